Source: an optimization exercise on an open RTL-to-GDS flow (aim: small area). Production flows keep margins and buffers that such runs may drop.
RTL that was checked went through simulation tests only; none was proved equivalent to the original.
Order is by start time. A run may have started before the one above it ended, and the first run may already hold edits.
The series may have gaps, and a smaller design here may also do less where the tests do not look.
The RTL of run 1 was laid out without a check of its function.

==> design/flow/design.v <==
module pe (
    input logic clk,
    input logic [31:0] a,
    input logic [31:0] b,
    input logic [3:0] opcode,
    output logic [31:0] out
);
typedef enum logic [3:0] {NOP, LOAD_A, LOAD_B, ADD, SUB, MUL, DOT, BUFFER_RES_1, BUFFER_RES_2,STORE, STOP} OPCODE; 
always_comb begin
    unique0 case(opcode)
        NOP: out = 0;
        LOAD_A: out = 0;
        LOAD_B: out = 0;
        ADD: out = a + b;
        SUB: out = a - b;
        MUL: out = a * b;
        DOT: out = a * b;
        BUFFER_RES_1: out = 0;
        BUFFER_RES_2: out = 0;
        STORE: out = 0;
        STOP: out = 0;
        default: out = 0;
    endcase
end
endmodule
module addsub (
    input logic clk,rst,
    input logic [31:0] a,
    input logic [31:0] b,
    output logic [31:0] out
);
reg [31:0] result_reg;
always_ff @(posedge clk) begin
    if(rst) begin
        result_reg <= 0;
    end else begin
        result_reg <= a + b;
    end
end
assign out = result_reg;
endmodule
module summation_tree #(
    parameter PE_ELEMENTS = 4,  
    parameter DATA_LEN = 32    
)(
    input  logic [PE_ELEMENTS-1:0][DATA_LEN-1:0] pe_out,
    input  logic                clk,
    input  logic                rstn,
    output logic [DATA_LEN-1:0] sum_out
);
    localparam NUM_STAGES = $clog2(PE_ELEMENTS);  
    logic [NUM_STAGES-1:0][PE_ELEMENTS-1:0][DATA_LEN-1:0] sumstage;
    genvar i, j;
    generate
        for (i = 0; i < PE_ELEMENTS; i++) begin : init_stage
            assign sumstage[0][i] = pe_out[i];
        end
    endgenerate
    generate
        for (i = 1; i < NUM_STAGES; i++) begin : summation_stages
            localparam VAR = PE_ELEMENTS >> i;  
            for (j = 0; j < VAR; j++) begin : adders
                addsub adder (
                    .clk(clk),
                    .rst(!rstn),
                    .a(sumstage[i-1][2*j]),
                    .b(sumstage[i-1][2*j+1]),
                    .out(sumstage[i][j])
                );
            end
        end
    endgenerate
    addsub lastadder (
                    .clk(clk),
                    .rst(!rstn),
                    .a(sumstage[NUM_STAGES-1][0]),
                    .b(sumstage[NUM_STAGES-1][1]),
                    .out(sum_out)
    );
endmodule
module execute_stage#(
    parameter PE_ELEMENTS = 4,
    parameter  DATA_LEN = 32,
    localparam OPCODE_LEN = 4
)(
    input logic rstn, clk,
    input logic [OPCODE_LEN-1:0] opcode,
    input logic [PE_ELEMENTS-1:0][DATA_LEN-1:0]data_a,
    input logic [PE_ELEMENTS-1:0][DATA_LEN-1:0]data_b,
    output logic [PE_ELEMENTS-1:0][DATA_LEN-1:0] result_stage_1,
    output logic result_stage_1_valid,
    output logic [DATA_LEN-1:0] result_stage_2,
    output logic result_stage_2_valid,
    output logic store_result,
    output logic stop
);
localparam NUM_STAGES = $clog2(PE_ELEMENTS);  
typedef enum logic [OPCODE_LEN-1:0] {NOP, LOAD_A, LOAD_B, ADD, SUB, MUL, DOT, BUFFER_RES_1, BUFFER_RES_2,STORE, STOP} OPCODE; 
logic [(PE_ELEMENTS-1):0][DATA_LEN-1:0] pe_stage_1_output_buffer[NUM_STAGES]; 
logic [OPCODE_LEN-1:0] opcode_buffer[NUM_STAGES];
logic [PE_ELEMENTS-1:0][DATA_LEN-1:0] pe_out;
logic [DATA_LEN-1:0] sum_out;
logic [DATA_LEN-1:0] acc_output;
logic [DATA_LEN-1:0] acc_output_hold;
genvar i;
generate
    for (i = 0; i < PE_ELEMENTS; i++) begin : pe_inst
        pe pe_instance (
            .clk(clk),
            .a(data_a[i]),
            .b(data_b[i]),
            .opcode(opcode),
            .out(pe_out[i])
        );
    end
endgenerate
summation_tree #(
    .PE_ELEMENTS(PE_ELEMENTS),  
    .DATA_LEN(DATA_LEN)    
) sum_tree (
    .pe_out(pe_out),
    .clk(clk),
    .rstn(rstn),
    .sum_out(sum_out)
);
addsub adder4(
    .clk(clk),
    .rst(!rstn),
    .a(sum_out),
    .b(acc_output),
    .out(acc_output_hold)
);
always @(posedge clk) begin
    if (!rstn) begin
        for (int i = 0; i < NUM_STAGES; i++) begin
            for (int j = 0; j < PE_ELEMENTS; j++) begin
                pe_stage_1_output_buffer[i][j] <= '0;
            end
        end
    end else begin
        for (int j = 0; j < PE_ELEMENTS; j++) begin
            pe_stage_1_output_buffer[0][j] <= pe_out[j];
        end
        for (int i = 1; i < NUM_STAGES; i++) begin
            for (int j = 0; j < PE_ELEMENTS; j++) begin
                pe_stage_1_output_buffer[i][j] <= pe_stage_1_output_buffer[i-1][j];
            end
        end
    end
end
always@(posedge clk) begin
    if (!rstn) begin
        for (int i = 0; i < NUM_STAGES; i++) begin
            opcode_buffer[i] <= '0;
        end
    end else begin
        opcode_buffer[0] <= opcode;  
        for (int i = 1; i < NUM_STAGES; i++) begin
            opcode_buffer[i] <= opcode_buffer[i-1];
        end
    end
end
assign result_stage_1 = pe_stage_1_output_buffer[NUM_STAGES-1];
assign result_stage_2 = acc_output_hold;
assign result_stage_1_valid = opcode_buffer[NUM_STAGES-2] == BUFFER_RES_1;
assign result_stage_2_valid = opcode_buffer[NUM_STAGES-1] == BUFFER_RES_2;
assign store_result = opcode_buffer[NUM_STAGES-1] == STORE;
assign stop = opcode_buffer[NUM_STAGES-1] == STOP;
always_comb begin
    acc_output = (opcode_buffer[NUM_STAGES-1] == BUFFER_RES_2) ? 0 : acc_output_hold;
end
endmodule
module mem_stage#(
    parameter PE_ELEMENTS = 4,
    parameter DMEM_DEPTH = 1024,
    parameter DATA_LEN = 32,
    localparam DRAM_ADDR_WIDTH  = $clog2(DMEM_DEPTH/PE_ELEMENTS)
)(
    input logic rstn, clk,
    input logic [PE_ELEMENTS-1:0][DATA_LEN-1:0] result_stage_1,
    input logic result_stage_1_valid,
    input logic [DATA_LEN-1:0] result_stage_2,
    input logic result_stage_2_valid,
    input store_result,
    input logic [DRAM_ADDR_WIDTH-1:0]write_addr,
    output logic [DRAM_ADDR_WIDTH-1:0] mat_res_addr,
    output logic [PE_ELEMENTS-1:0][DATA_LEN-1:0] mat_res_din,
    output logic mat_res_en
);
logic [PE_ELEMENTS-1:0][DATA_LEN-1:0] result;
always_ff@(posedge clk) begin
    if (!rstn) begin
        result <= 0;
    end
    else if (result_stage_1_valid && !store_result)
        result <= result_stage_1;
    else if (result_stage_2_valid && !store_result) begin
        result[PE_ELEMENTS-1] <= result_stage_2;
        for (int i=1; i<PE_ELEMENTS; i++) begin
            result[i-1] <= result[i];
        end
    end
end
assign mat_res_addr = write_addr;
assign mat_res_din = result;
assign mat_res_en = store_result;
endmodule
module decode_stage#(
    parameter PE_ELEMENTS = 4,
    parameter DMEM_DEPTH = 1024,
    parameter DATA_LEN = 32,
    localparam DMEM_ADDR_WIDTH  = $clog2(DMEM_DEPTH/PE_ELEMENTS)
)(
    input logic rstn, clk,
    input logic [11:0] imem_read_data,
    output logic [3:0] opcode,
    output logic [PE_ELEMENTS-1:0][DATA_LEN-1:0]data_a,
    output logic [PE_ELEMENTS-1:0][DATA_LEN-1:0]data_b,
    output logic [DMEM_ADDR_WIDTH-1:0]write_addr,
    output logic [(DMEM_ADDR_WIDTH-1):0] mat_a_addr,
    input logic [PE_ELEMENTS-1:0][DATA_LEN-1:0] mat_a_dout,
    output logic mat_a_en,
    output logic [(DMEM_ADDR_WIDTH-1):0] mat_b_addr,
    input logic [PE_ELEMENTS-1:0][DATA_LEN-1:0] mat_b_dout,
    output logic mat_b_en
);
localparam OPCODE_LEN = 4;
typedef enum logic [OPCODE_LEN-1:0] {NOP, LOAD_A, LOAD_B, ADD, SUB, MUL, DOT, BUFFER_RES_1, BUFFER_RES_2,STORE, STOP} OPCODE; 
logic rena, renb,write_addr_buf_en ;
logic [OPCODE_LEN-1:0] opcode_buffer;
logic [DMEM_ADDR_WIDTH-1:0] write_addr_buffer;
always_comb begin
    unique0 case (imem_read_data[OPCODE_LEN-1:0])
        STOP: begin
            rena = 0;
            renb = 0;
            write_addr_buf_en = 0; 
        end
        LOAD_A: begin
            rena = 1;
            renb = 0;
            write_addr_buf_en = 0; 
        end
        LOAD_B: begin
            rena = 0;
            renb = 1;
            write_addr_buf_en = 0; 
        end
        ADD: begin
            rena = 0;
            renb = 0;
            write_addr_buf_en = 0; 
        end
        SUB: begin
            rena = 0;
            renb = 0;
            write_addr_buf_en = 0;  
        end
        MUL: begin
            rena = 0;
            renb = 0;
            write_addr_buf_en = 0; 
        end
        DOT: begin
            rena = 0;
            renb = 0;
            write_addr_buf_en = 0;  
        end
        BUFFER_RES_1: begin
            rena = 0;
            renb = 0;
            write_addr_buf_en = 0;  
        end
        BUFFER_RES_2: begin
            rena = 0;
            renb = 0;
            write_addr_buf_en = 0; 
        end
        STORE: begin
            rena = 0;
            renb = 0;
            write_addr_buf_en = 1;  
        end
        default: begin
            rena = 0;
            renb = 0;
            write_addr_buf_en = 0;  
        end
    endcase
end
always_ff@(posedge clk) begin
    if (!rstn) begin
        write_addr_buffer <= 0;
    end else if (write_addr_buf_en == 1) begin
        write_addr_buffer <= imem_read_data[11:OPCODE_LEN];
    end
end
always_ff@(posedge clk) begin
    if (!rstn) begin
        opcode_buffer <= 0;
    end else begin 
        opcode_buffer <= imem_read_data[OPCODE_LEN-1:0];
    end
end
assign mat_a_en = rena;
assign mat_a_addr = imem_read_data[11:4];
assign data_a = mat_a_dout;
assign mat_b_en = renb;
assign mat_b_addr = imem_read_data[11:4];
assign data_b = mat_b_dout;
assign opcode = opcode_buffer;
assign write_addr = write_addr_buffer;
endmodule
module fetch_stage#(
    parameter  IMEM_DEPTH = 2048,
    localparam PC_LEN  = $clog2(2*IMEM_DEPTH)
)(
    input logic rstn, clk, start,
    output logic [11:0] imem_read_data,
    output logic [(PC_LEN-1):0] instr_addr,
    input logic [15:0] instr_dout,
    output logic instr_en
);
localparam ILEN = 12;  
localparam OPCODE_LEN = 4;
logic [PC_LEN-1:0] pc;
logic start_buffer;
assign imem_read_data = instr_dout[11:0];
assign instr_en = 1'b1;
always_ff@(posedge clk) begin
    if (!rstn) begin
        pc <= 0;
        start_buffer <= 0;
    end
    else begin
        if (start_buffer == 1) begin
            if (imem_read_data[OPCODE_LEN-1:0] != 4'b1010)
                pc <= pc + 1;
            else begin
                start_buffer <= 0;
                pc <= 0;
            end
        end
        else begin
            if (start == 1) begin
                pc <= 0;
                start_buffer <= 1;
            end
        end 
    end 
end
assign instr_addr = pc;
endmodule
module proc #(
    parameter PE_ELEMENTS = 4,
    parameter DMEM_DEPTH = 1024,
    parameter IMEM_DEPTH = 2048,
    parameter DATA_LEN = 32   
)(
    input logic rstn, clk, start,
    output logic stop,
    output logic [($clog2(2*IMEM_DEPTH)-1):0] instr_addr,
    input logic [15:0] instr_dout,
    output logic instr_en,
    output logic [($clog2(DMEM_DEPTH/PE_ELEMENTS)-1):0] mat_a_addr,
    input logic [PE_ELEMENTS-1:0][DATA_LEN-1:0] mat_a_dout,
    output logic mat_a_en,
    output logic [($clog2(DMEM_DEPTH/PE_ELEMENTS)-1):0] mat_b_addr,
    input logic [PE_ELEMENTS-1:0][DATA_LEN-1:0] mat_b_dout,
    output logic mat_b_en,
    output logic [($clog2(DMEM_DEPTH/PE_ELEMENTS)-1):0] mat_res_addr,
    output logic [PE_ELEMENTS-1:0][DATA_LEN-1:0] mat_res_din,
    output logic mat_res_en 
);
localparam OPCODE_LEN = 4;
localparam PC_LEN  = $clog2(2*IMEM_DEPTH);
logic [11:0] imem_read_data;
logic [OPCODE_LEN-1:0] opcode;
logic [PE_ELEMENTS-1:0][DATA_LEN-1:0]data_a;
logic [PE_ELEMENTS-1:0][DATA_LEN-1:0]data_b;
logic [($clog2(DMEM_DEPTH/PE_ELEMENTS)-1):0]write_addr;
logic [PE_ELEMENTS-1:0][DATA_LEN-1:0] result_stage_1;
logic result_stage_1_valid;
logic [DATA_LEN-1:0] result_stage_2;
logic result_stage_2_valid;
logic store_result;
fetch_stage #(
    .IMEM_DEPTH(IMEM_DEPTH)
) fetch (
    .rstn(rstn),
    .clk(clk),
    .start(start),
    .imem_read_data(imem_read_data),
    .instr_addr(instr_addr),
    .instr_dout(instr_dout),
    .instr_en(instr_en)
);
decode_stage #(
    .PE_ELEMENTS(PE_ELEMENTS),
    .DMEM_DEPTH(DMEM_DEPTH),
    .DATA_LEN(DATA_LEN)
)decode(
    .rstn(rstn & !start),
    .clk(clk),
    .imem_read_data(imem_read_data),
    .opcode(opcode),
    .data_a(data_a),
    .data_b(data_b),
    .write_addr(write_addr),
    .mat_a_addr(mat_a_addr),
    .mat_a_dout(mat_a_dout),
    .mat_a_en(mat_a_en),
    .mat_b_addr(mat_b_addr),
    .mat_b_dout(mat_b_dout),
    .mat_b_en(mat_b_en)
);
execute_stage#(
    .PE_ELEMENTS(PE_ELEMENTS),
    .DATA_LEN(DATA_LEN)
) execute(
    .rstn(rstn & !start),
    .clk(clk),
    .opcode(opcode),
    .data_a(data_a),
    .data_b(data_b),
    .result_stage_1(result_stage_1),
    .result_stage_1_valid(result_stage_1_valid),
    .result_stage_2(result_stage_2),
    .result_stage_2_valid(result_stage_2_valid),
    .store_result(store_result),
    .stop(stop)  
);
mem_stage #(
    .PE_ELEMENTS(PE_ELEMENTS),
    .DMEM_DEPTH(DMEM_DEPTH),
    .DATA_LEN(DATA_LEN)
)mem(
    .rstn(rstn & !start),
    .clk(clk),
    .result_stage_1(result_stage_1),
    .result_stage_1_valid(result_stage_1_valid),
    .result_stage_2(result_stage_2),
    .result_stage_2_valid(result_stage_2_valid),
    .store_result(store_result),
    .write_addr(write_addr),
    .mat_res_addr(mat_res_addr),
    .mat_res_din(mat_res_din),
    .mat_res_en(mat_res_en)
);
endmodule
module simd_proc (
    input  logic         clk,
    input  logic         rstn,
    input  logic         start,
    output logic         stop,
    output logic [10:0]  instr_addr,
    input  logic [15:0]  instr_dout,
    output logic         instr_en,
    output logic [3:0]   mat_a_addr,
    input  logic [511:0] mat_a_dout,
    output logic         mat_a_en,
    output logic [3:0]   mat_b_addr,
    input  logic [511:0] mat_b_dout,
    output logic         mat_b_en,
    output logic [3:0]   mat_res_addr,
    output logic [511:0] mat_res_din,
    output logic         mat_res_en
);
proc #(
    .PE_ELEMENTS(16),
    .DMEM_DEPTH(256),
    .IMEM_DEPTH(1024),
    .DATA_LEN(32)
) processor (
    .rstn(rstn),
    .clk(clk),
    .start(start),
    .stop(stop),
    .instr_addr(instr_addr),
    .instr_dout(instr_dout),
    .instr_en(instr_en),
    .mat_a_addr(mat_a_addr),
    .mat_a_dout(mat_a_dout),
    .mat_a_en(mat_a_en),
    .mat_b_addr(mat_b_addr),
    .mat_b_dout(mat_b_dout),
    .mat_b_en(mat_b_en),
    .mat_res_addr(mat_res_addr),
    .mat_res_din(mat_res_din),
    .mat_res_en(mat_res_en)
);
endmodule
==> design/flow/run.sh <==
#!/bin/bash
# synth_recipe.tcl (not shown) runs the flow's synth.tcl, then flattens the netlist and writes it again
# the make line also repeats each setting of config.mk as NAME=value (left out here)
make -C /OpenROAD-flow-scripts/flow DESIGN_CONFIG=/design/flow/config.mk WORK_HOME=/design/flow/orfs CLKGATE_MAP_FILE= SYNTH_SCRIPT=/design/flow/synth_recipe.tcl finish
==> design/flow/config.mk <==
export PLATFORM = sky130hd
export DESIGN_NAME = simd_proc
export DESIGN_NICKNAME = simd_proc
export VERILOG_FILES = /design/flow/design.v
export SDC_FILE = /design/flow/constraint.sdc
export NUM_CORES = 4
export LEC_CHECK = 0
export CAP_MARGIN = 20
export CORE_MARGIN = 2
export CORE_UTILIZATION = 40
export PLACE_DENSITY = 0.6
export SLEW_MARGIN = 20
==> design/flow/constraint.sdc <==
create_clock -name core_clock -period 12.0 [get_ports {clk}]
set_input_delay 2.4000 -clock core_clock [delete_from_list [all_inputs] [get_ports {clk}]]
set_output_delay 2.4000 -clock core_clock [all_outputs]
set_load 0.01 [all_outputs]
==> results of run 1 <==
==> synth_stat cells (all sizes together) (61+ instances only) <==
library cell	instances
and2	6753
inv	6708
fa	6560
nand2	5476
dfxtp	3108
ha	2993
clkbuf	2321
xnor2	1760
nor2	1733
a21oi	1188
o21ai	930
xor2	837
a21o	530
a311oi	498
nor3	306
nand2b	284
o21a	266
nor2b	206
nand3	161
o22ai	160
a22o	148
o21bai	148
o31ai	137
or3	126
a211oi	121
a31oi	121
and3	101
or2	65
nor4	63
nand4	61
==> area by class of cell <==
cell class	count	share of cell area [%]
inverters	6708	5.54
clock inverters	156	0.492
diodes	151	0.0832
repair buffers	3680	7.62
multi-input cells	32600	66.9
clock buffers	431	2.02
well taps	13300	3.66
flip-flops and latches	3108	13.7
==> path summary, 6_finish.rpt <==
path | start | endpoint
worst max-delay path | mat_b_dout[386] | register
worst min-delay path | processor.execute.pe_stage_1_output_buffer[1][16] | processor.execute.pe_stage_1_output_buffer[2][16]
worst max register to register | processor.decode.opcode_buffer[3] | register
worst min register to register | processor.execute.pe_stage_1_output_buffer[1][16] | processor.execute.pe_stage_1_output_buffer[2][16]
==> per-layer routing <==
layer / vias up / GRT usage [%] / wire (um)
li1: 141000 / - / -
met1: 162000 / 36.9 / 597000
met2: 12200 / 48.0 / 690000
met3: 3089 / 6.47 / 123000
met4: 62 / 21.7 / 138000
met5: - / 0 / 391
==> metrics by stage <==
stage | setup slack (ns) | std cells | instance area [um^2]
after floorplan | 0.767 | 44800 | 400000
after global placement | -0.380 | 59400 | 442000
after detailed placement | -0.116 | 59400 | 442000
after CTS | 0.803 | 60000 | 454000
after global routing | 0.401 | 60100 | 454000
final | 0.774 | 60100 | 454000
==> logic make-up (layout without fill, tap and decap cells) <==
| logic type | after synthesis | count (layout) | share of synthesized area [%] |
|---|---|---|---|
| buffers and inverters | 9085 | 11000 | 8.54 |
| other | 1 | 152 | 0.000938 |
| multiplexers | 27 | 27 | 0.0676 |
| adder cells (fa/ha/maj) | 9553 | 9553 | 42.2 |
| flip-flops | 3108 | 3108 | 15.6 |
| AND/OR/NAND/NOR | 15500 | 15500 | 19.7 |
| AO/OA/AOI/OAI | 4894 | 4894 | 8.21 |
| XOR/XNOR | 2600 | 2600 | 5.71 |
==> results.txt, run 1 <==
status no timing/DRC/antenna violations; Max-Cap Viols 0; WHS 0.366 ns; Synth area leaders fa_1, dfxtp_1, and2_1, ha_1, inv_1; Final Max Slew Viols 0; multi-input logic area 304000 um^2; ys flop type dfxtp_1; unrepaired setup endpoints after global routing false; # Post-CTS Setup Buffers 0; Post-CTS Resized 0; Critical Path AT 12.07 ns; Die Footprint 1010000 um^2; Synth area leader fa_1; WL/cell 25.8 um; Via density 5.30; final hold vios 0; cell family with most CP delay adder cells; worst-path fanout max 33; chip width 1000 um; GPL Wtd Cong 1.01; commonest non-fill, non-tap cells in the layout and2_1, inv_1, fa_1, nand2_1, dfxtp_1; H-Tree Depth 5; worst reg2reg setup slack 3.24 ns; Max-slew headroom 10.3%; startpoint type of the worst setup path input pin; global-route wire length before repair 2260000 um; port bufs 1573; clk slew on worst S/H paths 0.06 ns; Clock Root Buffer clkbuf_16; Yosys Warn Count 8; Final Net Count 57000; Synth Net Count 55400; post-route setup TNS 0 ns; fraction of layout cells with a size suffix above 1 6.04%; Num CTS Buffers 328; Ports 1583; die height 1000 um; Starting Density 40.1%; final WL 1550000 um; fin util 45.5%; initial DRC count 24100; crit share post-route 93.6%; GRT Total Usage 30.4%; drt pass-1 iters 6; crit end category register; row cnt 367; FF+latch count, synth 3108; Final min period 11.23 ns; final setup fails 0; post-synthesis cell area 400000 um^2; Seq/Total Area, Yosys 15.6%; CTS Sinks 3108; slowest stage delay, CP 0.88 ns; Synth cell types 108; initial antenna violation count 253; crit path kind input pin to register; Clk Latency, worst-skew pair 1.00 ns; Hold Path Depth 1; top cell type's share of synthesized area 32.8%; ys async rst share 0%; CTS tree done; Cells after Synth 44800; Filler cells 96500; Core ar. 997000 um^2; Area Growth Syn to Fin 13.6%; Routed Antenna Nets 0; vias in the first global route 335000; via count 319000; WP buf/inv 6; Worst-Margin Slew 1.34 ns; Crit-path slowest cell o22ai_1; Mean Syn Cell Area 8.93 um^2; worst r2r path cells 29; final clock skew 0.0905 ns; most common cell after layout, fill and taps aside and2_1; post-cts hold buffer count 0; Worst path depth 36; CTS Buffer Depth 4; most used cell, CP fa_1; DR DRC count 0; global route overflow 0; total area of sequential cells 62200 um^2; Hold Path Class register to register; Post-synth EDFFs 0; largest net degree at the start of global routing 300; Max Fclk 89.1 MHz; Final HPWL DP 1290000 um; Req. time, crit path 12.85 ns
Power of run 1 is left out: the tool's default activity adds up to more than one toggle a clock period on the data nets, which glitch-free logic cannot reach.
## Run 2: large edit since run 1, in outline
design/flow/design.v: 492 -> 2573 lines; modules unchanged: 0
  pe: edited, 25 -> 1204 lines, not shown
  addsub: edited, 16 -> 147 lines
  summation_tree: edited, 39 -> 1075 lines, shown in part
  simd_proc: edited, 42 -> 147 lines
  removed: execute_stage, mem_stage, decode_stage, fetch_stage, proc
==> module addsub as of run 2 <==
module addsub (
    input  logic [31:0] a,
    input  logic [31:0] b,
    input  logic sub,
    output logic [31:0] p
);
  wire [31:0] bx = b ^ {32{sub}};
  wire [31:0] hp = a ^ bx;
  wire [31:0] hg = a & bx;
  wire g0c = hg[0] | (hp[0] & sub);
  wire cg1 = hg[1] | (hp[1] & g0c);
  wire cp1 = hp[1] & hp[0];
  wire cg2 = hg[3] | (hp[3] & hg[2]);
  wire cp2 = hp[3] & hp[2];
  wire cg3 = hg[5] | (hp[5] & hg[4]);
  wire cp3 = hp[5] & hp[4];
  wire cg4 = hg[7] | (hp[7] & hg[6]);
  wire cp4 = hp[7] & hp[6];
  wire cg5 = hg[9] | (hp[9] & hg[8]);
  wire cp5 = hp[9] & hp[8];
  wire cg6 = hg[11] | (hp[11] & hg[10]);
  wire cp6 = hp[11] & hp[10];
  wire cg7 = hg[13] | (hp[13] & hg[12]);
  wire cp7 = hp[13] & hp[12];
  wire cg8 = hg[15] | (hp[15] & hg[14]);
  wire cp8 = hp[15] & hp[14];
  wire cg9 = hg[17] | (hp[17] & hg[16]);
  wire cp9 = hp[17] & hp[16];
  wire cg10 = hg[19] | (hp[19] & hg[18]);
  wire cp10 = hp[19] & hp[18];
  wire cg11 = hg[21] | (hp[21] & hg[20]);
  wire cp11 = hp[21] & hp[20];
  wire cg12 = hg[23] | (hp[23] & hg[22]);
  wire cp12 = hp[23] & hp[22];
  wire cg13 = hg[25] | (hp[25] & hg[24]);
  wire cp13 = hp[25] & hp[24];
  wire cg14 = hg[27] | (hp[27] & hg[26]);
  wire cp14 = hp[27] & hp[26];
  wire cg15 = hg[29] | (hp[29] & hg[28]);
  wire cp15 = hp[29] & hp[28];
  wire cg16 = cg2 | (cp2 & cg1);
  wire cp16 = cp2 & cp1;
  wire cg17 = cg4 | (cp4 & cg3);
  wire cp17 = cp4 & cp3;
  wire cg18 = cg6 | (cp6 & cg5);
  wire cp18 = cp6 & cp5;
  wire cg19 = cg8 | (cp8 & cg7);
  wire cp19 = cp8 & cp7;
  wire cg20 = cg10 | (cp10 & cg9);
  wire cp20 = cp10 & cp9;
  wire cg21 = cg12 | (cp12 & cg11);
  wire cp21 = cp12 & cp11;
  wire cg22 = cg14 | (cp14 & cg13);
  wire cp22 = cp14 & cp13;
  wire cg23 = cg17 | (cp17 & cg16);
  wire cp23 = cp17 & cp16;
  wire cg24 = cg19 | (cp19 & cg18);
  wire cp24 = cp19 & cp18;
  wire cg25 = cg21 | (cp21 & cg20);
  wire cp25 = cp21 & cp20;
  wire cg26 = cg24 | (cp24 & cg23);
  wire cp26 = cp24 & cp23;
  wire cg27 = cg25 | (cp25 & cg26);
  wire cp27 = cp25 & cp26;
  wire cg28 = cg18 | (cp18 & cg23);
  wire cp28 = cp18 & cp23;
  wire cg29 = cg20 | (cp20 & cg26);
  wire cp29 = cp20 & cp26;
  wire cg30 = cg22 | (cp22 & cg27);
  wire cp30 = cp22 & cp27;
  wire cg31 = cg3 | (cp3 & cg16);
  wire cp31 = cp3 & cp16;
  wire cg32 = cg5 | (cp5 & cg23);
  wire cp32 = cp5 & cp23;
  wire cg33 = cg7 | (cp7 & cg28);
  wire cp33 = cp7 & cp28;
  wire cg34 = cg9 | (cp9 & cg26);
  wire cp34 = cp9 & cp26;
  wire cg35 = cg11 | (cp11 & cg29);
  wire cp35 = cp11 & cp29;
  wire cg36 = cg13 | (cp13 & cg27);
  wire cp36 = cp13 & cp27;
  wire cg37 = cg15 | (cp15 & cg30);
  wire cp37 = cp15 & cp30;
  wire cg38 = hg[2] | (hp[2] & cg1);
  wire cp38 = hp[2] & cp1;
  wire cg39 = hg[4] | (hp[4] & cg16);
  wire cp39 = hp[4] & cp16;
  wire cg40 = hg[6] | (hp[6] & cg31);
  wire cp40 = hp[6] & cp31;
  wire cg41 = hg[8] | (hp[8] & cg23);
  wire cp41 = hp[8] & cp23;
  wire cg42 = hg[10] | (hp[10] & cg32);
  wire cp42 = hp[10] & cp32;
  wire cg43 = hg[12] | (hp[12] & cg28);
  wire cp43 = hp[12] & cp28;
  wire cg44 = hg[14] | (hp[14] & cg33);
  wire cp44 = hp[14] & cp33;
  wire cg45 = hg[16] | (hp[16] & cg26);
  wire cp45 = hp[16] & cp26;
  wire cg46 = hg[18] | (hp[18] & cg34);
  wire cp46 = hp[18] & cp34;
  wire cg47 = hg[20] | (hp[20] & cg29);
  wire cp47 = hp[20] & cp29;
  wire cg48 = hg[22] | (hp[22] & cg35);
  wire cp48 = hp[22] & cp35;
  wire cg49 = hg[24] | (hp[24] & cg27);
  wire cp49 = hp[24] & cp27;
  wire cg50 = hg[26] | (hp[26] & cg36);
  wire cp50 = hp[26] & cp36;
  wire cg51 = hg[28] | (hp[28] & cg30);
  wire cp51 = hp[28] & cp30;
  wire cg52 = hg[30] | (hp[30] & cg37);
  wire cp52 = hp[30] & cp37;
  assign p[0] = hp[0] ^ sub;
  assign p[1] = hp[1] ^ g0c;
  assign p[2] = hp[2] ^ cg1;
  assign p[3] = hp[3] ^ cg38;
  assign p[4] = hp[4] ^ cg16;
  assign p[5] = hp[5] ^ cg39;
  assign p[6] = hp[6] ^ cg31;
  assign p[7] = hp[7] ^ cg40;
  assign p[8] = hp[8] ^ cg23;
  assign p[9] = hp[9] ^ cg41;
  assign p[10] = hp[10] ^ cg32;
  assign p[11] = hp[11] ^ cg42;
  assign p[12] = hp[12] ^ cg28;
  assign p[13] = hp[13] ^ cg43;
  assign p[14] = hp[14] ^ cg33;
  assign p[15] = hp[15] ^ cg44;
  assign p[16] = hp[16] ^ cg26;
  assign p[17] = hp[17] ^ cg45;
  assign p[18] = hp[18] ^ cg34;
  assign p[19] = hp[19] ^ cg46;
  assign p[20] = hp[20] ^ cg29;
  assign p[21] = hp[21] ^ cg47;
  assign p[22] = hp[22] ^ cg35;
  assign p[23] = hp[23] ^ cg48;
  assign p[24] = hp[24] ^ cg27;
  assign p[25] = hp[25] ^ cg49;
  assign p[26] = hp[26] ^ cg36;
  assign p[27] = hp[27] ^ cg50;
  assign p[28] = hp[28] ^ cg30;
  assign p[29] = hp[29] ^ cg51;
  assign p[30] = hp[30] ^ cg37;
  assign p[31] = hp[31] ^ cg52;
endmodule
==> module summation_tree, changes in run 2, first 50 of 1113 lines <==
@@ -1,39 +1,1075 @@
-module summation_tree #(
-    parameter PE_ELEMENTS = 4,  
-    parameter DATA_LEN = 32    
-)(
-    input  logic [PE_ELEMENTS-1:0][DATA_LEN-1:0] pe_out,
-    input  logic                clk,
-    input  logic                rstn,
-    output logic [DATA_LEN-1:0] sum_out
+module summation_tree (
+    input  logic [511:0] q,
+    input  logic [31:0] acc,
+    output logic [31:0] p
 );
-    localparam NUM_STAGES = $clog2(PE_ELEMENTS);  
-    logic [NUM_STAGES-1:0][PE_ELEMENTS-1:0][DATA_LEN-1:0] sumstage;
-    genvar i, j;
-    generate
-        for (i = 0; i < PE_ELEMENTS; i++) begin : init_stage
-            assign sumstage[0][i] = pe_out[i];
-        end
-    endgenerate
-    generate
-        for (i = 1; i < NUM_STAGES; i++) begin : summation_stages
-            localparam VAR = PE_ELEMENTS >> i;  
-            for (j = 0; j < VAR; j++) begin : adders
-                addsub adder (
-                    .clk(clk),
-                    .rst(!rstn),
-                    .a(sumstage[i-1][2*j]),
-                    .b(sumstage[i-1][2*j+1]),
-                    .out(sumstage[i][j])
-                );
-            end
-        end
-    endgenerate
-    addsub lastadder (
-                    .clk(clk),
-                    .rst(!rstn),
-                    .a(sumstage[NUM_STAGES-1][0]),
-                    .b(sumstage[NUM_STAGES-1][1]),
-                    .out(sum_out)
-    );
+  wire n1 = acc[0] ^ q[0] ^ q[128];
+  wire n2 = (acc[0] & q[0]) | (acc[0] & q[128]) | (q[0] & q[128]);
+  wire n3 = q[160] ^ q[192] ^ q[224];
+  wire n4 = (q[160] & q[192]) | (q[160] & q[224]) | (q[192] & q[224]);
+  wire n5 = acc[1] ^ q[129] ^ q[161];
+  wire n6 = (acc[1] & q[129]) | (acc[1] & q[161]) | (q[129] & q[161]);
+  wire n7 = q[193] ^ q[1] ^ q[225];
==> module simd_proc as of run 2 <==
module simd_proc (
    input  logic         clk,
    input  logic         rstn,
    input  logic         start,
    output logic         stop,
    output logic [10:0]  instr_addr,
    input  logic [15:0]  instr_dout,
    output logic         instr_en,
    output logic [3:0]   mat_a_addr,
    input  logic [511:0] mat_a_dout,
    output logic         mat_a_en,
    output logic [3:0]   mat_b_addr,
    input  logic [511:0] mat_b_dout,
    output logic         mat_b_en,
    output logic [3:0]   mat_res_addr,
    output logic [511:0] mat_res_din,
    output logic         mat_res_en
);
localparam logic [3:0] LOAD_A = 4'd1, LOAD_B = 4'd2, ADD = 4'd3, SUB = 4'd4,
                       MUL = 4'd5, DOT = 4'd6, BRES1 = 4'd7, BRES2 = 4'd8,
                       STORE = 4'd9, STOP = 4'd10;
wire [3:0] iop = instr_dout[3:0];
wire       clear = !rstn || start;
logic [10:0] pc;
logic        running;
always_ff @(posedge clk) begin
    if (!rstn) begin
        pc <= '0;
        running <= 1'b0;
    end else if (running) begin
        if (iop == STOP) begin
            pc <= '0;
            running <= 1'b0;
        end else begin
            pc <= pc + 11'd1;
        end
    end else if (start) begin
        pc <= '0;
        running <= 1'b1;
    end
end
assign instr_addr = pc;
assign instr_en   = 1'b1;
assign mat_a_en   = (iop == LOAD_A);
assign mat_a_addr = instr_dout[7:4];
assign mat_b_en   = (iop == LOAD_B);
assign mat_b_addr = instr_dout[7:4];
logic op_mul, op_add, op_sub, op_br1, op_br2, op_st, op_sp;
always_ff @(posedge clk) begin
    if (clear) begin
        {op_mul, op_add, op_sub, op_br1, op_br2, op_st, op_sp} <= '0;
    end else begin
        op_mul <= (iop == MUL) || (iop == DOT);
        op_add <= (iop == ADD);
        op_sub <= (iop == SUB);
        op_br1 <= (iop == BRES1);
        op_br2 <= (iop == BRES2);
        op_st  <= (iop == STORE);
        op_sp  <= (iop == STOP);
    end
end
logic [3:0] waddr;
always_ff @(posedge clk) begin
    if (iop == STORE) waddr <= instr_dout[7:4];
end
logic d0_br1, d0_br2, d0_st, d0_sp;
logic d1_br1, d1_br2, d1_st, d1_sp;
logic d2_br1, d2_br2, d2_st, d2_sp;
logic d3_br2, d3_st, d3_sp;
always_ff @(posedge clk) begin
    if (clear) begin
        {d0_br1, d0_br2, d0_st, d0_sp} <= '0;
        {d1_br1, d1_br2, d1_st, d1_sp} <= '0;
        {d2_br1, d2_br2, d2_st, d2_sp} <= '0;
        {d3_br2, d3_st, d3_sp} <= '0;
    end else begin
        {d0_br1, d0_br2, d0_st, d0_sp} <= {op_br1, op_br2, op_st, op_sp};
        {d1_br1, d1_br2, d1_st, d1_sp} <= {d0_br1, d0_br2, d0_st, d0_sp};
        {d2_br1, d2_br2, d2_st, d2_sp} <= {d1_br1, d1_br2, d1_st, d1_sp};
        {d3_br2, d3_st, d3_sp} <= {d2_br2, d2_st, d2_sp};
    end
end
logic cd1, cd2, cd3;
always_ff @(posedge clk) begin
    cd1 <= clear;
    cd2 <= cd1;
    cd3 <= cd2;
end
assign stop       = d3_sp;
assign mat_res_en = d3_st;
assign mat_res_addr = waddr;
logic [511:0] pe_out;
logic [255:0] mlo;
logic [255:0] mres;
genvar i;
generate
    for (i = 0; i < 8; i++) begin : g_mul
        pe u_mul (
            .a(op_mul ? mat_a_dout[32*(i+8) +: 32] : mat_a_dout[32*i +: 32]),
            .b(op_mul ? mat_b_dout[32*(i+8) +: 32] : mat_b_dout[32*i +: 32]),
            .p(mres[32*i +: 32])
        );
    end
    for (i = 0; i < 16; i++) begin : g_lane
        logic [31:0] as_out, m_out;
        addsub u_as (
            .a  (mat_a_dout[32*i +: 32]),
            .b  (mat_b_dout[32*i +: 32]),
            .sub(op_sub),
            .p  (as_out)
        );
        if (i < 8) begin : g_lo
            assign m_out = mlo[32*i +: 32];
        end else begin : g_hi
            assign m_out = mres[32*(i-8) +: 32];
        end
        assign pe_out[32*i +: 32] = ({32{op_mul}} & m_out) | ({32{op_add || op_sub}} & as_out);
    end
endgenerate
always_ff @(posedge clk) begin
    if (!op_mul) mlo <= mres;
end
logic [511:0] q;
always_ff @(posedge clk) q <= pe_out;
logic [31:0] acc, acc_sum, acc_d1, acc_d2, acc_d3;
summation_tree u_sum (
    .q  (q),
    .acc(d0_br2 ? 32'd0 : acc),
    .p  (acc_sum)
);
always_ff @(posedge clk) begin
    acc <= (clear || cd1) ? 32'd0 : acc_sum;
    acc_d1 <= acc;
    acc_d2 <= acc_d1;
    acc_d3 <= acc_d2;
end
logic [511:0] prow;
always_ff @(posedge clk) begin
    if ((op_br1 && !d0_st) || cd2) prow <= q;
end
logic [511:0] res;
always_ff @(posedge clk) begin
    if ((d2_br1 && !d3_st) || cd3) res <= prow;
    else if (d3_br2) res <= {acc_d3, res[511:32]};
end
assign mat_res_din = res;
endmodule
--- a/design/flow/config.mk
+++ b/design/flow/config.mk
@@ -9,4 +9,4 @@
 export CORE_MARGIN = 2
-export CORE_UTILIZATION = 40
-export PLACE_DENSITY = 0.6
+export CORE_UTILIZATION = 55
+export PLACE_DENSITY = 0.68
 export SLEW_MARGIN = 20
==> run 2 against run 1 <==
  * Still clean on timing, DRC and antenna
  * Critical path depth decreased by 4
  * Area after synthesis decreased by 48%
  * Core utilization is 18 points higher
  * Synthesized cell count shrank 57%
  * Die area fell by 62%
  * Sequential share of layout area is 8.3 points higher
  * Largest cell class unchanged
==> results.txt, run 2 <==
status no timing/DRC/antenna violations; Synth area leaders fa_1, edfxtp_1, xnor2_1, dfxtp_1, ha_1; Clk Latency, worst-skew pair 0.93 ns; Synth cell types 79; Hold Path Class register to register; Max-Cap Viols 0; FF+latch count, synth 1961; ys async rst share 0%; Worst-Margin Slew 1.30 ns; post-synthesis cell area 206000 um^2; unrepaired setup endpoints after global routing false; drt pass-1 iters 8; Die Footprint 380000 um^2; fraction of layout cells with a size suffix above 1 9.56%; CTS Buffer Depth 4; H-Tree Depth 4; crit path kind input pin to register; top cell type's share of synthesized area 23.4%; Cells after Synth 19100; Crit-path slowest cell fa_1; final hold vios 0; top cells by count, synth inv_1, xnor2_1, fa_1; Max-slew headroom 12.7%; Final Net Count 25100; WL/cell 34.0 um; Synth area leader fa_1; via count 159000; Seq/Total Area, Yosys 25.3%; final clock skew 0.0662 ns; Synth Net Count 23600; Mean Syn Cell Area 10.8 um^2; worst-path fanout max 13; final setup fails 0; Yosys Warn Count 1; Final HPWL DP 749000 um; Core ar. 372000 um^2; largest net degree at the start of global routing 159; Final Max Slew Viols 0; startpoint type of the worst setup path input pin; Post-synth EDFFs 1284; GPL Wtd Cong 1.06; Area Growth Syn to Fin 15.0%; Max Fclk 93.2 MHz; most used cell, CP xnor2_1; slowest stage delay, CP 0.56 ns; crit share post-route 89.4%; port bufs 1573; GRT Total Usage 45.8%; Critical Path AT 11.50 ns; CTS Sinks 1961; CTS tree done; DR DRC count 0; final WL 879000 um; Clock Root Buffer clkbuf_16; initial antenna violation count 150; Post-CTS Resized 0; commonest non-fill, non-tap cells in the layout inv_1, xnor2_1, fa_1, clkdlybuf4s50_1, edfxtp_1; clk slew on worst S/H paths 0.06 ns; post-route setup TNS 0 ns; row cnt 224; Starting Density 55.3%; # Post-CTS Setup Buffers 0; chip width 616 um; die height 616 um; biggest regs prow (512), q (512), res (512); Routed Antenna Nets 0; most common cell after layout, fill and taps aside inv_1; post-cts hold buffer count 0; ys flop type edfxtp_1; vias in the first global route 157000; crit end category register; initial DRC count 18000; most common cell in the netlist inv_1; global-route wire length before repair 1210000 um; Final min period 10.73 ns; Via density 6.14; Ports 1583; Num CTS Buffers 204; global route overflow 0; Req. time, crit path 12.77 ns
==> run 2: changes by cell type after synthesis, moves of 1284 or more <==
cell      change
clkbuf_1   -1582
nor2_1     -1500
edfxtp_1   +1284
nand2_1    -4741
ha_1       -1924
inv_1      -3753
dfxtp_1    -2431
fa_1       -4150
and2_1     -6711
==> run 2: layout make-up <==
class / count / area [um^2]
fill: 30700 / 136000
multi-input combinational: 13200 / 139000
clock inverter: 94 / 936
antenna: 123 / 308
timing repair buffer: 2254 / 21300
inverter: 2959 / 11100
clock buffer: 289 / 5890
sequential: 1961 / 52100
tap: 4972 / 6220
==> run 2: worst paths after layout <==
check	from	endpoint	slack, ns	cells past startpoint
hold reg to reg	acc_d1[25]	acc_d2[25]	0.28	0
hold / removal	acc_d1[25]	acc_d2[25]	0.28	0
setup / recovery	mat_b_dout[327]	q[351]	1.27	32
setup reg to reg	op_mul	q[351]	1.57	32
==> run 2: stage by stage <==
stage | worst slack [ns] | utilization [%] | hold WS (ns) | instances | cell area [um^2]
3_3_place_gp | 0.529 | 61.7 | 0.311 | 25300 | 230000
5_1_grt | 0.820 | 63.6 | 0.271 | 25800 | 237000
2_1_floorplan | 0.523 | - | 0.310 | 19100 | 206000
6_report | 1.27 | 63.6 | 0.279 | 25900 | 237000
3_5_place_dp | 0.465 | 61.7 | 0.312 | 25300 | 230000
4_1_cts | 1.36 | 63.5 | 0.274 | 25700 | 237000
==> run 2: cells by family (layout without fill, tap and decap cells) <==
logic type / Yosys count / count (layout) / share of synthesized area [%]
flip-flops: 1961 / 1961 / 25.3
buffers and inverters: 3967 / 5596 / 7.49
multiplexers: 1178 / 1178 / 6.83
AND/OR/NAND/NOR: 1633 / 1633 / 3.81
other: 1 / 124 / 0.00182
AO/OA/AOI/OAI: 3806 / 3806 / 13.5
XOR/XNOR: 3102 / 3102 / 13.2
adder cells (fa/ha/maj): 3479 / 3479 / 29.9
==> run 2: layer usage <==
metal  wire [um]  vias up  track usage [%]
met5         453        -                0
met4       92000       66             39.2
met3       97100     1955             13.1
met2      373000     8629             67.0
met1      316000    80800             55.7
li1            -    67400                -
==> run 2: worst max-delay path, delay by kind of cell <==
kind                       cells  cell delay [ns]
buffers and inverters          5             1.27
xor gates and xnor gates       8             1.41
adders and majority gates      6             2.71
and+or+nand+nor                2             0.75
AOI/OAI and AO/OA             10             2.45
muxes                          1             0.48
Power of run 2 is not shown: the default activity estimate is doubtful for this run.
--- run 3: outline of the changes from run 2 ---
design/flow/design.v: 2573 -> 2602 lines; modules unchanged: 2
  summation_tree: edited, 1075 -> 707 lines, shown in part
  sum_lo: new, 382 lines
  simd_proc: edited, 147 -> 162 lines
==> module summation_tree as of run 3, first 35 of 707 lines <==
module summation_tree (
    input  logic [255:0] q,
    input  logic [95:0] acc,
    output logic [31:0] p
);
  wire n1 = acc[0] ^ acc[32] ^ acc[64];
  wire n2 = (acc[0] & acc[32]) | (acc[0] & acc[64]) | (acc[32] & acc[64]);
  wire n3 = acc[1] ^ acc[33] ^ acc[65];
  wire n4 = (acc[1] & acc[33]) | (acc[1] & acc[65]) | (acc[33] & acc[65]);
  wire n5 = q[129] ^ q[161];
  wire n6 = q[129] & q[161];
  wire n7 = acc[2] ^ acc[34] ^ acc[66];
  wire n8 = (acc[2] & acc[34]) | (acc[2] & acc[66]) | (acc[34] & acc[66]);
  wire n9 = q[130] ^ q[162] ^ q[194];
  wire n10 = (q[130] & q[162]) | (q[130] & q[194]) | (q[162] & q[194]);
  wire n11 = acc[35] ^ acc[3] ^ acc[67];
  wire n12 = (acc[35] & acc[3]) | (acc[35] & acc[67]) | (acc[3] & acc[67]);
  wire n13 = q[131] ^ q[163] ^ q[195];
  wire n14 = (q[131] & q[163]) | (q[131] & q[195]) | (q[163] & q[195]);
  wire n15 = acc[36] ^ acc[4] ^ acc[68];
  wire n16 = (acc[36] & acc[4]) | (acc[36] & acc[68]) | (acc[4] & acc[68]);
  wire n17 = q[100] ^ q[132] ^ q[164];
  wire n18 = (q[100] & q[132]) | (q[100] & q[164]) | (q[132] & q[164]);
  wire n19 = acc[37] ^ acc[5] ^ acc[69];
  wire n20 = (acc[37] & acc[5]) | (acc[37] & acc[69]) | (acc[5] & acc[69]);
  wire n21 = q[101] ^ q[133] ^ q[165];
  wire n22 = (q[101] & q[133]) | (q[101] & q[165]) | (q[133] & q[165]);
  wire n23 = acc[38] ^ acc[6] ^ acc[70];
  wire n24 = (acc[38] & acc[6]) | (acc[38] & acc[70]) | (acc[6] & acc[70]);
  wire n25 = q[102] ^ q[134] ^ q[166];
  wire n26 = (q[102] & q[134]) | (q[102] & q[166]) | (q[134] & q[166]);
  wire n27 = acc[39] ^ acc[71] ^ acc[7];
  wire n28 = (acc[39] & acc[71]) | (acc[39] & acc[7]) | (acc[71] & acc[7]);
  wire n29 = q[103] ^ q[135] ^ q[167];
  wire n30 = (q[103] & q[135]) | (q[103] & q[167]) | (q[135] & q[167]);
==> module sum_lo as of run 3 <==
module sum_lo (
    input  logic [255:0] q,
    output logic [31:0] s,
    output logic [31:0] c
);
  wire n1 = q[0] ^ q[128] ^ q[160];
  wire n2 = (q[0] & q[128]) | (q[0] & q[160]) | (q[128] & q[160]);
  wire n3 = q[129] ^ q[161] ^ q[193];
  wire n4 = (q[129] & q[161]) | (q[129] & q[193]) | (q[161] & q[193]);
  wire n5 = q[1] ^ q[225];
  wire n6 = q[1] & q[225];
  wire n7 = q[130] ^ q[162] ^ q[194];
  wire n8 = (q[130] & q[162]) | (q[130] & q[194]) | (q[162] & q[194]);
  wire n9 = q[226] ^ q[2] ^ q[34];
  wire n10 = (q[226] & q[2]) | (q[226] & q[34]) | (q[2] & q[34]);
  wire n11 = q[131] ^ q[163] ^ q[195];
  wire n12 = (q[131] & q[163]) | (q[131] & q[195]) | (q[163] & q[195]);
  wire n13 = q[227] ^ q[35] ^ q[3];
  wire n14 = (q[227] & q[35]) | (q[227] & q[3]) | (q[35] & q[3]);
  wire n15 = q[100] ^ q[132] ^ q[164];
  wire n16 = (q[100] & q[132]) | (q[100] & q[164]) | (q[132] & q[164]);
  wire n17 = q[196] ^ q[228] ^ q[36];
  wire n18 = (q[196] & q[228]) | (q[196] & q[36]) | (q[228] & q[36]);
  wire n19 = q[101] ^ q[133] ^ q[165];
  wire n20 = (q[101] & q[133]) | (q[101] & q[165]) | (q[133] & q[165]);
  wire n21 = q[197] ^ q[229] ^ q[37];
  wire n22 = (q[197] & q[229]) | (q[197] & q[37]) | (q[229] & q[37]);
  wire n23 = q[102] ^ q[134] ^ q[166];
  wire n24 = (q[102] & q[134]) | (q[102] & q[166]) | (q[134] & q[166]);
  wire n25 = q[198] ^ q[230] ^ q[38];
  wire n26 = (q[198] & q[230]) | (q[198] & q[38]) | (q[230] & q[38]);
  wire n27 = q[103] ^ q[135] ^ q[167];
  wire n28 = (q[103] & q[135]) | (q[103] & q[167]) | (q[135] & q[167]);
  wire n29 = q[199] ^ q[231] ^ q[39];
  wire n30 = (q[199] & q[231]) | (q[199] & q[39]) | (q[231] & q[39]);
  wire n31 = q[104] ^ q[136] ^ q[168];
  wire n32 = (q[104] & q[136]) | (q[104] & q[168]) | (q[136] & q[168]);
  wire n33 = q[200] ^ q[232] ^ q[40];
  wire n34 = (q[200] & q[232]) | (q[200] & q[40]) | (q[232] & q[40]);
  wire n35 = q[105] ^ q[137] ^ q[169];
  wire n36 = (q[105] & q[137]) | (q[105] & q[169]) | (q[137] & q[169]);
  wire n37 = q[201] ^ q[233] ^ q[41];
  wire n38 = (q[201] & q[233]) | (q[201] & q[41]) | (q[233] & q[41]);
  wire n39 = q[106] ^ q[10] ^ q[138];
  wire n40 = (q[106] & q[10]) | (q[106] & q[138]) | (q[10] & q[138]);
  wire n41 = q[170] ^ q[202] ^ q[234];
  wire n42 = (q[170] & q[202]) | (q[170] & q[234]) | (q[202] & q[234]);
  wire n43 = q[107] ^ q[11] ^ q[139];
  wire n44 = (q[107] & q[11]) | (q[107] & q[139]) | (q[11] & q[139]);
  wire n45 = q[171] ^ q[203] ^ q[235];
  wire n46 = (q[171] & q[203]) | (q[171] & q[235]) | (q[203] & q[235]);
  wire n47 = q[108] ^ q[12] ^ q[140];
  wire n48 = (q[108] & q[12]) | (q[108] & q[140]) | (q[12] & q[140]);
  wire n49 = q[172] ^ q[204] ^ q[236];
  wire n50 = (q[172] & q[204]) | (q[172] & q[236]) | (q[204] & q[236]);
  wire n51 = q[109] ^ q[13] ^ q[141];
  wire n52 = (q[109] & q[13]) | (q[109] & q[141]) | (q[13] & q[141]);
  wire n53 = q[173] ^ q[205] ^ q[237];
  wire n54 = (q[173] & q[205]) | (q[173] & q[237]) | (q[205] & q[237]);
  wire n55 = q[110] ^ q[142] ^ q[14];
  wire n56 = (q[110] & q[142]) | (q[110] & q[14]) | (q[142] & q[14]);
  wire n57 = q[174] ^ q[206] ^ q[238];
  wire n58 = (q[174] & q[206]) | (q[174] & q[238]) | (q[206] & q[238]);
  wire n59 = q[111] ^ q[143] ^ q[15];
  wire n60 = (q[111] & q[143]) | (q[111] & q[15]) | (q[143] & q[15]);
  wire n61 = q[175] ^ q[207] ^ q[239];
  wire n62 = (q[175] & q[207]) | (q[175] & q[239]) | (q[207] & q[239]);
  wire n63 = q[112] ^ q[144] ^ q[16];
  wire n64 = (q[112] & q[144]) | (q[112] & q[16]) | (q[144] & q[16]);
  wire n65 = q[176] ^ q[208] ^ q[240];
  wire n66 = (q[176] & q[208]) | (q[176] & q[240]) | (q[208] & q[240]);
  wire n67 = q[113] ^ q[145] ^ q[177];
  wire n68 = (q[113] & q[145]) | (q[113] & q[177]) | (q[145] & q[177]);
  wire n69 = q[17] ^ q[209] ^ q[241];
  wire n70 = (q[17] & q[209]) | (q[17] & q[241]) | (q[209] & q[241]);
  wire n71 = q[114] ^ q[146] ^ q[178];
  wire n72 = (q[114] & q[146]) | (q[114] & q[178]) | (q[146] & q[178]);
  wire n73 = q[18] ^ q[210] ^ q[242];
  wire n74 = (q[18] & q[210]) | (q[18] & q[242]) | (q[210] & q[242]);
  wire n75 = q[115] ^ q[147] ^ q[179];
  wire n76 = (q[115] & q[147]) | (q[115] & q[179]) | (q[147] & q[179]);
  wire n77 = q[19] ^ q[211] ^ q[243];
  wire n78 = (q[19] & q[211]) | (q[19] & q[243]) | (q[211] & q[243]);
  wire n79 = q[116] ^ q[148] ^ q[180];
  wire n80 = (q[116] & q[148]) | (q[116] & q[180]) | (q[148] & q[180]);
  wire n81 = q[20] ^ q[212] ^ q[244];
  wire n82 = (q[20] & q[212]) | (q[20] & q[244]) | (q[212] & q[244]);
  wire n83 = q[117] ^ q[149] ^ q[181];
  wire n84 = (q[117] & q[149]) | (q[117] & q[181]) | (q[149] & q[181]);
  wire n85 = q[213] ^ q[21] ^ q[245];
  wire n86 = (q[213] & q[21]) | (q[213] & q[245]) | (q[21] & q[245]);
  wire n87 = q[118] ^ q[150] ^ q[182];
  wire n88 = (q[118] & q[150]) | (q[118] & q[182]) | (q[150] & q[182]);
  wire n89 = q[214] ^ q[22] ^ q[246];
  wire n90 = (q[214] & q[22]) | (q[214] & q[246]) | (q[22] & q[246]);
  wire n91 = q[119] ^ q[151] ^ q[183];
  wire n92 = (q[119] & q[151]) | (q[119] & q[183]) | (q[151] & q[183]);
  wire n93 = q[215] ^ q[23] ^ q[247];
  wire n94 = (q[215] & q[23]) | (q[215] & q[247]) | (q[23] & q[247]);
  wire n95 = q[120] ^ q[152] ^ q[184];
  wire n96 = (q[120] & q[152]) | (q[120] & q[184]) | (q[152] & q[184]);
  wire n97 = q[216] ^ q[248] ^ q[24];
  wire n98 = (q[216] & q[248]) | (q[216] & q[24]) | (q[248] & q[24]);
  wire n99 = q[121] ^ q[153] ^ q[185];
  wire n100 = (q[121] & q[153]) | (q[121] & q[185]) | (q[153] & q[185]);
  wire n101 = q[217] ^ q[249] ^ q[25];
  wire n102 = (q[217] & q[249]) | (q[217] & q[25]) | (q[249] & q[25]);
  wire n103 = q[122] ^ q[154] ^ q[186];
  wire n104 = (q[122] & q[154]) | (q[122] & q[186]) | (q[154] & q[186]);
  wire n105 = q[218] ^ q[250] ^ q[26];
  wire n106 = (q[218] & q[250]) | (q[218] & q[26]) | (q[250] & q[26]);
  wire n107 = q[123] ^ q[155] ^ q[187];
  wire n108 = (q[123] & q[155]) | (q[123] & q[187]) | (q[155] & q[187]);
  wire n109 = q[219] ^ q[251] ^ q[27];
  wire n110 = (q[219] & q[251]) | (q[219] & q[27]) | (q[251] & q[27]);
  wire n111 = q[124] ^ q[156] ^ q[188];
  wire n112 = (q[124] & q[156]) | (q[124] & q[188]) | (q[156] & q[188]);
  wire n113 = q[220] ^ q[252] ^ q[28];
  wire n114 = (q[220] & q[252]) | (q[220] & q[28]) | (q[252] & q[28]);
  wire n115 = q[125] ^ q[157] ^ q[189];
  wire n116 = (q[125] & q[157]) | (q[125] & q[189]) | (q[157] & q[189]);
  wire n117 = q[221] ^ q[253] ^ q[29];
  wire n118 = (q[221] & q[253]) | (q[221] & q[29]) | (q[253] & q[29]);
  wire n119 = q[126] ^ q[158] ^ q[190];
  wire n120 = (q[126] & q[158]) | (q[126] & q[190]) | (q[158] & q[190]);
  wire n121 = q[222] ^ q[254] ^ q[30];
  wire n122 = (q[222] & q[254]) | (q[222] & q[30]) | (q[254] & q[30]);
  wire n123 = q[127] ^ q[159] ^ q[191];
  wire n124 = q[223] ^ q[255] ^ q[31];
  wire n125 = q[192] ^ q[224] ^ q[32];
  wire n126 = (q[192] & q[224]) | (q[192] & q[32]) | (q[224] & q[32]);
  wire n127 = q[33] ^ q[65] ^ q[97];
  wire n128 = (q[33] & q[65]) | (q[33] & q[97]) | (q[65] & q[97]);
  wire n129 = n5 ^ n2;
  wire n130 = n5 & n2;
  wire n131 = q[66] ^ q[98] ^ n6;
  wire n132 = (q[66] & q[98]) | (q[66] & n6) | (q[98] & n6);
  wire n133 = n4 ^ n7 ^ n9;
  wire n134 = (n4 & n7) | (n4 & n9) | (n7 & n9);
  wire n135 = q[67] ^ q[99] ^ n10;
  wire n136 = (q[67] & q[99]) | (q[67] & n10) | (q[99] & n10);
  wire n137 = n8 ^ n11 ^ n13;
  wire n138 = (n8 & n11) | (n8 & n13) | (n11 & n13);
  wire n139 = q[4] ^ q[68] ^ n12;
  wire n140 = (q[4] & q[68]) | (q[4] & n12) | (q[68] & n12);
  wire n141 = n14 ^ n15 ^ n17;
  wire n142 = (n14 & n15) | (n14 & n17) | (n15 & n17);
  wire n143 = q[5] ^ q[69] ^ n16;
  wire n144 = (q[5] & q[69]) | (q[5] & n16) | (q[69] & n16);
  wire n145 = n18 ^ n19 ^ n21;
  wire n146 = (n18 & n19) | (n18 & n21) | (n19 & n21);
  wire n147 = q[6] ^ q[70] ^ n20;
  wire n148 = (q[6] & q[70]) | (q[6] & n20) | (q[70] & n20);
  wire n149 = n22 ^ n23 ^ n25;
  wire n150 = (n22 & n23) | (n22 & n25) | (n23 & n25);
  wire n151 = q[71] ^ q[7] ^ n24;
  wire n152 = (q[71] & q[7]) | (q[71] & n24) | (q[7] & n24);
  wire n153 = n26 ^ n27 ^ n29;
  wire n154 = (n26 & n27) | (n26 & n29) | (n27 & n29);
  wire n155 = q[72] ^ q[8] ^ n28;
  wire n156 = (q[72] & q[8]) | (q[72] & n28) | (q[8] & n28);
  wire n157 = n30 ^ n31 ^ n33;
  wire n158 = (n30 & n31) | (n30 & n33) | (n31 & n33);
  wire n159 = q[73] ^ q[9] ^ n32;
  wire n160 = (q[73] & q[9]) | (q[73] & n32) | (q[9] & n32);
  wire n161 = n34 ^ n35 ^ n37;
  wire n162 = (n34 & n35) | (n34 & n37) | (n35 & n37);
  wire n163 = q[42] ^ q[74] ^ n36;
  wire n164 = (q[42] & q[74]) | (q[42] & n36) | (q[74] & n36);
  wire n165 = n38 ^ n39 ^ n41;
  wire n166 = (n38 & n39) | (n38 & n41) | (n39 & n41);
  wire n167 = q[43] ^ q[75] ^ n40;
  wire n168 = (q[43] & q[75]) | (q[43] & n40) | (q[75] & n40);
  wire n169 = n42 ^ n43 ^ n45;
  wire n170 = (n42 & n43) | (n42 & n45) | (n43 & n45);
  wire n171 = q[44] ^ q[76] ^ n44;
  wire n172 = (q[44] & q[76]) | (q[44] & n44) | (q[76] & n44);
  wire n173 = n46 ^ n47 ^ n49;
  wire n174 = (n46 & n47) | (n46 & n49) | (n47 & n49);
  wire n175 = q[45] ^ q[77] ^ n48;
  wire n176 = (q[45] & q[77]) | (q[45] & n48) | (q[77] & n48);
  wire n177 = n50 ^ n51 ^ n53;
  wire n178 = (n50 & n51) | (n50 & n53) | (n51 & n53);
  wire n179 = q[46] ^ q[78] ^ n52;
  wire n180 = (q[46] & q[78]) | (q[46] & n52) | (q[78] & n52);
  wire n181 = n54 ^ n55 ^ n57;
  wire n182 = (n54 & n55) | (n54 & n57) | (n55 & n57);
  wire n183 = q[47] ^ q[79] ^ n56;
  wire n184 = (q[47] & q[79]) | (q[47] & n56) | (q[79] & n56);
  wire n185 = n58 ^ n59 ^ n61;
  wire n186 = (n58 & n59) | (n58 & n61) | (n59 & n61);
  wire n187 = q[48] ^ q[80] ^ n60;
  wire n188 = (q[48] & q[80]) | (q[48] & n60) | (q[80] & n60);
  wire n189 = n62 ^ n63 ^ n65;
  wire n190 = (n62 & n63) | (n62 & n65) | (n63 & n65);
  wire n191 = q[49] ^ q[81] ^ n64;
  wire n192 = (q[49] & q[81]) | (q[49] & n64) | (q[81] & n64);
  wire n193 = n66 ^ n67 ^ n69;
  wire n194 = (n66 & n67) | (n66 & n69) | (n67 & n69);
  wire n195 = q[50] ^ q[82] ^ n68;
  wire n196 = (q[50] & q[82]) | (q[50] & n68) | (q[82] & n68);
  wire n197 = n70 ^ n71 ^ n73;
  wire n198 = (n70 & n71) | (n70 & n73) | (n71 & n73);
  wire n199 = q[51] ^ q[83] ^ n72;
  wire n200 = (q[51] & q[83]) | (q[51] & n72) | (q[83] & n72);
  wire n201 = n74 ^ n75 ^ n77;
  wire n202 = (n74 & n75) | (n74 & n77) | (n75 & n77);
  wire n203 = q[52] ^ q[84] ^ n76;
  wire n204 = (q[52] & q[84]) | (q[52] & n76) | (q[84] & n76);
  wire n205 = n78 ^ n79 ^ n81;
  wire n206 = (n78 & n79) | (n78 & n81) | (n79 & n81);
  wire n207 = q[53] ^ q[85] ^ n80;
  wire n208 = (q[53] & q[85]) | (q[53] & n80) | (q[85] & n80);
  wire n209 = n82 ^ n83 ^ n85;
  wire n210 = (n82 & n83) | (n82 & n85) | (n83 & n85);
  wire n211 = q[54] ^ q[86] ^ n84;
  wire n212 = (q[54] & q[86]) | (q[54] & n84) | (q[86] & n84);
  wire n213 = n86 ^ n87 ^ n89;
  wire n214 = (n86 & n87) | (n86 & n89) | (n87 & n89);
  wire n215 = q[55] ^ q[87] ^ n88;
  wire n216 = (q[55] & q[87]) | (q[55] & n88) | (q[87] & n88);
  wire n217 = n90 ^ n91 ^ n93;
  wire n218 = (n90 & n91) | (n90 & n93) | (n91 & n93);
  wire n219 = q[56] ^ q[88] ^ n92;
  wire n220 = (q[56] & q[88]) | (q[56] & n92) | (q[88] & n92);
  wire n221 = n94 ^ n95 ^ n97;
  wire n222 = (n94 & n95) | (n94 & n97) | (n95 & n97);
  wire n223 = q[57] ^ q[89] ^ n96;
  wire n224 = (q[57] & q[89]) | (q[57] & n96) | (q[89] & n96);
  wire n225 = n98 ^ n101 ^ n99;
  wire n226 = (n98 & n101) | (n98 & n99) | (n101 & n99);
  wire n227 = q[58] ^ q[90] ^ n100;
  wire n228 = (q[58] & q[90]) | (q[58] & n100) | (q[90] & n100);
  wire n229 = n102 ^ n103 ^ n105;
  wire n230 = (n102 & n103) | (n102 & n105) | (n103 & n105);
  wire n231 = q[59] ^ q[91] ^ n104;
  wire n232 = (q[59] & q[91]) | (q[59] & n104) | (q[91] & n104);
  wire n233 = n106 ^ n107 ^ n109;
  wire n234 = (n106 & n107) | (n106 & n109) | (n107 & n109);
  wire n235 = q[60] ^ q[92] ^ n108;
  wire n236 = (q[60] & q[92]) | (q[60] & n108) | (q[92] & n108);
  wire n237 = n110 ^ n111 ^ n113;
  wire n238 = (n110 & n111) | (n110 & n113) | (n111 & n113);
  wire n239 = q[61] ^ q[93] ^ n112;
  wire n240 = (q[61] & q[93]) | (q[61] & n112) | (q[93] & n112);
  wire n241 = n114 ^ n115 ^ n117;
  wire n242 = (n114 & n115) | (n114 & n117) | (n115 & n117);
  wire n243 = q[62] ^ q[94] ^ n116;
  wire n244 = (q[62] & q[94]) | (q[62] & n116) | (q[94] & n116);
  wire n245 = n118 ^ n119 ^ n121;
  wire n246 = (n118 & n119) | (n118 & n121) | (n119 & n121);
  wire n247 = q[63] ^ q[95] ^ n120;
  wire n248 = n122 ^ n123 ^ n124;
  wire n249 = q[64] ^ q[96];
  wire n250 = q[64] & q[96];
  wire n251 = n126 ^ n127 ^ n3;
  wire n252 = (n126 & n127) | (n126 & n3) | (n127 & n3);
  wire n253 = n128 ^ n130 ^ n131;
  wire n254 = (n128 & n130) | (n128 & n131) | (n130 & n131);
  wire n255 = n132 ^ n134 ^ n135;
  wire n256 = (n132 & n134) | (n132 & n135) | (n134 & n135);
  wire n257 = n136 ^ n138 ^ n139;
  wire n258 = (n136 & n138) | (n136 & n139) | (n138 & n139);
  wire n259 = n140 ^ n142 ^ n143;
  wire n260 = (n140 & n142) | (n140 & n143) | (n142 & n143);
  wire n261 = n144 ^ n146 ^ n147;
  wire n262 = (n144 & n146) | (n144 & n147) | (n146 & n147);
  wire n263 = n148 ^ n150 ^ n151;
  wire n264 = (n148 & n150) | (n148 & n151) | (n150 & n151);
  wire n265 = n152 ^ n154 ^ n155;
  wire n266 = (n152 & n154) | (n152 & n155) | (n154 & n155);
  wire n267 = n156 ^ n158 ^ n159;
  wire n268 = (n156 & n158) | (n156 & n159) | (n158 & n159);
  wire n269 = n160 ^ n162 ^ n163;
  wire n270 = (n160 & n162) | (n160 & n163) | (n162 & n163);
  wire n271 = n164 ^ n166 ^ n167;
  wire n272 = (n164 & n166) | (n164 & n167) | (n166 & n167);
  wire n273 = n168 ^ n170 ^ n171;
  wire n274 = (n168 & n170) | (n168 & n171) | (n170 & n171);
  wire n275 = n172 ^ n174 ^ n175;
  wire n276 = (n172 & n174) | (n172 & n175) | (n174 & n175);
  wire n277 = n176 ^ n178 ^ n179;
  wire n278 = (n176 & n178) | (n176 & n179) | (n178 & n179);
  wire n279 = n180 ^ n182 ^ n183;
  wire n280 = (n180 & n182) | (n180 & n183) | (n182 & n183);
  wire n281 = n184 ^ n186 ^ n187;
  wire n282 = (n184 & n186) | (n184 & n187) | (n186 & n187);
  wire n283 = n188 ^ n190 ^ n191;
  wire n284 = (n188 & n190) | (n188 & n191) | (n190 & n191);
  wire n285 = n192 ^ n194 ^ n195;
  wire n286 = (n192 & n194) | (n192 & n195) | (n194 & n195);
  wire n287 = n196 ^ n198 ^ n199;
  wire n288 = (n196 & n198) | (n196 & n199) | (n198 & n199);
  wire n289 = n200 ^ n202 ^ n203;
  wire n290 = (n200 & n202) | (n200 & n203) | (n202 & n203);
  wire n291 = n204 ^ n206 ^ n207;
  wire n292 = (n204 & n206) | (n204 & n207) | (n206 & n207);
  wire n293 = n208 ^ n210 ^ n211;
  wire n294 = (n208 & n210) | (n208 & n211) | (n210 & n211);
  wire n295 = n212 ^ n214 ^ n215;
  wire n296 = (n212 & n214) | (n212 & n215) | (n214 & n215);
  wire n297 = n216 ^ n218 ^ n219;
  wire n298 = (n216 & n218) | (n216 & n219) | (n218 & n219);
  wire n299 = n220 ^ n222 ^ n223;
  wire n300 = (n220 & n222) | (n220 & n223) | (n222 & n223);
  wire n301 = n224 ^ n226 ^ n227;
  wire n302 = (n224 & n226) | (n224 & n227) | (n226 & n227);
  wire n303 = n228 ^ n230 ^ n231;
  wire n304 = (n228 & n230) | (n228 & n231) | (n230 & n231);
  wire n305 = n232 ^ n234 ^ n235;
  wire n306 = (n232 & n234) | (n232 & n235) | (n234 & n235);
  wire n307 = n236 ^ n238 ^ n239;
  wire n308 = (n236 & n238) | (n236 & n239) | (n238 & n239);
  wire n309 = n240 ^ n242 ^ n243;
  wire n310 = (n240 & n242) | (n240 & n243) | (n242 & n243);
  wire n311 = n244 ^ n246 ^ n247;
  wire n312 = n249 ^ n1;
  wire n313 = n249 & n1;
  wire n314 = n250 ^ n129 ^ n251;
  wire n315 = (n250 & n129) | (n250 & n251) | (n129 & n251);
  wire n316 = n252 ^ n133 ^ n253;
  wire n317 = (n252 & n133) | (n252 & n253) | (n133 & n253);
  wire n318 = n137 ^ n254 ^ n255;
  wire n319 = (n137 & n254) | (n137 & n255) | (n254 & n255);
  wire n320 = n141 ^ n256 ^ n257;
  wire n321 = (n141 & n256) | (n141 & n257) | (n256 & n257);
  wire n322 = n145 ^ n258 ^ n259;
  wire n323 = (n145 & n258) | (n145 & n259) | (n258 & n259);
  wire n324 = n149 ^ n260 ^ n261;
  wire n325 = (n149 & n260) | (n149 & n261) | (n260 & n261);
  wire n326 = n153 ^ n262 ^ n263;
  wire n327 = (n153 & n262) | (n153 & n263) | (n262 & n263);
  wire n328 = n157 ^ n264 ^ n265;
  wire n329 = (n157 & n264) | (n157 & n265) | (n264 & n265);
  wire n330 = n161 ^ n266 ^ n267;
  wire n331 = (n161 & n266) | (n161 & n267) | (n266 & n267);
  wire n332 = n165 ^ n268 ^ n269;
  wire n333 = (n165 & n268) | (n165 & n269) | (n268 & n269);
  wire n334 = n169 ^ n270 ^ n271;
  wire n335 = (n169 & n270) | (n169 & n271) | (n270 & n271);
  wire n336 = n173 ^ n272 ^ n273;
  wire n337 = (n173 & n272) | (n173 & n273) | (n272 & n273);
  wire n338 = n177 ^ n274 ^ n275;
  wire n339 = (n177 & n274) | (n177 & n275) | (n274 & n275);
  wire n340 = n181 ^ n276 ^ n277;
  wire n341 = (n181 & n276) | (n181 & n277) | (n276 & n277);
  wire n342 = n185 ^ n278 ^ n279;
  wire n343 = (n185 & n278) | (n185 & n279) | (n278 & n279);
  wire n344 = n189 ^ n280 ^ n281;
  wire n345 = (n189 & n280) | (n189 & n281) | (n280 & n281);
  wire n346 = n193 ^ n282 ^ n283;
  wire n347 = (n193 & n282) | (n193 & n283) | (n282 & n283);
  wire n348 = n197 ^ n284 ^ n285;
  wire n349 = (n197 & n284) | (n197 & n285) | (n284 & n285);
  wire n350 = n201 ^ n286 ^ n287;
  wire n351 = (n201 & n286) | (n201 & n287) | (n286 & n287);
  wire n352 = n205 ^ n288 ^ n289;
  wire n353 = (n205 & n288) | (n205 & n289) | (n288 & n289);
  wire n354 = n209 ^ n290 ^ n291;
  wire n355 = (n209 & n290) | (n209 & n291) | (n290 & n291);
  wire n356 = n213 ^ n292 ^ n293;
  wire n357 = (n213 & n292) | (n213 & n293) | (n292 & n293);
  wire n358 = n217 ^ n294 ^ n295;
  wire n359 = (n217 & n294) | (n217 & n295) | (n294 & n295);
  wire n360 = n221 ^ n296 ^ n297;
  wire n361 = (n221 & n296) | (n221 & n297) | (n296 & n297);
  wire n362 = n225 ^ n298 ^ n299;
  wire n363 = (n225 & n298) | (n225 & n299) | (n298 & n299);
  wire n364 = n229 ^ n300 ^ n301;
  wire n365 = (n229 & n300) | (n229 & n301) | (n300 & n301);
  wire n366 = n233 ^ n302 ^ n303;
  wire n367 = (n233 & n302) | (n233 & n303) | (n302 & n303);
  wire n368 = n237 ^ n304 ^ n305;
  wire n369 = (n237 & n304) | (n237 & n305) | (n304 & n305);
  wire n370 = n241 ^ n306 ^ n307;
  wire n371 = (n241 & n306) | (n241 & n307) | (n306 & n307);
  wire n372 = n245 ^ n308 ^ n309;
  wire n373 = (n245 & n308) | (n245 & n309) | (n308 & n309);
  wire n374 = n248 ^ n310 ^ n311;
  assign s = {n373, n371, n369, n367, n365, n363, n361, n359, n357, n355, n353, n351, n349, n347, n345, n343, n341, n339, n337, n335, n333, n331, n329, n327, n325, n323, n321, n319, n317, n315, n313, n125};
  assign c = {n374, n372, n370, n368, n366, n364, n362, n360, n358, n356, n354, n352, n350, n348, n346, n344, n342, n340, n338, n336, n334, n332, n330, n328, n326, n324, n322, n320, n318, n316, n314, n312};
endmodule
==> module simd_proc, changes in run 3 <==
@@ -91,8 +91,13 @@
 assign mat_res_addr = waddr;
-logic [511:0] pe_out;
-logic [255:0] mlo;
-logic [255:0] mres;
+wire i_mul = !clear && ((iop == MUL) || (iop == DOT));
+wire i_as  = !clear && ((iop == ADD) || (iop == SUB));
+wire i_sub = (iop == SUB);
+wire i_br1 = !clear && (iop == BRES1);
+wire op_as = op_add || op_sub;
+wire op_ar = op_mul || op_as;
+logic [255:0] mlo, mres, as_lo, pe_hi;
 genvar i;
 generate
-    for (i = 0; i < 8; i++) begin : g_mul
+    for (i = 0; i < 8; i++) begin : g_lane
+        logic [31:0] as_hi;
         pe u_mul (
@@ -102,17 +107,15 @@
         );
-    end
-    for (i = 0; i < 16; i++) begin : g_lane
-        logic [31:0] as_out, m_out;
-        addsub u_as (
+        addsub u_as_lo (
             .a  (mat_a_dout[32*i +: 32]),
             .b  (mat_b_dout[32*i +: 32]),
+            .sub(i_sub),
+            .p  (as_lo[32*i +: 32])
+        );
+        addsub u_as_hi (
+            .a  (mat_a_dout[32*(i+8) +: 32]),
+            .b  (mat_b_dout[32*(i+8) +: 32]),
             .sub(op_sub),
-            .p  (as_out)
+            .p  (as_hi)
         );
-        if (i < 8) begin : g_lo
-            assign m_out = mlo[32*i +: 32];
-        end else begin : g_hi
-            assign m_out = mres[32*(i-8) +: 32];
-        end
-        assign pe_out[32*i +: 32] = ({32{op_mul}} & m_out) | ({32{op_add || op_sub}} & as_out);
+        assign pe_hi[32*i +: 32] = ({32{op_mul}} & mres[32*i +: 32]) | ({32{op_as}} & as_hi);
     end
@@ -120,6 +123,17 @@
 always_ff @(posedge clk) begin
-    if (!op_mul) mlo <= mres;
+    if (!(i_mul && op_mul) && !(i_br1 && op_ar))
+        mlo <= ({256{i_mul}} & mres) | ({256{i_as}} & as_lo);
 end
-logic [511:0] q;
-always_ff @(posedge clk) q <= pe_out;
+logic [255:0] q;
+always_ff @(posedge clk) q <= pe_hi;
+logic [31:0] lo_s, lo_c, lo_sr, lo_cr;
+sum_lo u_sum_lo (
+    .q(mlo),
+    .s(lo_s),
+    .c(lo_c)
+);
+always_ff @(posedge clk) begin
+    lo_sr <= op_ar ? lo_s : 32'd0;
+    lo_cr <= op_ar ? lo_c : 32'd0;
+end
 logic [31:0] acc, acc_sum, acc_d1, acc_d2, acc_d3;
@@ -127,3 +141,3 @@
     .q  (q),
-    .acc(d0_br2 ? 32'd0 : acc),
+    .acc({d0_br2 ? 32'd0 : acc, lo_sr, lo_cr}),
     .p  (acc_sum)
@@ -138,3 +152,4 @@
 always_ff @(posedge clk) begin
-    if ((op_br1 && !d0_st) || cd2) prow <= q;
+    if ((op_br1 && !d0_st) || cd1) prow[255:0]   <= mlo;
+    if ((op_br1 && !d0_st) || cd2) prow[511:256] <= q;
 end
removed: design/flow/run.sh
==> design/flow/flow/run.sh (new file) <==
#!/bin/bash
# Own flow: the standard layout (standard.sh: the standard ORFS synthesis
# and layout), with two changes:
#  1. After the standard synthesis, flow/invopt.py removes inverters around
#     full-adder cells: a full adder is self-dual, so an adder whose inputs
#     and outputs are all inverted is the same adder without the inverters.
#     Only combinational cells change; every register keeps its name and cell.
#  2. The buffer global placement puts on every input and output port is the
#     platform's buf_1 instead of the clkdlybuf4s50_1 that buffer_ports picks
#     when given no cell.
# Each tool's output goes to a log of its own here: synth.log (synthesis),
# invopt.log, standard.log (the rest of ORFS); each ORFS step also keeps its
# own log under orfs/logs/.
set -euo pipefail
cd "$(dirname "$0")/.."
R=orfs/results/sky130hd/simd_proc/base
bash standard.sh synth > synth.log 2>&1
cp "$R/1_2_yosys.v" "$R/1_2_yosys.standard.v"
python3 flow/invopt.py "$R/1_2_yosys.standard.v" "$R/1_2_yosys.v" > invopt.log 2>&1
rm -f "$R/1_synth.odb" "$R/1_synth.sdc"
export BUFFER_PORTS_ARGS="-buffer_cell sky130_fd_sc_hd__buf_1"
bash standard.sh > standard.log 2>&1
==> design/flow/flow/invopt.py (new file) <==
#!/usr/bin/env python3
"""Remove inverters around full adders in a Yosys gate netlist (sky130hd).

A full adder is self-dual: FA(~a, ~b, ~c) = (~sum, ~cout).  Yosys' extract_fa
often leaves full adders with all inputs and outputs inverted; the inverters
between two adder cells cannot be absorbed by ABC.  This script rewrites the
netlist: every chain of inverters is collapsed onto its source net, each full
adder may be "flipped" (its inputs and outputs taken in the other polarity),
the flips are chosen greedily to minimise the number of source nets that need
an inverted copy, and one inverter is made for each such net.  Flip-flops,
ports and every other cell are left as they are.

usage: invopt.py IN.v OUT.v
"""
import re, sys, collections

OUT_PINS = {'X', 'Y', 'Q', 'Q_N', 'SUM', 'COUT', 'HI', 'LO'}

def main(inp, outp):
    txt = open(inp).read()
    m = re.search(r'^\s*sky130_fd_sc_hd__\w+\s', txt, re.M)
    head = txt[:m.start()]
    body = txt[m.start():]
    end = body.rindex('endmodule')
    tail = body[end:]
    body = body[:end]
    cell_re = re.compile(r'\s*(sky130_fd_sc_hd__\w+)\s+(\S+)\s*\((.*?)\);', re.S)
    cells = []
    pos = 0
    for cm in cell_re.finditer(body):
        assert body[pos:cm.start()].strip() == '', body[pos:cm.start()][:200]
        pos = cm.end()
        pins = [(p, n.strip()) for p, n in re.findall(r'\.(\w+)\(([^()]*)\)', cm.group(3))]
        cells.append([cm.group(1), cm.group(2), pins])
    assert body[pos:].strip() == ''
    # ports
    outports = set()
    for d, rng, names in re.findall(r'^\s*(input|output)\s+(\[[^\]]*\])?\s*([^;]+);', head, re.M):
        for nm in names.split(','):
            nm = nm.strip()
            if rng:
                hi, lo = map(int, rng[1:-1].split(':'))
                bits = [f'{nm}[{i}]' for i in range(min(hi, lo), max(hi, lo) + 1)]
            else:
                bits = [nm]
            if d == 'output':
                outports.update(bits)
    driver = {}
    loads = collections.defaultdict(list)
    for ci, (typ, name, pins) in enumerate(cells):
        for pi, (p, n) in enumerate(pins):
            if p in OUT_PINS:
                driver[n] = (ci, pi)
            else:
                loads[n].append((ci, pi))
    is_inv = [('__inv_' in c[0]) for c in cells]
    is_fa = [c[0].startswith('sky130_fd_sc_hd__fa_') for c in cells]
    def inv_in(ci):
        return dict(cells[ci][2])['A']
    def inv_out(ci):
        return dict(cells[ci][2])['Y']
    # base of every net: follow inverters upward
    base = {}
    def get_base(n):
        if n in base:
            return base[n]
        chain = []
        cur, par = n, 0
        while cur in driver and is_inv[driver[cur][0]]:
            chain.append(cur)
            cur = inv_in(driver[cur][0]); par ^= 1
        base[n] = (cur, par)
        return base[n]
    allnets = set(driver) | set(loads)
    for n in allnets:
        get_base(n)
    # trees: base net -> member nets; a tree with an output port, or whose
    # inverters' outputs are ports, is left untouched
    tree = collections.defaultdict(list)
    for n, (b, p) in base.items():
        tree[b].append(n)
    frozen = set()
    for b, members in tree.items():
        if any(x in outports for x in members):
            frozen.add(b)
    # consumers of each managed base: (cell, pin index, parity)
    cons = collections.defaultdict(list)
    for n, lst in loads.items():
        b, p = base[n]
        if b in frozen:
            continue
        for (ci, pi) in lst:
            if is_inv[ci]:
                continue
            cons[b].append((ci, pi, p))
    managed = set(cons.keys())
    # FA flippable if none of its nets is in a frozen tree
    flip = [0] * len(cells)
    fa_ok = []
    for ci in range(len(cells)):
        if not is_fa[ci]:
            continue
        ok = all(base[n][0] not in frozen for p, n in cells[ci][2])
        fa_ok.append(ci) if ok else None
    def drv_flip(b):
        d = driver.get(b)
        return flip[d[0]] if d is not None and is_fa[d[0]] else 0
    def need_count(b):
        df = drv_flip(b)
        return sum(1 for (ci, pi, p) in cons[b] if (p ^ flip[ci] ^ df) if True) if cons[b] else 0
    cnt = {b: need_count(b) for b in managed}
    def fa_bases(ci):
        ins, outs = [], []
        for p, n in cells[ci][2]:
            (outs if p in OUT_PINS else ins).append(base[n][0])
        return ins, outs
    def cost_of(bs):
        return sum(1 for b in set(bs) if b in managed and cnt[b] > 0)
    before = sum(1 for b in managed if cnt[b] > 0)
    orig_inv = sum(is_inv)
    import random
    def greedy(order):
        passes = 0
        improved = True
        while improved and passes < 30:
            improved = False; passes += 1
            for ci in order:
                ins, outs = fa_bases(ci)
                aff = set(ins) | set(outs)
                c0 = cost_of(aff)
                old = {b: cnt[b] for b in aff if b in managed}
                flip[ci] ^= 1
                for b in aff:
                    if b in managed:
                        cnt[b] = need_count(b)
                c1 = cost_of(aff)
                if c1 < c0:
                    improved = improved or c1 < c0
                else:
                    flip[ci] ^= 1
                    for b, v in old.items():
                        cnt[b] = v
        return passes
    rng = random.Random(1)
    passes = greedy(fa_ok)
    best = (sum(1 for b in managed if cnt[b] > 0), list(flip))
    for trial in range(0):
        order = list(fa_ok); rng.shuffle(order)
        passes += greedy(order)
        cur = sum(1 for b in managed if cnt[b] > 0)
        if cur < best[0]:
            best = (cur, list(flip))
    flip[:] = best[1]
    for b in managed:
        cnt[b] = need_count(b)
    after = sum(1 for b in managed if cnt[b] > 0)
    # rewrite
    new_inv = {}
    inv_type = {}
    for ci in range(len(cells)):
        if is_inv[ci]:
            b = base[inv_out(ci)][0]
            t = cells[ci][0]
            if b not in inv_type or t > inv_type[b]:
                inv_type[b] = t
    newwires = []
    k = 0
    for b in managed:
        if cnt[b] > 0:
            k += 1
            nn = f'_invopt_{k}_'
            new_inv[b] = nn
            newwires.append(nn)
    for b in managed:
        df = drv_flip(b)
        for (ci, pi, p) in cons[b]:
            need = p ^ flip[ci] ^ df
            pin = cells[ci][2][pi][0]
            cells[ci][2][pi] = (pin, new_inv[b] if need else b)
    out_cells = []
    for ci, c in enumerate(cells):
        if is_inv[ci] and base[inv_out(ci)][0] in managed:
            continue  # replaced
        if is_inv[ci] and base[inv_out(ci)][0] not in frozen and base[inv_out(ci)][0] not in managed:
            # inverter tree with no consumers left (only inverters): drop
            if not any(x in outports for x in tree[base[inv_out(ci)][0]]):
                continue
        out_cells.append(c)
    for b, nn in new_inv.items():
        out_cells.append([inv_type.get(b, 'sky130_fd_sc_hd__inv_1'), f'_invopt_i{nn[8:]}', [('A', b), ('Y', nn)]])
    lines = [head.rstrip('\n')]
    for nn in newwires:
        lines.append(f'  wire {nn};')
    for typ, name, pins in out_cells:
        lines.append(f'  {typ} {name} (' if not name.startswith('\\') else f'  {typ} {name}  (')
        lines.append(',\n'.join(f'    .{p}({n} )' if n.startswith('\\') else f'    .{p}({n})' for p, n in pins))
        lines.append('  );')
    lines.append(tail)
    open(outp, 'w').write('\n'.join(lines))
    nflip = sum(flip)
    new_count = sum(1 for c in out_cells if '__inv_' in c[0])
    print(f'invopt: {orig_inv} inverters -> {new_count}; {nflip} of {len(fa_ok)} full adders flipped; '
          f'inverted nets {before} -> {after}; {passes} passes')

if __name__ == '__main__':
    main(sys.argv[1], sys.argv[2])
==> design/flow/standard.sh (new file) <==
#!/bin/bash
# synth_recipe.tcl (not shown) runs the flow's synth.tcl, then flattens the netlist and writes it again
# the make line also repeats each setting of config.mk as NAME=value (left out here)
make -C /OpenROAD-flow-scripts/flow DESIGN_CONFIG=/design/flow/config.mk WORK_HOME=/design/flow/orfs CLKGATE_MAP_FILE= SYNTH_SCRIPT=/design/flow/synth_recipe.tcl "${@:-finish}"
==> run 3 against run 2 <==
  * Still clean on timing, DRC and antenna
  * Count of clock-buffer cells in the layout fell by 33
  * Die area fell by 4.8%
  * Non-clock buffer count fell by 31
  * Worst hold slack improved by 0.026 ns
==> results.txt, run 3 <==
Via density 6.49; via count 153000; Critical Path AT 11.30 ns; Filler cells 29900; # Post-CTS Setup Buffers 0; worst reg2reg setup slack 1.38 ns; GPL Wtd Cong 1.08; hold_sp acc_d1[16]; vias in the first global route 150000; slowest stage delay, CP 0.59 ns; Ports 1583; status no timing/DRC/antenna violations; global-route wire length before repair 1200000 um; drt pass-1 iters 6; Reg2Reg Launch Point op_mul; commonest non-fill, non-tap cells in the layout xnor2_1, fa_1, buf_1, edfxtp_1, inv_1; crit path kind input pin to register; Worst-Margin Slew 1.35 ns; biggest regs prow (512), res (512); CTS Buffer Depth 4; worst r2r path cells 33; DR DRC count 0; worst-path fanout max 11; post-cts hold buffer count 0; final clock skew 0.0903 ns; final WL 875000 um; Core ar. 355000 um^2; row cnt 219; crit share post-route 89.5%; fraction of layout cells with a size suffix above 1 10.6%; final setup fails 0; WL/cell 37.0 um; Hold Path Class register to register; Crit-path slowest cell fa_1; Final Net Count 23100; Final Max Slew Viols 0; Max-slew headroom 9.27%; CTS tree done; Max-Cap Viols 0; most used cell, CP xnor2_1; Req. time, crit path 12.56 ns; initial antenna violation count 180; port bufs 1573; Hold Path Depth 0; Mean Syn Cell Area 11.4 um^2; GRT Total Usage 47.8%; chip width 601 um; Synth Net Count 21700; Die Footprint 361000 um^2; Area Growth Syn to Fin 10.2%; Clock Root Buffer clkbuf_16; global route overflow 0; post-route setup TNS 0 ns; Max Fclk 93.1 MHz; Routed Antenna Nets 0; final hold vios 0; Final min period 10.74 ns; Clk Latency, worst-skew pair 0.89 ns; Final HPWL DP 740000 um; largest net degree at the start of global routing 163; WHS Endpoint acc_d2[16]; startpoint type of the worst setup path input pin; unrepaired setup endpoints after global routing false; die height 601 um; H-Tree Depth 4; Num CTS Buffers 193; clk slew on worst S/H paths 0.06 ns; Cells after Synth 17200; Starting Density 55.2%; Post-CTS Resized 0; CTS Sinks 1769; post-synthesis cell area 196000 um^2; R2R Path End mlo[95]; crit end category register; most common cell after layout, fill and taps aside xnor2_1; initial DRC count 19800; Yosys Warn Count 1
## run 3: cell type report
cell class	instances	area, um^2	area share (%)
inverter	1291	4860	2.25
antenna	128	320	0.148
timing repair buffer	2223	11000	5.11
clock inverter	95	1140	0.526
clock buffer	256	5330	2.47
sequential	1769	48300	22.3
multi-input combinational	13100	139000	64.4
tap	4751	5940	2.75
## run 3: per-layer routing
metal,global-route usage [%],wire length (um)
met1,57.2,301000
met2,68.1,361000
met3,16.3,113000
met4,42.8,99600
met5,0.330,674
## run 3: metrics by stage
| stage | hold WS, ns | std cells | setup WS [ns] | util [%] | area (um^2) |
|---|---|---|---|---|---|
| after CTS | 0.314 | 23500 | 1.25 | 60.7 | 216000 |
| after global routing | 0.325 | 23600 | 0.865 | 60.8 | 216000 |
| after floorplan | 0.310 | 17200 | 1.08 | - | 196000 |
| after detailed placement | 0.312 | 23100 | 0.625 | 58.9 | 209000 |
| final | 0.305 | 23600 | 1.26 | 60.8 | 216000 |
| after global placement | 0.310 | 23100 | 0.717 | 58.9 | 209000 |
## run 3: critical path, delay by kind of cell
| family | cells | cell delay (ns) |
|---|---|---|
| AO/OA/AOI/OAI | 10 | 1.75 |
| AND/OR/NAND/NOR | 2 | 0.61 |
| XOR/XNOR | 8 | 1.94 |
| multiplexers | 1 | 0.43 |
| buffers and inverters | 5 | 0.88 |
| adder cells (fa/ha/maj) | 7 | 3.28 |
## run 3: worst max path at each step
stage                     from  endpoint  slack [ns]
2_1_floorplan  mat_b_dout[385]  mlo[159]        1.08
3_3_place_gp   mat_b_dout[487]  mlo[255]        0.72
3_5_place_dp   mat_b_dout[265]   mlo[31]        0.62
4_1_cts                 op_mul   mlo[31]        1.25
5_1_grt        mat_b_dout[265]   mlo[31]        0.87
6_report         mat_b_dout[9]   mlo[31]        1.26
Power of run 3 is not shown: the default activity estimate is doubtful for this run.
==> inputs of run 4 (changes only) <==
==> design/flow/flow/run.sh (replaced) <==
#!/bin/bash
# Own flow: the standard layout (standard.sh: the standard ORFS synthesis
# and layout), with three changes:
#  1. After the standard synthesis, flow/invopt.py removes inverters around
#     full-adder cells: a full adder is self-dual, so an adder whose inputs
#     and outputs are all inverted is the same adder without the inverters.
#  2. flow/remap.sh then maps the combinational cells again with ABC for area
#     (flow/abc_area.script: amap, then ABC's timing-driven buffering and
#     sizing).  Flip-flops, full/half adders and the tie cell stay as they
#     are, with the same instance names, so every register keeps its name and
#     its cell.
#  3. The buffer global placement puts on every input and output port is the
#     platform's buf_1 instead of the clkdlybuf4s50_1 that buffer_ports picks
#     when given no cell.
# Each tool's output goes to a log of its own here: synth.log (synthesis),
# invopt.log, remap.log (Yosys/ABC), checknet.log, standard.log (the rest of
# ORFS); each
# ORFS step also keeps its own log under orfs/logs/.
set -euo pipefail
cd "$(dirname "$0")/.."
R=orfs/results/sky130hd/simd_proc/base
bash standard.sh synth > synth.log 2>&1
cp "$R/1_2_yosys.v" "$R/1_2_yosys.standard.v"
python3 flow/invopt.py "$R/1_2_yosys.standard.v" "$R/1_2_yosys.invopt.v" > invopt.log 2>&1 \
  || cp "$R/1_2_yosys.standard.v" "$R/1_2_yosys.invopt.v"
# use the re-mapped netlist only if it keeps every flip-flop as it was
if bash flow/remap.sh "$R/1_2_yosys.invopt.v" "$R/1_2_yosys.remap.v" "$PWD/remap.log" "$PWD/flow/abc_area.script" \
    && python3 flow/checknet.py "$R/1_2_yosys.standard.v" "$R/1_2_yosys.remap.v" > checknet.log 2>&1; then
  cp "$R/1_2_yosys.remap.v" "$R/1_2_yosys.v"
else
  echo "remap not used" >> checknet.log
  cp "$R/1_2_yosys.invopt.v" "$R/1_2_yosys.v"
fi
rm -f "$R/1_synth.odb" "$R/1_synth.sdc"
export BUFFER_PORTS_ARGS="-buffer_cell sky130_fd_sc_hd__buf_1"
bash standard.sh > standard.log 2>&1
==> design/flow/flow/abc_area.script (new file) <==
strash
dch
amap
topo
stime -c
buffer -c
upsize -c
dnsize -c
==> design/flow/flow/checknet.py (new file) <==
#!/usr/bin/env python3
"""Check that netlist B keeps netlist A's flip-flops (same instance names and
cell types) and holds only platform cells.  Exit 1 if not.
usage: checknet.py A.v B.v"""
import re, sys
def cells(path):
    txt = open(path).read()
    if re.search(r'^\s*\\?\$', txt, re.M):
        return None
    return re.findall(r'^[ \t]*([A-Za-z_\\][^ \t(]*)[ \t]+([^ \t(]+)[ \t]*\([ \t]*$', txt, re.M)
a, b = cells(sys.argv[1]), cells(sys.argv[2])
if a is None or b is None:
    sys.exit('generic cells left')
ffa = sorted((n, t) for t, n in a if 'df' in t)
ffb = sorted((n, t) for t, n in b if 'df' in t)
bad = [t for t, n in b if t not in ('module',) and not t.startswith('sky130_fd_sc_hd__') and t not in ('input', 'output', 'wire', 'assign')]
if ffa != ffb:
    sys.exit(f'flip-flops differ: {len(ffa)} vs {len(ffb)}')
if bad:
    sys.exit(f'unexpected cells: {sorted(set(bad))[:5]}')
print(f'ok: {len(ffb)} flip-flops kept, {len(b)} cells')
==> design/flow/flow/remap.sh (new file) <==
#!/bin/bash
# Re-map the combinational cells of a gate netlist for area (ABC amap), keeping
# every flip-flop, full/half-adder and tie cell as it is (same instance names).
# usage: remap.sh IN.v OUT.v LOG SCRIPT
set -euo pipefail
IN=$1; OUT=$2; LOG=$3; SCRIPT=$4
LIB=${FLOW_HOME:-/OpenROAD-flow-scripts/flow}/platforms/sky130hd/lib/sky130_fd_sc_hd__tt_025C_1v80.lib
YOSYS=$(command -v yosys || echo ${FLOW_HOME:-/OpenROAD-flow-scripts/flow}/../tools/install/yosys/bin/yosys)
YS=$(mktemp --suffix=.ys -p "$(dirname "$OUT")")
cat > "$YS" <<EOT
read_liberty -ignore_miss_func $LIB
setattr -mod -set keep_hierarchy 1 sky130_fd_sc_hd__fa_1 sky130_fd_sc_hd__ha_1 sky130_fd_sc_hd__dfxtp_1 sky130_fd_sc_hd__edfxtp_1 sky130_fd_sc_hd__conb_1
read_verilog $IN
hierarchy -top simd_proc
flatten
opt_clean -purge simd_proc
abc -script $SCRIPT -liberty $LIB -dont_use sky130_fd_sc_hd__probe_p_8 -dont_use sky130_fd_sc_hd__probec_p_8 -dont_use sky130_fd_sc_hd__lpflow_bleeder_1 -dont_use sky130_fd_sc_hd__lpflow_clkbufkapwr_1 -dont_use sky130_fd_sc_hd__lpflow_clkbufkapwr_16 -dont_use sky130_fd_sc_hd__lpflow_clkbufkapwr_2 -dont_use sky130_fd_sc_hd__lpflow_clkbufkapwr_4 -dont_use sky130_fd_sc_hd__lpflow_clkbufkapwr_8 -dont_use sky130_fd_sc_hd__lpflow_clkinvkapwr_1 -dont_use sky130_fd_sc_hd__lpflow_clkinvkapwr_16 -dont_use sky130_fd_sc_hd__lpflow_clkinvkapwr_2 -dont_use sky130_fd_sc_hd__lpflow_clkinvkapwr_4 -dont_use sky130_fd_sc_hd__lpflow_clkinvkapwr_8 -dont_use sky130_fd_sc_hd__lpflow_decapkapwr_12 -dont_use sky130_fd_sc_hd__lpflow_decapkapwr_3 -dont_use sky130_fd_sc_hd__lpflow_decapkapwr_4 -dont_use sky130_fd_sc_hd__lpflow_decapkapwr_6 -dont_use sky130_fd_sc_hd__lpflow_decapkapwr_8 -dont_use sky130_fd_sc_hd__lpflow_inputiso0n_1 -dont_use sky130_fd_sc_hd__lpflow_inputiso0p_1 -dont_use sky130_fd_sc_hd__lpflow_inputiso1n_1 -dont_use sky130_fd_sc_hd__lpflow_inputiso1p_1 -dont_use sky130_fd_sc_hd__lpflow_inputisolatch_1 -dont_use sky130_fd_sc_hd__lpflow_isobufsrc_1 -dont_use sky130_fd_sc_hd__lpflow_isobufsrc_16 -dont_use sky130_fd_sc_hd__lpflow_isobufsrc_2 -dont_use sky130_fd_sc_hd__lpflow_isobufsrc_4 -dont_use sky130_fd_sc_hd__lpflow_isobufsrc_8 -dont_use sky130_fd_sc_hd__lpflow_isobufsrckapwr_16 -dont_use sky130_fd_sc_hd__lpflow_lsbuf_lh_hl_isowell_tap_1 -dont_use sky130_fd_sc_hd__lpflow_lsbuf_lh_hl_isowell_tap_2 -dont_use sky130_fd_sc_hd__lpflow_lsbuf_lh_hl_isowell_tap_4 -dont_use sky130_fd_sc_hd__lpflow_lsbuf_lh_isowell_4 -dont_use sky130_fd_sc_hd__lpflow_lsbuf_lh_isowell_tap_1 -dont_use sky130_fd_sc_hd__lpflow_lsbuf_lh_isowell_tap_2 -dont_use sky130_fd_sc_hd__lpflow_lsbuf_lh_isowell_tap_4  -D 12000 simd_proc
opt_clean -purge simd_proc
setundef -zero simd_proc
splitnets simd_proc
opt_clean -purge simd_proc
hilomap -singleton -hicell sky130_fd_sc_hd__conb_1 HI -locell sky130_fd_sc_hd__conb_1 LO simd_proc
insbuf -buf sky130_fd_sc_hd__buf_1 A X simd_proc
select -module simd_proc
write_verilog -selected -noattr -nohex -nodec $OUT
select -clear
tee -o $OUT.stat stat -liberty $LIB simd_proc
EOT
"$YOSYS" -q -l "$LOG" "$YS" > /dev/null
rm -f "$YS"
--- a/design/flow/config.mk
+++ b/design/flow/config.mk
@@ -7,3 +7,3 @@
 export LEC_CHECK = 0
-export CAP_MARGIN = 20
+export CAP_MARGIN = 30
 export CORE_MARGIN = 2
@@ -11,2 +11,2 @@
 export PLACE_DENSITY = 0.68
-export SLEW_MARGIN = 20
+export SLEW_MARGIN = 30
==> run 4 against run 3 <==
  * Routed wire length grew 16%
  * Sequential cell count unchanged
  * Largest cell class unchanged
  * Setup slack lost 0.93 ns
  * Non-clock buffer count is 505 higher
  * Register-to-register slack got worse by 1.0 ns
  * Global-route usage up 9.9 points
==> results.txt, run 4 <==
Synth Net Count 23700; GPL Wtd Cong 1.18; Post-DP Area 202000 um^2; fraction of layout cells with a size suffix above 1 9.69%; Max Fclk 85.7 MHz; initial antenna violation count 204; dpl ws -0.0384 ns; clk slew on worst S/H paths 0.07 ns; port bufs 1573; global-route wire length before repair 1380000 um; Mean Syn Cell Area 9.77 um^2; final clock skew 0.102 ns; post-synthesis cell area 187000 um^2; Clock Root Buffer clkbuf_16; vias in the first global route 172000; Final Max Slew Viols 0; CTS Sinks 1769; unrepaired setup endpoints after global routing false; status no timing/DRC/antenna violations; Num CTS Buffers 177; Yosys Warn Count 1; Final HPWL DP 823000 um; final WL 1020000 um; # Post-CTS Setup Buffers 0; most common cell after layout, fill and taps aside o22ai_1; largest net degree at the start of global routing 163; Starting Density 55.4%; die height 587 um; Worst-Margin Slew 1.25 ns; GRT Total Usage 57.7%; Via density 7.35; CTS Buffer Depth 4; WL/cell 40.5 um; startpoint type of the worst setup path register; Req. time, crit path 12.58 ns; Cells after Synth 19100; CTS tree done; chip width 587 um; worst-path fanout max 146; biggest regs prow (512), res (512); via count 184000; worst setup margin 0.332 ns; Crit-path slowest cell dfxtp_4; crit share post-route 97.2%; crit end category register; Final Net Count 24800; post-cts hold buffer count 0; post-placement cell count 24600; Area Growth Syn to Fin 11.6%; drt pass-1 iters 16; DR DRC count 0; Ports 1583; Critical Path AT 12.25 ns; final setup fails 0; most used cell, CP nor2_1; Routed Antenna Nets 0; initial DRC count 31000; Clk Latency, worst-skew pair 0.91 ns; Final min period 11.67 ns; Max-Cap Viols 0; Hold Path Class register to register; post-route cell area 209000 um^2; commonest non-fill, non-tap cells in the layout o22ai_1, fa_1, inv_1, buf_1, nor2_1; final hold vios 0; Die Footprint 344000 um^2; H-Tree Depth 4; row cnt 213; crit path kind register to register; global route overflow 0; Post-CTS Resized 0; Core ar. 337000 um^2; Max-slew headroom 15.7%; final instance count without filler cells 25100; slowest stage delay, CP 0.88 ns
-- run 4: cell type report --
| type | count | area (um^2) |
|---|---|---|
| Inverter | 2012 | 7600 |
| Tap cell | 4515 | 5650 |
| Antenna cell | 163 | 408 |
| Timing Repair Buffer | 2728 | 15200 |
| Fill cell | 28900 | 129000 |
| Clock buffer | 232 | 4960 |
| Sequential cell | 1769 | 48300 |
| Multi-Input combinational cell | 13600 | 125000 |
| Clock inverter | 87 | 1040 |
-- run 4: worst max-delay path: cells and delay by family, from the launching register on --
family	cells	cell delay, ns
AOI/OAI and AO/OA	14	4.18
adders and majority gates	7	2.91
and+or+nand+nor	14	1.51
buffers and inverters	6	1.39
DFF	1	0.88
xor gates and xnor gates	1	0.20
-- run 4: final timing paths --
check,from,to,slack [ns],cells past startpoint
worst max-delay path,op_mul,mlo[223],0.33,42
worst min-delay path,acc_d1[19],acc_d2[19],0.24,0
worst max register to register,op_mul,mlo[223],0.33,42
worst min register to register,acc_d1[19],acc_d2[19],0.24,0
-- run 4: metal layers --
metal | vias to the layer above | routed length, um | GRT usage [%]
met2 | 17300 | 383000 | 76.0
met3 | 4823 | 181000 | 32.0
met4 | 132 | 133000 | 56.0
met1 | 88600 | 317000 | 64.2
li1 | 73500 | - | -
met5 | - | 2330 | 4.46
-- run 4: metrics by stage --
stage          TNS, ns  hold slack (ns)  util (%)
5_1_grt              0            0.253      61.7
4_1_cts              0            0.234      61.6
3_5_place_dp   -0.0384            0.312      59.8
6_report             0            0.241      61.8
2_1_floorplan  -505.70            0.310         -
3_3_place_gp         0            0.310      59.7
Power of run 4 is not shown: the default activity estimate is doubtful for this run.

==> port drivers added, routing unchanged <==
The flow's constraints put no driver on any port. The routed layouts listed below were extracted and timed again, unchanged, in two steps.
Step 1, drivers: a clkbuf_16 drives clk and a buf_2 each remaining input, both assumed.
Step 2 also shifts input and output timing later by t, the mid clock arrival at the registers, as if the neighbouring blocks saw the same clock.
Three values: ideal ports, drivers, drivers and shift; two values: the first two.
run	t, ns	slack for setup (ns)	worst setup path at the end	worst data-port slew with drivers (ns)
run 1	1.060	0.774 / 0.740 / -0.320	input to register	0.31
run 2	1.014	1.271 / 1.294 / 0.281	input to register	0.30
run 3	0.939	1.262 / 1.333 / 0.394	input to register	0.39
run 4	0.964	0.332 / 0.332 / -0.417	input to register	0.28
Met with ideal ports but missed after step 2: setup timing in run 1 and run 4. The setup slack of run 1, which loses most, moves by -0.034 ns with the drivers and by -1.094 ns with both steps.
